What follows belongs to an exercise in optimizing a design on an open flow for small area; a production flow would make more cautious choices. RTL that was checked went through simulation tests only; none was proved equivalent to the original. The runs stand in the order in which they began. Some may have run side by side, so a run need not build on the results above it, and the first need not be the original design. Not every run is shown, and edits may drop behaviour that the tests do not exercise. For runs 3 and 10, only the layout was checked, not whether the RTL still works. Power figures rest on the tool's default switching activity, not on a simulated workload.

==> flow/design.v <==
`timescale 1ns / 1ps
module packet_data #(
    parameter data_width = 8,
    parameter depth = 32
)(
    input wire clk,
    input wire rst,
    input wire [data_width-1:0] s_axis_data,  
    input wire s_axis_valid,
    output reg s_axis_ready,
    input wire s_axis_last,
    input wire [data_width + data_width - 1 : 0] packet_config,
    output reg [data_width-1 : 0] m_axis_data,
    output reg m_axis_valid,
    input wire m_axis_ready,
    output reg m_axis_last,
    output  full,
    output  empty
);
    reg [data_width-1:0] mem_1 [depth-1:0];
    reg [data_width-1:0] mem_2 [depth-1:0];
    reg mem_3 [depth-1:0];
    reg [data_width-1:0] wr_ptr;
    reg [data_width-1:0] rd_ptr;
    reg [data_width:0] wr_ptr2;
    reg m_tvalid;
    assign full = (wr_ptr == depth)?1:0;
    assign empty = (wr_ptr == 0)?1:0;
    wire [data_width-1:0] k;
    wire [data_width-1:0] len;
    assign {k,len} = packet_config ;
    wire [data_width-1:0] result;
    reg [data_width - 1:0] pipe1, pipe2, pipe3;
    integer i;
     always@(posedge clk) begin
       if(rst) begin
         s_axis_ready <= 0;
       end else begin
         s_axis_ready <= 1;
       end
     end
    always @(posedge clk) begin
        if (rst) begin
             wr_ptr <= 0;
             m_tvalid <= 0;
             for(i = 0; i < depth; i = i + 1)
             begin
               mem_1[i] <= 0;
               mem_2[i] <= 0;
               mem_3[i] <= 0;
             end
        end else begin
            if (s_axis_valid && s_axis_ready && ~full) begin
                mem_1[wr_ptr] <= s_axis_data;
                mem_3[wr_ptr] <= s_axis_last;  
                m_tvalid <= s_axis_valid;  
               if (wr_ptr > len - 1 - k) begin
                  mem_2[wr_ptr2] <= s_axis_data;
                  wr_ptr2 <= wr_ptr2 + 1;
                   pipe1 <= result;
                   pipe2 <= pipe1;
                   pipe3 <= pipe2;
                end else begin
                    wr_ptr2 <= 0;
                end
                wr_ptr <= wr_ptr + 1;
            end
            if (s_axis_last) begin
                wr_ptr <= 0;
                m_tvalid <= 0;
            end
        end
    end
    always @(posedge clk ) begin
        if (rst) begin
            m_axis_data <= 8'd0;
            m_axis_valid <= 0;
            m_axis_last <= 0;
            rd_ptr <= 0;
        end else begin
            if (m_axis_ready && ~empty) begin
                if (rd_ptr < depth) begin
                m_axis_data <=   result;
                m_axis_valid <=  1'b1;                
                m_axis_last <= mem_3[rd_ptr];
                rd_ptr <= rd_ptr + 1;
                if (rd_ptr == len - 1) begin               
                    rd_ptr <= 0;
                end
            end else begin
                m_axis_valid <= 0;
                m_axis_data  <= 0;
            end
        end
    end
 end
  assign result = mem_1[rd_ptr] + mem_2[rd_ptr];
endmodule
==> flow/constraint.sdc <==
create_clock -name core_clock -period 10.0 [get_ports {clk}]
set_input_delay 2.0000 -clock core_clock [delete_from_list [all_inputs] [get_ports {clk}]]
set_output_delay 2.0000 -clock core_clock [all_outputs]
set_load 0.01 [all_outputs]
==> flow/run.sh <==
#!/bin/bash
# synth_recipe.tcl (not shown) runs the flow's synth.tcl, then flattens the netlist and writes it again
# the make line also repeats each setting of config.mk as NAME=value (left out here)
make -C /OpenROAD-flow-scripts/flow DESIGN_CONFIG=/design/flow/config.mk WORK_HOME=/design/flow/orfs CLKGATE_MAP_FILE= SYNTH_SCRIPT=/design/flow/synth_recipe.tcl finish
==> flow/config.mk <==
export PLATFORM = sky130hd
export DESIGN_NAME = packet_data
export DESIGN_NICKNAME = packet_data
export VERILOG_FILES = /design/flow/design.v
export SDC_FILE = /design/flow/constraint.sdc
export NUM_CORES = 4
export LEC_CHECK = 0
export CAP_MARGIN = 20
export CORE_MARGIN = 2
export CORE_UTILIZATION = 40
export SLEW_MARGIN = 20
==> impl_metrics.yaml, run 1 <==
status:
  outcome: "complete, no violations"
cts:
  post_cts_buffers: 0
  ctsHoldBuffers: 0
  worstSkewPairLatency_ns: 0.64
  cts.clk_slew.worst_paths_ns: 0.06
  htree_num_levels: 2
  root_buffer: "clkbuf_16"
  cts_buffer_depth: 3
  cts_tree: "done"
  numCtsBuffers: 59
  cts.repair.resized: 0
  clock-sinks: 581
setup_path:
  r2r_slack_ns: 5.33
  crit_family: "simple AND/OR/NAND/NOR gates"
  cp_max_fo: 92
  slowest_delay_ns: 0.76
  r2r_end: "m_axis_data[6]$_SDFFE_PP0P_"
  cpMaxStageDelayCell: "nor4_1"
  cp_common_cell: "nor4_1"
  arrival_ns: 7.74
  cp-start-kind: "input port"
  endpoint_kind: "flop"
  r2r_cells: 13
  path_cells: "clkdlybuf4s50_1, nor3_1, nand2_1, xnor2_1, ha_1, a21oi_1, nand2_1, a21o_1, o21ai_0, nand3_1, ha_1, nor4_1, nand3_1, nor4_1, nand2_4, buf_4, nor4_1"
  path_buf_inv: 2
  cp_data_required_time_ns: 10.38
  path_class: "input port to flop"
logic_synthesis:
  syn_nets: 2178
  ys_ff_latch: 581
  synth.most_common_cell: "edfxtp_1"
  synth-seq-area-share: 0.601
  synth_edf_count: 549
  async_reset_ff_frac: 0
  ys_top_cells_by_area: "edfxtp_1 (58%), mux4_2 (12%), and2_1 (6.4%)"
  synth_cell_types: 52
  synth.largest_area_cell: "edfxtp_1"
  synth.top_cell.area_share: 0.579
  yosys-top-cells-count: "edfxtp_1 (549), and2_1 (293), nor2_1 (157)"
  yosys_warnings: 1
  synth_area_um2: 28500
  synthCells: 2106
  synth_ff_type: "edfxtp_1"
  avgSynthCellArea_um2: 13.5
cells_and_area:
  drive_gt1_frac: 0.169
  syn2layout_area_growth_pct: 11.6
  fill_cells: 6152
  instances_no_fill: 3077
  fin_nets: 2162
routing:
  drt-vias-per-instance: 5.89
  firstDrtPassIters: 5
  vias: 18100
  drc_errors: 0
  first_iter_violations: 2062
  wire_per_inst_um: 26.5
  wirelength_mm: 81.4
  ant_nets: 0
floorplan:
  die_h_um: 271
  start_util: 0.405
  core.rowCount: 97
  core_um2: 70300
  die_w_um: 271
  top_level_ports: 42
  die-area_um2: 73400
power_and_ir_drop:
  vdd_drop_max_mv: 0.128
  power_w: 0.00533
  p_leak_nw: 10.5
  p_per_area_nw_per_um2: 168
timing:
  timing.hold.ws_ns: 0.513
  max_freq_mhz: 136
  tightest_slew_ns: 1.18
  setup_violations: 0
  rsz0062_at_grt: "no"
  tns_ns: 0
  clock_skew_ns: 0.0391
  min_period_ns: 7.35
  relSlewSlack: 0.209
  setup_ws_ns: 2.65
  finalCritPeriodShare: 0.735
  hold_viol_final: 0
  drv_slew: 0
grt:
  antenna_found_initial: 2
  grt_pass1_wl_mm: 120
  grt_pass1_vias: 17900
  overflow: 0
  grt_use_total: 0.221
  grt_max_degree: 107
job:
  drv_cap: 0
place:
  place_inst: 2967
  place_congestion: 0.856
  place_hpwl_mm: 51.0
  pre_cts_slack_ns: 2.13
  port_buffers: 41
worst_hold_path:
  hold_path.class: "flop to flop"
  holdPathEnd: "m_axis_data[7]$_SDFFE_PP0P_"
  hp-start: "m_axis_data[7]$_SDFFE_PP0P_"
  hold_depth: 2
[layout by cell type, fill, tap and decap left out, drive strengths merged, types with 30 or more instances in the layout]
| cell type | Yosys | final |
|---|---|---|
| edfxtp | 549 | 549 |
| and2 | 293 | 293 |
| nor2 | 157 | 157 |
| mux4 | 152 | 152 |
| nor4 | 134 | 134 |
| buf | 59 | 92 |
| nand3 | 89 | 89 |
| clkbuf | 144 | 74 |
| nand2 | 65 | 65 |
| o21ai | 63 | 63 |
| nor3 | 46 | 46 |
| xor2 | 42 | 42 |
| ha | 41 | 41 |
| clkdlybuf4s50 | 0 | 34 |
| nand4 | 33 | 33 |
| dfxtp | 32 | 32 |
| inv | 29 | 30 |
[how the worst max path moves through the flow]
stage                     startpoint                          to  slack [ns]  cells past startpoint
floorplan           packet_config[0]  mem_2[20][0]$_SDFFCE_PN0P_        3.60                     15
global placement    packet_config[0]  mem_2[24][1]$_SDFFCE_PN0P_        2.38                     17
detailed placement  packet_config[2]  mem_2[18][4]$_SDFFCE_PN0P_        2.13                     17
CTS                 packet_config[0]  mem_2[18][4]$_SDFFCE_PN0P_        2.76                     17
global route        packet_config[0]   mem_2[2][5]$_SDFFCE_PN0P_        2.22                     17
finish              packet_config[0]  mem_2[18][4]$_SDFFCE_PN0P_        2.65                     17
[cell type report]
cell class,count,area (um^2),area share
Clock buffer,74,1630,0.0511
Inverter,29,111,0.00350
Tap cell,940,1180,0.0370
Timing Repair Buffer,126,1040,0.0326
Clock inverter,33,267,0.00838
Sequential cell,581,17100,0.539
Multi-Input combinational cell,1293,10400,0.328
Antenna cell,1,2.50,0.0000787
[stage by stage]
| step | utilization | instance area (um^2) |
|---|---|---|
| global route | 0.452 | 31800 |
| finish | 0.452 | 31800 |
| detailed placement | 0.425 | 29900 |
| global placement | 0.425 | 29900 |
| CTS | 0.452 | 31800 |
| floorplan | - | 28500 |
[worst reg2reg max path, cell delays in order (launching register included)]
cell and delay (ns):
dfxtp_4 0.65, buf_12 0.48, mux4_2 0.88, mux4_2 0.50, mux2_2 0.36, ha_1 0.25
fa_1 0.41, a21o_1 0.20, a21oi_1 0.22, o21bai_1 0.09, a21oi_1 0.17, xnor2_1 0.08
a22oi_1 0.15, nor2_1 0.05
[state kept, by name, summed over array words and instances, names as in the netlist, named ones only]
| name | cells |
|---|---|
| mem_1 | 256 |
| mem_2 | 256 |
| mem_3 | 32 |
| m_axis_data | 8 |
| rd_ptr | 8 |
| wr_ptr | 8 |
| wr_ptr2 | 5 |
| m_axis_last | 1 |
| m_axis_valid | 1 |
| s_axis_ready | 1 |
[logic make-up after synthesis]
logic type               synth area share
AND/OR/NAND/NOR                     0.172
flip-flops                          0.601
buffers and inverters              0.0336
multiplexers                        0.130
AO/OA/AOI/OAI                      0.0223
XOR/XNOR                           0.0209
adder cells (fa/ha/maj)            0.0194
[routing by layer]
layer / share of wire / up-vias / GRT usage
met3: 0.089 / 132 / 0.0473
li1: - / 7931 / -
met5: 0.00016 / - / 0
met2: 0.46 / 849 / 0.343
met1: 0.42 / 9214 / 0.314
met4: 0.026 / 2 / 0.0634
[power breakdown]
group / switching, W / internal, W
combinational: 0.000231 / 0.000129
clock: 0.000950 / 0.00125
sequential: 0.0000323 / 0.00274
==> run 2, diff against run 1 <==
==> flow/design.v (replaced) <==
`timescale 1ns / 1ps
module packet_data #(
    parameter data_width = 8,
    parameter depth = 32
)(
    input wire clk,
    input wire rst,
    input wire [data_width-1:0] s_axis_data,
    input wire s_axis_valid,
    output reg s_axis_ready,
    input wire s_axis_last,
    input wire [data_width + data_width - 1 : 0] packet_config,
    output reg [data_width-1 : 0] m_axis_data,
    output reg m_axis_valid,
    input wire m_axis_ready,
    output reg m_axis_last,
    output  full,
    output  empty
);
    wire [7:0] k   = packet_config[15:8];
    wire [7:0] len = packet_config[7:0];
    reg [7:0] mem_1 [0:31];
    reg [7:0] mem_2 [0:30];
    reg       mem_3 [0:31];
    reg [5:0] wr_ptr;
    reg [4:0] wr_ptr2;
    reg [5:0] rd_ptr;
    assign full  = wr_ptr[5];
    assign empty = (wr_ptr == 6'd0);
    wire beat = s_axis_valid & s_axis_ready & ~wr_ptr[5];
    wire [8:0] t = {1'b0, len} + {1'b0, ~k};
    wire hit = t[8] & (t[7:5] == 3'd0) & (wr_ptr[4:0] > t[4:0]);
    always @(posedge clk) begin
        s_axis_ready <= ~rst;
    end
    always @(posedge clk) begin
        if (rst) begin
            wr_ptr <= 6'd0;
        end else if (s_axis_last) begin
            wr_ptr <= 6'd0;
        end else if (beat) begin
            wr_ptr <= wr_ptr + 6'd1;
        end
    end
    always @(posedge clk) begin
        if (!rst && beat) begin
            if (hit) wr_ptr2 <= wr_ptr2 + 5'd1;
            else     wr_ptr2 <= 5'd0;
        end
    end
    wire [7:0] wdata = rst ? 8'd0 : s_axis_data;
    wire       wlast = ~rst & s_axis_last;
    genvar g;
    generate
        for (g = 0; g < 32; g = g + 1) begin : w1
            always @(posedge clk) begin
                if (rst | (beat & (wr_ptr[4:0] == g))) begin
                    mem_1[g] <= wdata;
                    mem_3[g] <= wlast;
                end
            end
        end
        for (g = 0; g < 31; g = g + 1) begin : w2
            always @(posedge clk) begin
                if (rst | (beat & hit & (wr_ptr2 == g))) begin
                    mem_2[g] <= wdata;
                end
            end
        end
    endgenerate
    wire [4:0] ra = rd_ptr[4:0];
    reg [7:0] rd1, rd2;
    reg       rd3;
    integer i;
    always @(*) begin
        rd1 = 8'd0;
        rd2 = 8'd0;
        rd3 = 1'b0;
        for (i = 0; i < 32; i = i + 1) begin
            rd1 = rd1 | (mem_1[i] & {8{ra == i}});
            rd3 = rd3 | (mem_3[i] & (ra == i));
        end
        for (i = 0; i < 31; i = i + 1) begin
            rd2 = rd2 | (mem_2[i] & {8{ra == i}});
        end
    end
    wire [5:0] rd_inc = rd_ptr + 6'd1;
    always @(posedge clk) begin
        if (rst) begin
            m_axis_data  <= 8'd0;
            m_axis_valid <= 1'b0;
            m_axis_last  <= 1'b0;
            rd_ptr       <= 6'd0;
        end else if (m_axis_ready && !empty) begin
            if (!rd_ptr[5]) begin
                m_axis_data  <= rd1 + rd2;
                m_axis_valid <= 1'b1;
                m_axis_last  <= rd3;
                rd_ptr       <= (len == {2'b00, rd_inc}) ? 6'd0 : rd_inc;
            end else begin
                m_axis_valid <= 1'b0;
                m_axis_data  <= 8'd0;
            end
        end
    end
endmodule
==> run 2 against run 1 <==
  * Still clean on timing, DRC and antenna
  * Non-clock buffer count is 21 lower
  * Clock power hardly changed
  * Wire length is 0.35% higher
  * Via count is 16% lower
  * Total power is 0.22% lower
  * Critical path type unchanged
  * Highest routed layer unchanged
==> impl_metrics.yaml, run 2 <==
status:
  outcome: "complete, no violations"
setup_path:
  cpMaxStageDelayCell: "o41ai_2"
  cp.depth: 14
  slowest_delay_ns: 1.03
  cp_common_cell: "ha_1"
  reg2reg_from: "rd_ptr[2]$_SDFFE_PP0P_"
  r2r_slack_ns: 4.23
  path_cells: "clkdlybuf4s50_1, ha_1, inv_1, fa_1, nor2b_1, o21ai_0, a21oi_1, nand2b_1, ha_1, and4_1, a221oi_1, o211ai_1, buf_4, o41ai_2"
  cp_max_fo: 36
  arrival_ns: 6.00
  path_class: "input port to flop"
  startpoint: "packet_config[0]"
  endpoint_kind: "flop"
  path_buf_inv: 3
  crit_family: "compound AO/OA/AOI/OAI gates"
  r2r_cells: 15
  cp_data_required_time_ns: 10.23
  cp-start-kind: "input port"
routing:
  vias: 15200
  wirelength_mm: 81.7
  firstDrtPassIters: 6
  ant_nets: 0
  drt-vias-per-instance: 6.49
  first_iter_violations: 2576
  wire_per_inst_um: 35.0
  drc_errors: 0
timing:
  clock_skew_ns: 0.0308
  setup_violations: 0
  max_freq_mhz: 173
  finalCritPeriodShare: 0.578
  drv_slew: 0
  tightest_slew_ns: 1.14
  tns_ns: 0
  relSlewSlack: 0.239
  min_period_ns: 5.78
  rsz0062_at_grt: "no"
  hold_viol_final: 0
grt:
  grt_use_total: 0.275
  antenna_found_initial: 2
  grt_pass1_wl_mm: 113
  grt_max_degree: 64
  overflow: 0
  grt_pass1_vias: 14300
floorplan:
  start_util: 0.403
  core.rowCount: 87
  die_w_um: 242
  core_um2: 56300
  top_level_ports: 42
  die_h_um: 242
  die-area_um2: 58600
cts:
  cts.repair.resized: 0
  ctsHoldBuffers: 0
  clock-sinks: 564
  worstSkewPairLatency_ns: 0.63
  root_buffer: "clkbuf_16"
  cts.clk_slew.worst_paths_ns: 0.06
  cts_tree: "done"
  numCtsBuffers: 57
  cts_buffer_depth: 3
  htree_num_levels: 2
  post_cts_buffers: 0
logic_synthesis:
  synth.top_cell.area_share: 0.716
  synth_edf_count: 541
  synthCells: 1449
  avgSynthCellArea_um2: 15.7
  synth.largest_area_cell: "edfxtp_1"
  synth.most_common_cell: "edfxtp_1"
  ys_top_cells_by_area: "edfxtp_1 (72%), a22oi_1 (3.2%), ha_1 (2.0%)"
  yosys-top-cells-count: "edfxtp_1 (541), a22oi_1 (97), nand2_1 (81)"
  syn_nets: 1517
  yosys_warnings: 4
  synth_area_um2: 22700
  synth-seq-area-share: 0.736
  ys_ff_latch: 564
  synth_ff_type: "edfxtp_1"
  synth_cell_types: 76
  async_reset_ff_frac: 0
cells_and_area:
  mostFrequentLayoutCells: "edfxtp_1 (541), a22oi_1 (97), nand2_1 (81), nor2_1 (73), buf_4 (64)"
  fin_nets: 1600
  largest_reg_flops: 256
  syn2layout_area_growth_pct: 16.1
  final_common_cell: "edfxtp_1"
  drive_gt1_frac: 0.146
  reg_top3: "mem_1: 256 flops, mem_2: 248 flops, mem_3: 32 flops"
  largest_register: "mem_1"
  instances_no_fill: 2337
  finish.utilization: 0.468
power_and_ir_drop:
  p_clk_frac: 0.408
  p_leak_nw: 8.81
  p_comb_frac: 0.053
  internal-power_w: 0.00411
  swShare: 0.228
  p_switching_w: 0.00121
  p_per_area_nw_per_um2: 202
  p_seq_frac: 0.539
  vdd_drop_max_mv: 0.149
place:
  place_congestion: 0.996
  place_hpwl_mm: 53.0
  place_inst: 2229
  port_buffers: 41
worst_hold_path:
  hp-start: "m_axis_valid$_SDFFE_PP0P_"
  hold_depth: 2
  hold_path.class: "flop to flop"
job:
  drv_cap: 0
==> run 2: changes by cell type after synthesis, sizes merged, moves of 59 or more <==
| cell | change |
|---|---|
| nor4 | -128 |
| nor2 | -82 |
| a22oi | +88 |
| clkbuf | -93 |
| mux4 | -149 |
| nand3 | -59 |
| and2 | -290 |
==> run 2: per-layer routing <==
layer | vias to the layer above | global-route usage | wire [um]
met2 | 1290 | 0.400 | 34900
met1 | 7622 | 0.382 | 31300
met3 | 241 | 0.0836 | 11600
li1 | 6022 | - | -
met5 | - | 0 | 13
met4 | 2 | 0.116 | 3900
==> run 2: path summary, 6_finish.rpt <==
path	to
worst min register to register	m_axis_valid$_SDFFE_PP0P_
worst max register to register	m_axis_data[6]$_SDFFE_PP0P_
worst min-delay path	m_axis_valid$_SDFFE_PP0P_
worst max-delay path	mem_2[7][5]$_DFFE_PP_
==> run 2: final cells by class <==
| type | instances | area (um^2) |
|---|---|---|
| clock buffer | 69 | 1480 |
| multi-input combinational | 763 | 5770 |
| inverter | 41 | 154 |
| sequential | 564 | 16700 |
| timing repair buffer | 105 | 886 |
| clock inverter | 37 | 383 |
| antenna | 2 | 5.00 |
| tap | 756 | 946 |
| fill | 4829 | 29900 |
==> run 2: kinds of logic (layout without fill, tap and decap cells) <==
logic type               count (synthesis)  in the layout  share of synthesized area
AO/OA/AOI/OAI                          346            346                      0.117
XOR/XNOR                                18             18                    0.00695
adder cells (fa/ha/maj)                 39             39                     0.0222
buffers and inverters                  122            252                     0.0236
flip-flops                             564            564                      0.736
multiplexers                            44             44                     0.0221
other                                    0              2                          0
AND/OR/NAND/NOR                        316            316                     0.0715
==> run 2: metrics by stage <==
step                area, um^2  worst slack (ns)  power, W  hold WS (ns)
global route             26300              3.99   0.00543         0.502
floorplan                22700              4.32   0.00301         0.476
detailed placement       24400              3.50   0.00318         0.448
global placement         24400              3.70   0.00318         0.447
CTS                      26300              4.16   0.00530         0.456
finish                   26300              4.22   0.00531         0.456
==> run 2: power by group through the flow <==
| stage | combinational [W] | sequential [W] | clock (W) |
|---|---|---|---|
| finish | 0.000279 | 0.00287 | 0.00217 |
| CTS | 0.000273 | 0.00286 | 0.00217 |
| detailed placement | 0.000272 | 0.00291 | 0 |
| floorplan | 0.000137 | 0.00287 | 0 |
| global route | 0.000291 | 0.00288 | 0.00226 |
| global placement | 0.000269 | 0.00291 | 0 |
==> run 2: tightest hold or removal path, cell delays in order (launching register included) <==
cell     delay, ns
dfxtp_1       0.31
nand2_1       0.05
a21oi_1       0.05
==> run 3, diff against run 2 <==
--- a/flow/design.v
+++ b/flow/design.v
@@ -1,3 +1,45 @@
 `timescale 1ns / 1ps
+module pd_dec32 (
+    input  wire [4:0]  a,
+    output wire [31:0] y
+);
+    wire [3:0] lo = 4'b0001 << a[1:0];
+    wire [7:0] hi = 8'b00000001 << a[4:2];
+    genvar g;
+    generate
+        for (g = 0; g < 32; g = g + 1) begin : d
+            assign y[g] = lo[g % 4] & hi[g / 4];
+        end
+    endgenerate
+endmodule
+module pd_wdec32 (
+    input  wire [4:0]  a,
+    input  wire        en,
+    input  wire        rst,
+    output wire [31:0] y
+);
+    wire [3:0] lo = (4'b0001 << a[1:0]) & {4{en}};
+    wire [7:0] hi = 8'b00000001 << a[4:2];
+    genvar g;
+    generate
+        for (g = 0; g < 32; g = g + 1) begin : d
+            assign y[g] = (lo[g % 4] | rst) & (hi[g / 4] | rst);
+        end
+    endgenerate
+endmodule
+module pd_mux32 (
+    input  wire [31:0] d,
+    input  wire [31:0] s,
+    output wire        y
+);
+    assign y = |(d & s);
+endmodule
+module pd_mux31 (
+    input  wire [30:0] d,
+    input  wire [30:0] s,
+    output wire        y
+);
+    assign y = |(d & s);
+endmodule
 module packet_data #(
     parameter data_width = 8,
@@ -20,7 +62,4 @@
     wire [7:0] k   = packet_config[15:8];
     wire [7:0] len = packet_config[7:0];
-    reg [7:0] mem_1 [0:31];
-    reg [7:0] mem_2 [0:30];
-    reg       mem_3 [0:31];
     reg [5:0] wr_ptr;
     reg [4:0] wr_ptr2;
@@ -51,38 +90,53 @@
     wire [7:0] wdata = rst ? 8'd0 : s_axis_data;
     wire       wlast = ~rst & s_axis_last;
-    genvar g;
+    wire [31:0] we1, we2;
+    pd_wdec32 u_we1 (.a(wr_ptr[4:0]), .en(beat),       .rst(rst), .y(we1));
+    pd_wdec32 u_we2 (.a(wr_ptr2),     .en(beat & hit), .rst(rst), .y(we2));
+    genvar g, b;
     generate
         for (g = 0; g < 32; g = g + 1) begin : w1
+            reg [7:0] mem_1;
+            reg       mem_3;
             always @(posedge clk) begin
-                if (rst | (beat & (wr_ptr[4:0] == g))) begin
-                    mem_1[g] <= wdata;
-                    mem_3[g] <= wlast;
+                if (we1[g]) begin
+                    mem_1 <= wdata;
+                    mem_3 <= wlast;
                 end
             end
         end
         for (g = 0; g < 31; g = g + 1) begin : w2
+            reg [7:0] mem_2;
             always @(posedge clk) begin
-                if (rst | (beat & hit & (wr_ptr2 == g))) begin
-                    mem_2[g] <= wdata;
+                if (we2[g]) begin
+                    mem_2 <= wdata;
                 end
             end
         end
     endgenerate
-    wire [4:0] ra = rd_ptr[4:0];
-    reg [7:0] rd1, rd2;
-    reg       rd3;
-    integer i;
-    always @(*) begin
-        rd1 = 8'd0;
-        rd2 = 8'd0;
-        rd3 = 1'b0;
-        for (i = 0; i < 32; i = i + 1) begin
-            rd1 = rd1 | (mem_1[i] & {8{ra == i}});
-            rd3 = rd3 | (mem_3[i] & (ra == i));
+    wire [31:0] sel;
+    pd_dec32 u_rsel (.a(rd_ptr[4:0]), .y(sel));
+    wire [7:0] rd1, rd2;
+    wire       rd3;
+    generate
+        for (b = 0; b < 8; b = b + 1) begin : r
+            wire [31:0] c1;
+            wire [30:0] c2;
+            for (g = 0; g < 32; g = g + 1) begin : c
+                assign c1[g] = w1[g].mem_1[b];
+                if (g < 31) begin : c2b
+                    assign c2[g] = w2[g].mem_2[b];
+                end
+            end
+            pd_mux32 u_m1 (.d(c1), .s(sel),       .y(rd1[b]));
+            pd_mux31 u_m2 (.d(c2), .s(sel[30:0]), .y(rd2[b]));
         end
-        for (i = 0; i < 31; i = i + 1) begin
-            rd2 = rd2 | (mem_2[i] & {8{ra == i}});
+    endgenerate
+    wire [31:0] c3;
+    generate
+        for (g = 0; g < 32; g = g + 1) begin : c3b
+            assign c3[g] = w1[g].mem_3;
         end
-    end
+    endgenerate
+    pd_mux32 u_m3 (.d(c3), .s(sel), .y(rd3));
     wire [5:0] rd_inc = rd_ptr + 6'd1;
     always @(posedge clk) begin
--- a/flow/config.mk
+++ b/flow/config.mk
@@ -10,2 +10,3 @@
 export CORE_UTILIZATION = 40
 export SLEW_MARGIN = 20
+export SYNTH_HIERARCHICAL = 1
==> run 3 against run 2 <==
  * First-iteration DRC count fell by 33%
  * Global-route usage down 7.2 points
  * Clock skew increased by 0.0063 ns
  * Via count decreased by 14%
  * Critical endpoint is now w2[22].mem_2[6]$_DFFE_PP_
  * Highest routed layer is now met4
==> impl_metrics.yaml, run 3 <==
setup_path:
  reg2reg_from: "wr_ptr[3]$_SDFFE_PP0P_"
  arrival_ns: 7.33
  cp_data_required_time_ns: 10.23
  r2r_end: "w2[22].mem_2[5]$_DFFE_PP_"
  endpoint_kind: "flop"
  slowest_delay_ns: 1.09
  path_cells: "clkdlybuf4s50_1, ha_1, inv_1, fa_1, nor2b_1, o21ai_0, a21oi_1, nand2b_1, ha_1, and3_1, and3_1, a311oi_4, nand2_2, a2111oi_2, nand3b_1, o21ai_0"
  r2r_cells: 8
  path_buf_inv: 2
  path_class: "input port to flop"
  crit_family: "compound AO/OA/AOI/OAI gates"
  cpMaxStageDelayCell: "o21ai_0"
  r2r_slack_ns: 5.33
  cp_max_fo: 8
  cp-start-kind: "input port"
grt:
  overflow: 0
  grt_pass1_wl_mm: 83.1
  antenna_found_initial: 2
  grt_max_degree: 64
  grt_use_total: 0.202
  grt_pass1_vias: 12300
place:
  port_buffers: 41
  place_congestion: 0.876
  dpl-instance-area_um2: 23400
  place_hpwl_mm: 37.1
timing:
  min_period_ns: 7.11
  finalCritPeriodShare: 0.711
  tns_ns: 0
  hold_viol_final: 0
  clock_skew_ns: 0.0371
  max_freq_mhz: 141
  tightest_slew_ns: 1.19
  relSlewSlack: 0.202
  rsz0062_at_grt: "no"
  drv_slew: 0
  setup_violations: 0
  timing.hold.ws_ns: 0.474
floorplan:
  core.rowCount: 85
  die-area_um2: 56400
  die_w_um: 238
  start_util: 0.405
  core_um2: 53900
  top_level_ports: 42
  die_h_um: 238
cts:
  ctsHoldBuffers: 0
  cts_buffer_depth: 3
  cts.clk_slew.worst_paths_ns: 0.06
  htree_num_levels: 2
  cts_tree: "done"
  root_buffer: "clkbuf_16"
  cts.repair.resized: 0
  worstSkewPairLatency_ns: 0.62
  numCtsBuffers: 54
  post_cts_buffers: 0
  clock-sinks: 564
cells_and_area:
  fin_area_um2: 25200
  final_common_cell: "edfxtp_1"
  syn2layout_area_growth_pct: 15.3
  largest_register: "w1.mem_1"
  mostFrequentLayoutCells: "edfxtp_1 (541), a22oi_1 (233), nand4_1 (57), clkbuf_16 (56), buf_4 (44)"
  largest_reg_flops: 256
  fin_nets: 1472
  drive_gt1_frac: 0.144
  reg_top3: "w1.mem_1: 256 flops, w2.mem_2: 248 flops, w1.mem_3: 32 flops"
job:
  drv_cap: 0
routing:
  wirelength_mm: 57.7
  wire_per_inst_um: 26.7
  first_iter_violations: 1730
  firstDrtPassIters: 7
  ant_nets: 0
  vias: 13100
  drc_errors: 0
  drt-vias-per-instance: 6.04
power_and_ir_drop:
  vdd_drop_max_mv: 0.161
  p_leak_nw: 8.22
  p_per_area_nw_per_um2: 199
worst_hold_path:
  holdPathEnd: "m_axis_valid$_SDFFE_PP0P_"
  hold_depth: 2
  hp-start: "m_axis_valid$_SDFFE_PP0P_"
  hold_path.class: "flop to flop"
logic_synthesis:
  yosys_warnings: 7
  syn_nets: 1349
  avgSynthCellArea_um2: 16.9
  synth_area_um2: 21800
  synthCells: 1294
status:
  outcome: "complete, no violations"
-- run 3: worst max-delay path by stage --
stage,end,start,cells past startpoint
after floorplan,w2[14].mem_2[0]$_DFFE_PP_,packet_config[8],16
after global placement,w2[22].mem_2[7]$_DFFE_PP_,packet_config[0],16
after detailed placement,w2[2].mem_2[5]$_DFFE_PP_,packet_config[0],16
after CTS,w2[14].mem_2[7]$_DFFE_PP_,packet_config[0],16
after global routing,w2[22].mem_2[0]$_DFFE_PP_,packet_config[0],16
final,w2[22].mem_2[6]$_DFFE_PP_,packet_config[0],16
-- run 3: worst reg2reg max path, stage by stage (launching register included) --
cell and delay (ns):
dfxtp_1 0.62, ha_1 0.33, and3_1 0.18, and3_1 0.21, a311oi_4 0.32, nand2_2 0.11
a2111oi_2 0.73, nand3b_1 0.70, o21ai_0 1.09
-- run 3: report_power, final --
part	switching, W	total, W	internal [W]	leakage [nW]
combinational	0.000161	0.000219	0.0000587	1.96
clock	0.000873	0.00197	0.00110	0.853
sequential	0.0000498	0.00282	0.00277	5.41
total	0.00108	0.00501	0.00393	8.22
-- run 3: through the flow --
stage | total power, W | cells | setup slack, ns | utilization
2_1_floorplan | 0.00297 | 1294 | 4.11 | -
3_3_place_gp | 0.00308 | 2056 | 2.53 | 0.434
3_5_place_dp | 0.00308 | 2056 | 2.37 | 0.434
4_1_cts | 0.00503 | 2158 | 3.02 | 0.466
5_1_grt | 0.00516 | 2159 | 2.64 | 0.467
6_report | 0.00501 | 2160 | 2.89 | 0.467
-- run 3: per-layer routing --
metal	track usage	part of all wire	wire length [um]	up-vias
met5	0	0	0	-
met2	0.309	0.45	25900	660
met4	0.0711	0.035	2020	0
met3	0.0376	0.088	5090	99
met1	0.292	0.43	24700	6614
li1	-	-	-	5681
-- run 3: layout make-up --
type	count	area, um^2
Fill cell	4552	28800
Sequential cell	564	16700
Multi-Input combinational cell	689	5030
Clock buffer	62	1420
Tap cell	696	871
Timing Repair Buffer	85	736
Clock inverter	40	300
Inverter	23	86.3
Antenna cell	1	2.50
==> run 4, diff against run 3 <==
==> flow/design.v (replaced) <==
`timescale 1ns / 1ps
module pd_fa (input wire a, b, c, output wire s, co);
    assign s  = a ^ b ^ c;
    assign co = (a & b) | (a & c) | (b & c);
endmodule
module pd_ha (input wire a, b, output wire s, co);
    assign s  = a ^ b;
    assign co = a & b;
endmodule
module pd_maj3 (input wire a, b, c, output wire y);
    assign y = (a & b) | (a & c) | (b & c);
endmodule
module pd_nor2 (input wire a, b, output wire y);
    assign y = ~(a | b);
endmodule
module pd_aoi222 (input wire a1, a2, b1, b2, c1, c2, output wire y);
    assign y = ~(a1 & a2 | b1 & b2 | c1 & c2);
endmodule
module pd_aoi22 (input wire a1, a2, b1, b2, output wire y);
    assign y = ~(a1 & a2 | b1 & b2);
endmodule
module pd_nand2 (input wire a, b, output wire y);
    assign y = ~(a & b);
endmodule
module pd_nand11 (input wire [10:0] a, output wire y);
    assign y = ~&a;
endmodule
module pd_predec (
    input  wire [4:0] a,
    output wire [3:0] nlo,
    output wire [7:0] nhi
);
    assign nlo = ~(4'b0001 << a[1:0]);
    assign nhi = ~(8'b00000001 << a[4:2]);
endmodule
module pd_wpredec (
    input  wire [4:0] a,
    input  wire       en,
    input  wire       rst,
    output wire [3:0] nlo,
    output wire [7:0] nhi
);
    assign nlo = ~(((4'b0001 << a[1:0]) & {4{en}}) | {4{rst}});
    assign nhi = ~((8'b00000001 << a[4:2]) | {8{rst}});
endmodule
module pd_dec32 (
    input  wire [3:0]  nlo,
    input  wire [7:0]  nhi,
    output wire [31:0] y
);
    genvar g;
    generate
        for (g = 0; g < 32; g = g + 1) begin : d
            pd_nor2 u (.a(nlo[g % 4]), .b(nhi[g / 4]), .y(y[g]));
        end
    endgenerate
endmodule
module pd_mux32 #(parameter N = 32) (
    input  wire [31:0] d,
    input  wire [31:0] s,
    output wire        y
);
    wire [10:0] n;
    genvar g;
    generate
        for (g = 0; g < 10; g = g + 1) begin : a
            pd_aoi222 u (.a1(d[3*g]), .a2(s[3*g]), .b1(d[3*g+1]), .b2(s[3*g+1]),
                         .c1(d[3*g+2]), .c2(s[3*g+2]), .y(n[g]));
        end
        if (N == 32) begin : f32
            pd_aoi22 u (.a1(d[30]), .a2(s[30]), .b1(d[31]), .b2(s[31]), .y(n[10]));
        end else begin : f31
            pd_nand2 u (.a(d[30]), .b(s[30]), .y(n[10]));
        end
    endgenerate
    pd_nand11 u_o (.a(n), .y(y));
endmodule
module pd_add8 (
    input  wire [7:0] a,
    input  wire [7:0] b,
    output wire [7:0] y
);
    wire [8:1] c;
    pd_ha u0 (.a(a[0]), .b(b[0]), .s(y[0]), .co(c[1]));
    genvar i;
    generate
        for (i = 1; i < 8; i = i + 1) begin : f
            pd_fa u (.a(a[i]), .b(b[i]), .c(c[i]), .s(y[i]), .co(c[i+1]));
        end
    endgenerate
endmodule
module pd_hit (
    input  wire [4:0] w,
    input  wire [7:0] len,
    input  wire [7:0] k,
    output wire       y
);
    wire [7:0] u;
    wire [8:1] d;
    assign u[0] = len[0] ^ k[0];
    assign d[1] = ~len[0] | k[0];
    genvar i;
    generate
        for (i = 1; i < 8; i = i + 1) begin : f
            pd_fa u_fa (.a(~len[i]), .b(k[i]), .c(d[i]), .s(u[i]), .co(d[i+1]));
        end
    endgenerate
    wire [5:1] e;
    assign e[1] = w[0] & u[0];
    generate
        for (i = 1; i < 5; i = i + 1) begin : g
            pd_maj3 u_mj (.a(w[i]), .b(u[i]), .c(e[i]), .y(e[i+1]));
        end
    endgenerate
    assign y = ~d[8] & u[7] & u[6] & u[5] & e[5];
endmodule
module packet_data #(
    parameter data_width = 8,
    parameter depth = 32
)(
    input wire clk,
    input wire rst,
    input wire [data_width-1:0] s_axis_data,
    input wire s_axis_valid,
    output reg s_axis_ready,
    input wire s_axis_last,
    input wire [data_width + data_width - 1 : 0] packet_config,
    output reg [data_width-1 : 0] m_axis_data,
    output reg m_axis_valid,
    input wire m_axis_ready,
    output reg m_axis_last,
    output  full,
    output  empty
);
    wire [7:0] k   = packet_config[15:8];
    wire [7:0] len = packet_config[7:0];
    reg [5:0] wr_ptr;
    reg [4:0] wr_ptr2;      
    reg [5:0] rd_ptr;
    assign full  = wr_ptr[5];
    assign empty = (wr_ptr == 6'd0);
    wire beat = s_axis_valid & s_axis_ready & ~wr_ptr[5];
    wire hit;
    pd_hit u_hit (.w(wr_ptr[4:0]), .len(len), .k(k), .y(hit));
    always @(posedge clk) begin
        s_axis_ready <= ~rst;
    end
    wire [5:0] wr_inc;
    wire [5:1] wc;
    assign wr_inc[0] = ~wr_ptr[0];
    assign wc[1] = wr_ptr[0];
    genvar g, b;
    generate
        for (g = 1; g < 5; g = g + 1) begin : wi
            pd_ha u (.a(wr_ptr[g]), .b(wc[g]), .s(wr_inc[g]), .co(wc[g+1]));
        end
    endgenerate
    assign wr_inc[5] = wc[5];
    always @(posedge clk) begin
        if (rst) begin
            wr_ptr <= 6'd0;
        end else if (s_axis_last) begin
            wr_ptr <= 6'd0;
        end else if (beat) begin
            wr_ptr <= wr_inc;
        end
    end
    always @(posedge clk) begin
        if (!rst && beat) begin
            if (hit) wr_ptr2 <= {wr_ptr2[3:0], ~(wr_ptr2[4] ^ wr_ptr2[2])};
            else     wr_ptr2 <= 5'd0;
        end
    end
    wire [7:0] wdata = rst ? 8'd0 : s_axis_data;
    wire       wlast = ~rst & s_axis_last;
    wire [3:0] wlo1, wlo2;
    wire [7:0] whi1, whi2;
    wire [31:0] we1, we2;
    pd_wpredec u_wp1 (.a(wr_ptr[4:0]), .en(beat),       .rst(rst), .nlo(wlo1), .nhi(whi1));
    pd_wpredec u_wp2 (.a(wr_ptr2),     .en(beat & hit), .rst(rst), .nlo(wlo2), .nhi(whi2));
    pd_dec32   u_we1 (.nlo(wlo1), .nhi(whi1), .y(we1));
    pd_dec32   u_we2 (.nlo(wlo2), .nhi(whi2), .y(we2));
    function [4:0] lfsr_state(input integer n);
        integer j;
        reg [4:0] s;
        begin
            s = 5'd0;
            for (j = 0; j < n; j = j + 1)
                s = {s[3:0], ~(s[4] ^ s[2])};
            lfsr_state = s;
        end
    endfunction
    generate
        for (g = 0; g < 32; g = g + 1) begin : w1
            reg [7:0] mem_1;
            reg       mem_3;
            always @(posedge clk) begin
                if (we1[g]) begin
                    mem_1 <= wdata;
                    mem_3 <= wlast;
                end
            end
        end
        for (g = 0; g < 31; g = g + 1) begin : w2
            localparam [4:0] ST = lfsr_state(g);
            reg [7:0] mem_2;
            always @(posedge clk) begin
                if (we2[ST]) begin
                    mem_2 <= wdata;
                end
            end
        end
    endgenerate
    wire [3:0] rlo;
    wire [7:0] rhi;
    wire [31:0] sel;
    pd_predec u_rp   (.a(rd_ptr[4:0]), .nlo(rlo), .nhi(rhi));
    pd_dec32  u_rsel (.nlo(rlo), .nhi(rhi), .y(sel));
    wire [7:0] rd1, rd2;
    wire       rd3;
    generate
        for (b = 0; b < 8; b = b + 1) begin : r
            wire [31:0] c1;
            wire [30:0] c2;
            for (g = 0; g < 32; g = g + 1) begin : c
                assign c1[g] = w1[g].mem_1[b];
                if (g < 31) begin : c2b
                    assign c2[g] = w2[g].mem_2[b];
                end
            end
            pd_mux32          u_m1 (.d(c1),         .s(sel), .y(rd1[b]));
            pd_mux32 #(.N(31)) u_m2 (.d({1'b0, c2}), .s(sel), .y(rd2[b]));
        end
    endgenerate
    wire [31:0] c3;
    generate
        for (g = 0; g < 32; g = g + 1) begin : c3b
            assign c3[g] = w1[g].mem_3;
        end
    endgenerate
    pd_mux32 u_m3 (.d(c3), .s(sel), .y(rd3));
    wire [7:0] sum;
    pd_add8 u_add (.a(rd1), .b(rd2), .y(sum));
    wire [5:0] rd_inc;
    wire [5:1] rc;
    assign rd_inc[0] = ~rd_ptr[0];
    assign rc[1] = rd_ptr[0];
    generate
        for (g = 1; g < 5; g = g + 1) begin : ri
            pd_ha u (.a(rd_ptr[g]), .b(rc[g]), .s(rd_inc[g]), .co(rc[g+1]));
        end
    endgenerate
    assign rd_inc[5] = rc[5];
    always @(posedge clk) begin
        if (rst) begin
            m_axis_data  <= 8'd0;
            m_axis_valid <= 1'b0;
            m_axis_last  <= 1'b0;
            rd_ptr       <= 6'd0;
        end else if (m_axis_ready && !empty) begin
            if (!rd_ptr[5]) begin
                m_axis_data  <= sum;
                m_axis_valid <= 1'b1;
                m_axis_last  <= rd3;
                rd_ptr       <= (len == {2'b00, rd_inc}) ? 6'd0 : rd_inc;
            end else begin
                m_axis_valid <= 1'b0;
                m_axis_data  <= 8'd0;
            end
        end
    end
endmodule
--- a/flow/config.mk
+++ b/flow/config.mk
@@ -9,4 +9,6 @@
 export CORE_MARGIN = 2
 export CORE_UTILIZATION = 40
+export CTS_BUF_LIST = sky130_fd_sc_hd__clkbuf_2 sky130_fd_sc_hd__clkbuf_4 sky130_fd_sc_hd__clkbuf_8
+export CTS_CLUSTER_SIZE = 30
 export SLEW_MARGIN = 20
 export SYNTH_HIERARCHICAL = 1
==> run 4 against run 3 <==
  * Non-clock buffer count rose by 2
  * Clock skew is 0.0094 ns lower
  * Critical path depth shrank 1
  * Largest cell class unchanged
  * First-iteration DRC count increased by 17%
  * Final cell count decreased by 6.5%
  * Utilization rose by 0.46 points
  * Largest power group unchanged
  * Sequential power is 1% lower
==> impl_metrics.yaml, run 4 <==
status:
  outcome: "complete, no violations"
power_and_ir_drop:
  p_leak_nw: 8.03
  vdd_drop_max_mv: 0.122
  p_per_area_nw_per_um2: 205
timing:
  drv_slew: 0
  rsz0062_at_grt: "no"
  max_freq_mhz: 141
  setup_violations: 0
  tightest_slew_ns: 1.18
  finalCritPeriodShare: 0.707
  clock_skew_ns: 0.0277
  relSlewSlack: 0.211
  tns_ns: 0
  hold_viol_final: 0
  timing.hold.ws_ns: 0.505
  min_period_ns: 7.07
logic_synthesis:
  avgSynthCellArea_um2: 18.9
  synth_area_um2: 20700
  synthCells: 1099
  yosys_warnings: 7
  syn_nets: 1152
worst_hold_path:
  holdPathEnd: "m_axis_last$_SDFFE_PP0P_"
  hold_depth: 2
  hold_path.class: "flop to flop"
  hp-start: "m_axis_last$_SDFFE_PP0P_"
routing:
  drt-vias-per-instance: 6.01
  drc_errors: 0
  ant_nets: 0
  firstDrtPassIters: 14
  first_iter_violations: 2028
  wirelength_mm: 54.0
  wire_per_inst_um: 26.8
  vias: 12100
setup_path:
  r2r_end: "m_axis_data[7]$_SDFFE_PP0P_"
  path_cells: "clkdlybuf4s50_1, ha_1, inv_1, fa_1, fa_1, fa_1, fa_1, fa_1, fa_1, fa_1, nand3b_1, nor2_1, and2_1, a31oi_1, nor2_1"
  cp_common_cell: "fa_1"
  cp_data_required_time_ns: 10.29
  endpoint_kind: "flop"
  r2r_cells: 16
  r2r_slack_ns: 4.11
  slowest_delay_ns: 0.69
  cpMaxStageDelayCell: "nor2_1"
  cp_max_fo: 8
  path_class: "input port to flop"
  arrival_ns: 7.37
  cp-start-kind: "input port"
  reg2reg_from: "rd_ptr[4]$_SDFFE_PP0P_"
cts:
  cts.repair.resized: 0
  clock-sinks: 564
  post_cts_buffers: 0
  worstSkewPairLatency_ns: 0.67
  cts.clk_slew.worst_paths_ns: 0.06
  numCtsBuffers: 87
  htree_num_levels: 3
  ctsHoldBuffers: 0
  cts_buffer_depth: 3
  cts_tree: "done"
  root_buffer: "clkbuf_8"
cells_and_area:
  largest_register: "w1.mem_1"
  final_common_cell: "edfxtp_1"
  fill_cells: 4415
  fin_nets: 1318
  multi_input_area_um2: 3950
  fin_area_um2: 24200
  drive_gt1_frac: 0.167
  largest_reg_flops: 256
  ff_latch_area_um2: 16700
  instances_no_fill: 2019
  reg_top3: "w1.mem_1: 256 flops, w2.mem_2: 248 flops, w1.mem_3: 32 flops"
  syn2layout_area_growth_pct: 16.6
  mostFrequentLayoutCells: "edfxtp_1 (541), a222oi_1 (170), nor2_1 (108), clkbuf_8 (92), buf_4 (45)"
  finish.utilization: 0.471
floorplan:
  core.rowCount: 83
  die_w_um: 232
  top_level_ports: 42
  die_h_um: 232
  start_util: 0.404
  die-area_um2: 53700
  core_um2: 51300
job:
  drv_cap: 0
place:
  place_inst: 1855
  dpl-instance-area_um2: 22300
  port_buffers: 41
  place_hpwl_mm: 32.9
  place_congestion: 0.819
grt:
  grt_pass1_wl_mm: 78.3
  antenna_found_initial: 2
  grt_use_total: 0.201
  grt_pass1_vias: 11800
  overflow: 0
  grt_max_degree: 64
## run 4: worst max path at each step
stage	to	depth (start not counted)	start	slack (ns)
detailed placement	w2[3].mem_2[4]$_DFFE_PP_	15	packet_config[0]	2.27
global placement	w2[15].mem_2[0]$_DFFE_PP_	15	packet_config[0]	2.38
CTS	w2[3].mem_2[6]$_DFFE_PP_	15	packet_config[0]	2.99
floorplan	w2[11].mem_2[0]$_DFFE_PP_	15	packet_config[8]	3.64
finish	w2[3].mem_2[5]$_DFFE_PP_	15	packet_config[0]	2.93
global route	w2[15].mem_2[3]$_DFFE_PP_	15	packet_config[0]	2.62
## run 4: power by group
part	total [W]	switching, W	internal [W]
Sequential	0.00278	0.0000399	0.00274
Combinational	0.000193	0.000147	0.0000458
Clock	0.00199	0.000872	0.00112
Total	0.00496	0.00106	0.00390
## run 4: cell type report
class / instances / area share
multi-input combinational: 502 / 0.164
timing repair buffer: 87 / 0.0311
clock inverter: 47 / 0.0159
clock buffer: 115 / 0.0595
tap: 680 / 0.0352
antenna: 1 / 0.000104
sequential: 564 / 0.691
inverter: 23 / 0.00357
## run 4: per-stage QoR
stage | worst slack, ns | total power (W)
after floorplan | 3.64 | 0.00291
after global placement | 2.38 | 0.00301
after detailed placement | 2.27 | 0.00302
after CTS | 2.99 | 0.00500
after global routing | 2.62 | 0.00512
final | 2.93 | 0.00496
## run 4: critical path: cells and delay by family
family                     cells  cell delay [ns]
and+or+nand+nor                4             1.40
adders and majority gates      8             3.00
buffers and inverters          2             0.55
AOI/OAI and AO/OA              1             0.41
## run 4: layer usage
| metal | vias up | share of wire | track usage | wire length (um) |
|---|---|---|---|---|
| li1 | 5161 | - | - | - |
| met1 | 6225 | 0.43 | 0.287 | 23000 |
| met2 | 672 | 0.47 | 0.315 | 25200 |
| met3 | 84 | 0.087 | 0.0378 | 4710 |
| met4 | 2 | 0.022 | 0.0625 | 1170 |
| met5 | - | 0.00015 | 0 | 8 |
==> run 5, diff against run 4 <==
--- a/flow/config.mk
+++ b/flow/config.mk
@@ -9,6 +9,5 @@
 export CORE_MARGIN = 2
 export CORE_UTILIZATION = 40
-export CTS_BUF_LIST = sky130_fd_sc_hd__clkbuf_2 sky130_fd_sc_hd__clkbuf_4 sky130_fd_sc_hd__clkbuf_8
-export CTS_CLUSTER_SIZE = 30
+export CTS_BUF_LIST = sky130_fd_sc_hd__clkbuf_4
 export SLEW_MARGIN = 20
 export SYNTH_HIERARCHICAL = 1
==> run 5 against run 4 <==
  * Area after synthesis is the same
  * Clock skew is 0.0023 ns higher
  * Die area stayed put
  * Utilization decreased by 0.25 points
  * Clock-buffer cell count up 80
  * Total power decreased by 3.4%
==> impl_metrics.yaml, run 5 <==
status:
  outcome: "complete, no violations"
setup_path:
  slowest_delay_ns: 0.53
  crit_family: "adder cells"
  cp-start-kind: "input port"
  path_cells: "clkdlybuf4s50_1, ha_1, inv_1, fa_1, fa_1, fa_1, fa_1, fa_1, fa_1, fa_1, nand3b_1, nor2_1, and2_1, a31oi_1, buf_4, nor2_1"
  cp_data_required_time_ns: 10.47
  cp_common_cell: "fa_1"
  cp_max_fo: 8
  path_class: "input port to flop"
  arrival_ns: 7.40
  path_buf_inv: 3
  endpoint_kind: "flop"
  cpMaxStageDelayCell: "nor2_1"
cts:
  numCtsBuffers: 140
  cts_tree: "done"
  cts.repair.resized: 0
  post_cts_buffers: 0
  root_buffer: "clkbuf_4"
  ctsHoldBuffers: 0
  cts.clk_slew.worst_paths_ns: 0.07
  clock-sinks: 564
  htree_num_levels: 4
  cts_buffer_depth: 3
  worstSkewPairLatency_ns: 0.86
power_and_ir_drop:
  p_comb_frac: 0.040
  p_seq_frac: 0.579
  p_per_area_nw_per_um2: 199
  internal-power_w: 0.00373
  swShare: 0.221
  p_clk_frac: 0.380
  p_switching_w: 0.00106
  p_leak_nw: 8.10
  vdd_drop_max_mv: 0.0884
cells_and_area:
  syn2layout_area_growth_pct: 16.0
  reg_top3: "w1.mem_1: 256 flops, w2.mem_2: 248 flops, w1.mem_3: 32 flops"
  fill_cells: 4474
  drive_gt1_frac: 0.218
  fin_area_um2: 24000
  mostFrequentLayoutCells: "edfxtp_1 (541), clkbuf_4 (196), a222oi_1 (170), nor2_1 (108), buf_4 (45)"
  final_common_cell: "edfxtp_1"
  multi_input_area_um2: 3960
  fin_nets: 1371
  ff_latch_area_um2: 16700
  largest_register: "w1.mem_1"
  instances_no_fill: 2091
  largest_reg_flops: 256
timing:
  min_period_ns: 6.93
  relSlewSlack: 0.176
  setup_ws_ns: 3.07
  max_freq_mhz: 144
  rsz0062_at_grt: "no"
  tightest_slew_ns: 1.23
  hold_viol_final: 0
  timing.hold.ws_ns: 0.512
  tns_ns: 0
  finalCritPeriodShare: 0.693
  clock_skew_ns: 0.0299
  drv_slew: 0
  setup_violations: 0
grt:
  grt_max_degree: 64
  overflow: 0
  grt_pass1_wl_mm: 78.7
  antenna_found_initial: 1
  grt_use_total: 0.203
  grt_pass1_vias: 12400
logic_synthesis:
  yosys_warnings: 7
  syn_nets: 1152
  synth_area_um2: 20700
  avgSynthCellArea_um2: 18.9
  synthCells: 1099
place:
  place_congestion: 0.819
  pre_cts_slack_ns: 2.27
  place_hpwl_mm: 32.9
  dpl-instance-area_um2: 22300
  place_inst: 1855
  port_buffers: 41
routing:
  drc_errors: 0
  first_iter_violations: 2014
  wirelength_mm: 54.2
  wire_per_inst_um: 25.9
  firstDrtPassIters: 14
  vias: 12400
  drt-vias-per-instance: 5.91
  ant_nets: 0
floorplan:
  start_util: 0.404
  top_level_ports: 42
  die_w_um: 232
  die-area_um2: 53700
  core_um2: 51300
  die_h_um: 232
  core.rowCount: 83
worst_hold_path:
  hold_path.class: "flop to flop"
job:
  drv_cap: 0
## run 5: final timing paths
path	start	cells past startpoint	slack [ns]	endpoint
worst max-delay path	packet_config[0]	16	3.07	w2[25].mem_2[4]$_DFFE_PP_
worst min-delay path	m_axis_last$_SDFFE_PP0P_	2	0.51	m_axis_last$_SDFFE_PP0P_
worst max register to register	rd_ptr[0]$_SDFFE_PP0P_	16	4.11	m_axis_data[7]$_SDFFE_PP0P_
worst min register to register	m_axis_last$_SDFFE_PP0P_	2	0.51	m_axis_last$_SDFFE_PP0P_
## run 5: metrics by stage
| step | utilization | power (W) |
|---|---|---|
| 6_report | 0.469 | 0.00479 |
| 2_1_floorplan | - | 0.00291 |
| 5_1_grt | 0.469 | 0.00498 |
| 3_3_place_gp | 0.435 | 0.00301 |
| 3_5_place_dp | 0.435 | 0.00302 |
| 4_1_cts | 0.468 | 0.00484 |
## run 5: layer usage
layer	part of all wire	wire length (um)	track usage	vias up
li1	-	-	-	5326
met1	0.41	22300	0.283	6234
met2	0.47	25300	0.313	709
met3	0.094	5110	0.0390	95
met4	0.028	1530	0.0863	0
met5	0	0	0	-
## run 5: cell type report
class	instances	area share
Antenna cell	1	0.000104
Sequential cell	564	0.695
Multi-Input combinational cell	502	0.165
Clock buffer	195	0.0609
Timing Repair Buffer	87	0.0312
Clock inverter	39	0.00942
Tap cell	680	0.0354
Inverter	23	0.00359
## run 5: worst min-delay path: cells and delay by family, from the launching register on
kind / cells / cell delay [ns]
flip-flops: 1 / 0.32
AO/OA/AOI/OAI: 2 / 0.14
## run 5: power groups by stage
| stage | Combinational, W | Sequential (W) | Clock, W |
|---|---|---|---|
| finish | 0.000193 | 0.00278 | 0.00182 |
| global route | 0.000209 | 0.00278 | 0.00198 |
| CTS | 0.000195 | 0.00277 | 0.00187 |
| detailed placement | 0.000194 | 0.00282 | 0 |
| global placement | 0.000191 | 0.00282 | 0 |
| floorplan | 0.000100 | 0.00281 | 0 |
==> run 6, diff against run 5 <==
==> flow/flow/run.sh (new file) <==
#!/bin/bash
# The standard layout (standard.sh), with a smaller clock tree (larger
# sink clusters, no dummy loads) and the smallest buffer on the ports.
set -u
export CTS_ARGS="-sink_clustering_enable -repair_clock_nets -dont_use_dummy_load -buf_list {sky130_fd_sc_hd__clkbuf_4 sky130_fd_sc_hd__clkbuf_8 sky130_fd_sc_hd__clkbuf_16} -sink_clustering_buffer sky130_fd_sc_hd__clkbuf_16 -sink_buffer_max_cap_derate 1.0 -sink_clustering_size 26 -sink_clustering_max_diameter 100"
export BUFFER_PORTS_ARGS="-buffer_cell sky130_fd_sc_hd__buf_1"
bash standard.sh > standard.log 2>&1
==> flow/standard.sh (new file) <==
#!/bin/bash
# synth_recipe.tcl (not shown) runs the flow's synth.tcl, then flattens the netlist and writes it again
# the make line also repeats each setting of config.mk as NAME=value (left out here)
make -C /OpenROAD-flow-scripts/flow DESIGN_CONFIG=/design/flow/config.mk WORK_HOME=/design/flow/orfs CLKGATE_MAP_FILE= SYNTH_SCRIPT=/design/flow/synth_recipe.tcl "${@:-finish}"
--- a/flow/config.mk
+++ b/flow/config.mk
@@ -9,5 +9,4 @@
 export CORE_MARGIN = 2
 export CORE_UTILIZATION = 40
-export CTS_BUF_LIST = sky130_fd_sc_hd__clkbuf_4
 export SLEW_MARGIN = 20
 export SYNTH_HIERARCHICAL = 1
removed: flow/run.sh
==> run 6 against run 5 <==
  * Design area fell by 5.8%
  * Still clean
  * Critical endpoint is now w2[18].mem_2[7]$_DFFE_PP_
  * Largest cell class unchanged
  * Sequential share of layout area increased by 4.3 points
  * Maximum frequency is 6.1% higher
==> impl_metrics.yaml, run 6 <==
status:
  outcome: "complete, no violations"
worst_hold_path:
  hold_path.class: "flop to flop"
  holdPathEnd: "m_axis_last$_SDFFE_PP0P_"
  hp-start: "m_axis_last$_SDFFE_PP0P_"
  hold_depth: 2
cells_and_area:
  final_common_cell: "edfxtp_1"
  fin_area_um2: 22700
  largest_register: "w1.mem_1"
  mostFrequentLayoutCells: "edfxtp_1 (541), a222oi_1 (170), nor2_1 (108), buf_4 (44), buf_1 (40)"
  instances_no_fill: 1881
  largest_reg_flops: 256
  fill_cells: 4453
  syn2layout_area_growth_pct: 9.33
  finish.utilization: 0.442
  drive_gt1_frac: 0.0951
  fin_nets: 1254
  reg_top3: "w1.mem_1: 256 flops, w2.mem_2: 248 flops, w1.mem_3: 32 flops"
power_and_ir_drop:
  vdd_drop_max_mv: 0.116
  p_per_area_nw_per_um2: 177
  p_leak_nw: 7.26
logic_synthesis:
  yosys_warnings: 7
  avgSynthCellArea_um2: 18.9
  synth_area_um2: 20700
  synthCells: 1099
  syn_nets: 1152
timing:
  max_freq_mhz: 153
  setup_violations: 0
  drv_slew: 0
  clock_skew_ns: 0.0327
  finalCritPeriodShare: 0.653
  relSlewSlack: 0.187
  setup_ws_ns: 3.47
  hold_viol_final: 0
  rsz0062_at_grt: "no"
  tns_ns: 0
  tightest_slew_ns: 1.21
  min_period_ns: 6.53
floorplan:
  die_h_um: 232
  start_util: 0.404
  die-area_um2: 53700
  core.rowCount: 83
  core_um2: 51300
  die_w_um: 232
  top_level_ports: 42
cts:
  clock-sinks: 564
  cts.clk_slew.worst_paths_ns: 0.11
  root_buffer: "clkbuf_4"
  cts.repair.resized: 0
  post_cts_buffers: 0
  numCtsBuffers: 25
  ctsHoldBuffers: 0
  cts_tree: "done"
  cts_buffer_depth: 3
  worstSkewPairLatency_ns: 0.88
  htree_num_levels: 1
place:
  place_congestion: 0.888
  pre_cts_slack_ns: 2.61
  port_buffers: 41
  place_hpwl_mm: 33.6
  dpl-instance-area_um2: 22100
  place_inst: 1854
setup_path:
  cp_data_required_time_ns: 10.51
  r2r_cells: 16
  cp_max_fo: 8
  endpoint_kind: "flop"
  reg2reg_from: "rd_ptr[0]$_SDFFE_PP0P_"
  arrival_ns: 7.04
  r2r_end: "m_axis_data[7]$_SDFFE_PP0P_"
  cp-start-kind: "input port"
  r2r_slack_ns: 4.04
  path_class: "input port to flop"
routing:
  firstDrtPassIters: 12
  vias: 11700
  wire_per_inst_um: 27.9
  first_iter_violations: 2146
  drt-vias-per-instance: 6.23
  wirelength_mm: 52.6
  ant_nets: 0
  drc_errors: 0
grt:
  grt_use_total: 0.194
  overflow: 0
  antenna_found_initial: 1
  grt_pass1_wl_mm: 76.1
  grt_pass1_vias: 11200
  grt_max_degree: 64
job:
  drv_cap: 0
[run 6: changes by cell type in the layout (fill, tap and decap cells not counted), sizes merged]
| cell | before | now |
|---|---|---|
| clkbuf | 196 | 26 |
| clkdlybuf4s50 | 40 | 0 |
| buf | 46 | 84 |
| clkinv | 27 | 1 |
| inv | 28 | 22 |
| clkinvlp | 5 | 0 |
| bufinv | 2 | 0 |
| diode | 1 | 2 |
[run 6: power by group]
part,leakage (nW),internal [W],switching [W]
Combinational,1.66,0.0000370,0.000147
Clock,0.285,0.000399,0.000656
Sequential,5.32,0.00273,0.0000391
[run 6: worst max-delay path, cell delays in order]
cell	delay [ns]
buf_1	0.13
ha_1	0.17
inv_1	0.05
fa_1	0.39
fa_1	0.40
fa_1	0.40
fa_1	0.41
fa_1	0.39
fa_1	0.39
fa_1	0.49
nand3b_1	0.07
nor2_1	0.36
and2_1	0.27
a31oi_1	0.29
buf_4	0.27
nor2_1	0.58
[run 6: cell type report]
cell class                      count  area [um^2]  area share
Antenna cell                        2         5.00    0.000221
Clock buffer                       25          573      0.0253
Inverter                           23         86.3     0.00381
Multi-Input combinational cell    502         3950       0.174
Sequential cell                   564        16700       0.737
Tap cell                          680          851      0.0375
Timing Repair Buffer               85          485      0.0214
[run 6: worst max-delay path by stage]
| stage | slack [ns] | cells past startpoint | from | end |
|---|---|---|---|---|
| 3_3_place_gp | 2.77 | 16 | packet_config[0] | w2[10].mem_2[6]$_DFFE_PP_ |
| 5_1_grt | 3.26 | 16 | packet_config[0] | w2[18].mem_2[7]$_DFFE_PP_ |
| 6_report | 3.47 | 16 | packet_config[0] | w2[18].mem_2[7]$_DFFE_PP_ |
| 3_5_place_dp | 2.61 | 16 | packet_config[0] | w2[18].mem_2[3]$_DFFE_PP_ |
| 2_1_floorplan | 3.64 | 15 | packet_config[8] | w2[11].mem_2[0]$_DFFE_PP_ |
| 4_1_cts | 3.56 | 16 | packet_config[0] | w2[18].mem_2[7]$_DFFE_PP_ |
[run 6: stage by stage]
step / hold WS, ns / total power [W]
final: 0.507 / 0.00401
after detailed placement: 0.485 / 0.00301
after CTS: 0.507 / 0.00403
after global routing: 0.545 / 0.00414
after floorplan: 0.482 / 0.00291
after global placement: 0.492 / 0.00300
[run 6: routing by layer]
layer / up-vias / routed length [um] / track usage / part of all wire
li1: 4953 / - / - / -
met1: 6032 / 22100 / 0.287 / 0.42
met2: 656 / 24400 / 0.304 / 0.46
met3: 79 / 4540 / 0.0221 / 0.086
met4: 2 / 1490 / 0.0571 / 0.028
met5: - / 13 / 0 / 0.00025
==> run 7, diff against run 6 <==
--- a/flow/config.mk
+++ b/flow/config.mk
@@ -8,5 +8,6 @@
 export CAP_MARGIN = 20
 export CORE_MARGIN = 2
-export CORE_UTILIZATION = 40
+export CORE_UTILIZATION = 60
+export GPL_TIMING_DRIVEN = 0
 export SLEW_MARGIN = 20
 export SYNTH_HIERARCHICAL = 1
==> run 7 against run 6 <==
  * Still clean on timing, DRC and antenna
  * Worst setup slack got worse by 0.27 ns
  * Maximum frequency fell by 4.0%
  * Clock-buffer cell count did not move
  * Sequential power barely moved
  * First-iteration DRC count fell by 18%
  * Final cell count fell by 13%
  * Wire length fell by 7.1%
  * Non-clock buffer count fell by 16
  * Die area fell by 33%
  * Via count fell by 2.8%
  * Clock skew rose by 0.038 ns
==> impl_metrics.yaml, run 7 <==
power_and_ir_drop:
  internal-power_w: 0.00317
  p_clk_frac: 0.262
  swShare: 0.207
  p_per_area_nw_per_um2: 178
  p_seq_frac: 0.691
  p_comb_frac: 0.047
  vdd_drop_max_mv: 0.176
  p_leak_nw: 7.21
  p_switching_w: 0.000829
cts:
  worstSkewPairLatency_ns: 0.88
  cts_buffer_depth: 3
  ctsHoldBuffers: 0
  cts_tree: "done"
  clock-sinks: 564
  post_cts_buffers: 0
  cts.clk_slew.worst_paths_ns: 0.11
  numCtsBuffers: 25
  root_buffer: "clkbuf_4"
  htree_num_levels: 1
  cts.repair.resized: 0
timing:
  setup_violations: 0
  max_freq_mhz: 147
  rsz0062_at_grt: "no"
  relSlewSlack: 0.211
  hold_viol_final: 0
  finalCritPeriodShare: 0.680
  tightest_slew_ns: 1.18
  min_period_ns: 6.80
  clock_skew_ns: 0.0708
  drv_slew: 0
  tns_ns: 0
cells_and_area:
  mostFrequentLayoutCells: "edfxtp_1 (541), a222oi_1 (170), nor2_1 (80), buf_1 (41), nand4_1 (34)"
  fill_cells: 2352
  multi_input_area_um2: 4030
  final_common_cell: "edfxtp_1"
  largest_register: "w1.mem_1"
  largest_reg_flops: 256
  finish.utilization: 0.657
  fin_nets: 1238
  reg_top3: "w1.mem_1: 256 flops, w2.mem_2: 248 flops, w1.mem_3: 32 flops"
  ff_latch_area_um2: 16700
  drive_gt1_frac: 0.101
  syn2layout_area_growth_pct: 8.71
grt:
  antenna_found_initial: 2
  grt_pass1_wl_mm: 70.7
  overflow: 0
  grt_max_degree: 37
  grt_pass1_vias: 10700
  grt_use_total: 0.270
setup_path:
  r2r_end: "m_axis_data[7]$_SDFFE_PP0P_"
  r2r_cells: 16
  r2r_slack_ns: 3.75
  reg2reg_from: "rd_ptr[0]$_SDFFE_PP0P_"
  path_cells: "buf_1, ha_1, inv_1, fa_1, fa_1, fa_1, fa_1, fa_1, fa_1, fa_1, nand3b_1, nor2_1, and2_1, a31oi_1, nor2_1"
  slowest_delay_ns: 0.74
  cp_data_required_time_ns: 10.45
  cp-start-kind: "input port"
  cp_common_cell: "fa_1"
  arrival_ns: 7.26
  cpMaxStageDelayCell: "nor2_1"
  cp_max_fo: 8
  path_class: "input port to flop"
  endpoint_kind: "flop"
logic_synthesis:
  avgSynthCellArea_um2: 18.9
  syn_nets: 1152
  yosys_warnings: 7
  synthCells: 1099
  synth_area_um2: 20700
floorplan:
  die_w_um: 190
  die-area_um2: 36000
  core.rowCount: 68
  die_h_um: 190
  core_um2: 34300
  top_level_ports: 42
  start_util: 0.604
worst_hold_path:
  hold_path.class: "flop to flop"
  hold_depth: 2
  hp-start: "m_axis_last$_SDFFE_PP0P_"
  holdPathEnd: "m_axis_last$_SDFFE_PP0P_"
place:
  place_hpwl_mm: 32.7
  port_buffers: 41
  place_congestion: 0.848
routing:
  ant_nets: 0
  vias: 11400
  first_iter_violations: 1750
  drt-vias-per-instance: 6.95
  drc_errors: 0
  wirelength_mm: 48.9
  firstDrtPassIters: 9
  wire_per_inst_um: 29.8
status:
  outcome: "complete, no violations"
job:
  drv_cap: 0
==> run 7: critical path, delay by kind of cell <==
kind	cells	cell delay, ns
buffers and inverters	2	0.18
AOI/OAI and AO/OA	1	0.37
adders and majority gates	8	2.98
and+or+nand+nor	4	1.71
==> run 7: worst max path at each step <==
stage / from / endpoint / slack (ns) / cells past startpoint
after global placement: packet_config[0] / w2[12].mem_2[0]$_DFFE_PP_ / 2.50 / 15
final: packet_config[0] / w2[12].mem_2[6]$_DFFE_PP_ / 3.20 / 15
after floorplan: packet_config[8] / w2[11].mem_2[0]$_DFFE_PP_ / 3.64 / 15
after global routing: packet_config[0] / w2[28].mem_2[6]$_DFFE_PP_ / 2.99 / 15
after detailed placement: packet_config[0] / w2[28].mem_2[0]$_DFFE_PP_ / 2.41 / 15
after CTS: packet_config[0] / w2[28].mem_2[2]$_DFFE_PP_ / 3.31 / 15
==> run 7: cell type report <==
type                    instances  area share
plain buffers                  10     0.00278
clock buffers                  25      0.0254
diodes                          1    0.000111
well taps                     455      0.0253
flip-flops and latches        564       0.741
multi-input cells             502       0.179
inverters                      23     0.00383
repair buffers                 59      0.0223
==> run 7: stage by stage <==
| step | worst slack [ns] | std cells | power (W) | area (um^2) | hold slack [ns] |
|---|---|---|---|---|---|
| 2_1_floorplan | 3.64 | 1099 | 0.00291 | 20700 | 0.482 |
| 4_1_cts | 3.31 | 1638 | 0.00402 | 22500 | 0.509 |
| 5_1_grt | 2.99 | 1639 | 0.00412 | 22500 | 0.554 |
| 6_report | 3.20 | 1639 | 0.00400 | 22500 | 0.514 |
| 3_3_place_gp | 2.50 | 1595 | 0.00299 | 21400 | 0.481 |
| 3_5_place_dp | 2.41 | 1613 | 0.00301 | 21900 | 0.492 |
==> run 7: power groups by stage <==
stage	Combinational [W]	Sequential (W)	Clock [W]
3_5_place_dp	0.000188	0.00282	0
4_1_cts	0.000189	0.00276	0.00107
3_3_place_gp	0.000169	0.00282	0
6_report	0.000188	0.00276	0.00105
2_1_floorplan	0.000100	0.00281	0
5_1_grt	0.000203	0.00278	0.00114
==> run 7: routing by layer <==
layer,routed length (um),track usage,vias to the layer above
met1,20900,0.416,5906
met2,23400,0.430,506
met3,3730,0.0260,48
li1,-,-,4932
met5,0,0,-
met4,870,0.0519,0
==> run 8, diff against run 7 <==
--- a/flow/config.mk
+++ b/flow/config.mk
@@ -9,5 +9,4 @@
 export CORE_MARGIN = 2
 export CORE_UTILIZATION = 60
-export GPL_TIMING_DRIVEN = 0
 export SLEW_MARGIN = 20
 export SYNTH_HIERARCHICAL = 1
==> run 8 against run 7 <==
  * Via count is 2.9% higher
  * Global-route usage grew 2.2 points
  * Still clean
  * First-iteration DRC count increased by 29%
  * Clock-buffer cell count is the same
  * Synthesized cell count stayed put
  * Flip-flop and latch count did not move
  * Register-to-register slack better by 0.37 ns
  * Final cell count is 1.0% higher
  * Wire length rose by 7.7%
==> impl_metrics.yaml, run 8 <==
floorplan:
  die_w_um: 190
  start_util: 0.604
  die-area_um2: 36000
  core.rowCount: 68
  core_um2: 34300
  top_level_ports: 42
  die_h_um: 190
timing:
  hold_viol_final: 0
  min_period_ns: 6.50
  clock_skew_ns: 0.0573
  rsz0062_at_grt: "no"
  finalCritPeriodShare: 0.650
  tightest_slew_ns: 1.25
  drv_slew: 0
  relSlewSlack: 0.160
  tns_ns: 0
  setup_violations: 0
  max_freq_mhz: 154
setup_path:
  cpMaxStageDelayCell: "nor2_1"
  path_cells: "buf_1, ha_1, inv_1, fa_1, fa_1, fa_1, fa_1, fa_1, fa_1, fa_1, nand3b_1, nor2_1, and2_1, a31oi_1, nor2_1"
  cp_max_fo: 8
  cp-start-kind: "input port"
  slowest_delay_ns: 0.66
  cp_data_required_time_ns: 10.47
  path_class: "input port to flop"
  endpoint_kind: "flop"
  cp_common_cell: "fa_1"
  arrival_ns: 6.97
power_and_ir_drop:
  power_w: 0.00400
  p_per_area_nw_per_um2: 179
  vdd_drop_max_mv: 0.127
  p_leak_nw: 7.27
routing:
  first_iter_violations: 2262
  vias: 11700
  drc_errors: 0
  firstDrtPassIters: 13
  drt-vias-per-instance: 7.08
  wirelength_mm: 52.6
  ant_nets: 0
  wire_per_inst_um: 31.8
cells_and_area:
  largest_register: "w1.mem_1"
  fill_cells: 2397
  largest_reg_flops: 256
  reg_top3: "w1.mem_1: 256 flops, w2.mem_2: 248 flops, w1.mem_3: 32 flops"
  drive_gt1_frac: 0.0967
  ff_latch_area_um2: 16700
  mostFrequentLayoutCells: "edfxtp_1 (541), a222oi_1 (170), nor2_1 (105), buf_4 (45), buf_1 (40)"
  final_common_cell: "edfxtp_1"
  multi_input_area_um2: 3950
  syn2layout_area_growth_pct: 8.00
  fin_nets: 1255
grt:
  grt_max_degree: 64
  overflow: 0
  grt_pass1_vias: 11000
  grt_use_total: 0.292
  antenna_found_initial: 2
  grt_pass1_wl_mm: 74.9
place:
  port_buffers: 41
  place_congestion: 0.875
  place_hpwl_mm: 33.0
logic_synthesis:
  syn_nets: 1152
  synthCells: 1099
  synth_area_um2: 20700
  avgSynthCellArea_um2: 18.9
  yosys_warnings: 7
cts:
  cts.clk_slew.worst_paths_ns: 0.10
  post_cts_buffers: 0
  ctsHoldBuffers: 0
  worstSkewPairLatency_ns: 0.88
  htree_num_levels: 1
  cts_buffer_depth: 3
  root_buffer: "clkbuf_4"
  cts_tree: "done"
  numCtsBuffers: 25
  cts.repair.resized: 0
  clock-sinks: 564
worst_hold_path:
  hold_path.class: "flop to flop"
status:
  outcome: "complete, no violations"
job:
  drv_cap: 0
[run 8: cell count changes in the layout (fill, tap and decap cells not counted), moves of 2 or more]
cell	change
nor2_1	+25
buf_12	-5
buf_2	-2
a31oi_2	-2
nor2_2	-25
buf_4	+44
a31oi_1	+2
buf_16	-6
clkbuf_1	-5
buf_8	-2
buf_6	-7
[run 8: critical path, delay by kind of cell]
| kind | cells | cell delay (ns) |
|---|---|---|
| buffers and inverters | 2 | 0.16 |
| AOI/OAI and AO/OA | 1 | 0.43 |
| and+or+nand+nor | 4 | 1.37 |
| adders and majority gates | 8 | 3.00 |
[run 8: stage by stage]
step / area, um^2 / util / hold slack [ns] / instances / setup slack [ns]
final: 22400 / 0.653 / 0.517 / 1656 / 3.50
after global routing: 22400 / 0.653 / 0.521 / 1656 / 3.31
after CTS: 22400 / 0.652 / 0.509 / 1654 / 3.61
after detailed placement: 21800 / 0.636 / 0.488 / 1629 / 2.69
after global placement: 21800 / 0.635 / 0.469 / 1629 / 2.83
after floorplan: 20700 / - / 0.482 / 1099 / 3.64
[run 8: worst paths after layout]
kind / start / to / slack [ns] / depth (start not counted)
hold / removal: m_axis_last$_SDFFE_PP0P_ / m_axis_last$_SDFFE_PP0P_ / 0.52 / 2
setup / recovery: packet_config[0] / w2[8].mem_2[7]$_DFFE_PP_ / 3.50 / 15
hold reg to reg: m_axis_last$_SDFFE_PP0P_ / m_axis_last$_SDFFE_PP0P_ / 0.52 / 2
setup reg to reg: rd_ptr[4]$_SDFFE_PP0P_ / m_axis_data[7]$_SDFFE_PP0P_ / 4.12 / 16
[run 8: layer usage]
layer / up-vias / wire length, um / track usage
li1: 4955 / - / -
met1: 5964 / 21200 / 0.437
met2: 726 / 24300 / 0.445
met3: 82 / 5290 / 0.0553
met4: 0 / 1740 / 0.0886
met5: - / 0 / 0
[run 8: layout make-up]
cell class	instances	share of cell area
timing repair buffer	86	0.0220
sequential	564	0.746
multi-input combinational	502	0.177
inverter	23	0.00386
antenna	1	0.000112
clock buffer	25	0.0256
tap	455	0.0254
[run 8: report_power, final]
part	internal, W	total, W	switching [W]
clock	0.000399	0.00105	0.000649
sequential	0.00273	0.00277	0.0000396
combinational	0.0000369	0.000185	0.000148
==> run 9, diff against run 8 <==
--- a/flow/config.mk
+++ b/flow/config.mk
@@ -6,7 +6,7 @@
 export NUM_CORES = 4
 export LEC_CHECK = 0
-export CAP_MARGIN = 20
+export CAP_MARGIN = 0
 export CORE_MARGIN = 2
 export CORE_UTILIZATION = 60
-export SLEW_MARGIN = 20
+export SLEW_MARGIN = 0
 export SYNTH_HIERARCHICAL = 1
==> run 9 against run 8 <==
  * Design area about the same
  * Global-route usage about the same
  * Hold slack worse by 0.0093 ns
  * Clock power about the same
  * Total power down 0.39%
  * First-iteration DRC count down 6.1%
  * Sequential power about the same
  * Utilization down 0.058 points
  * Highest routed layer unchanged
  * Clock-buffer cell count unchanged
  * Worst setup slack worse by 0.015 ns
  * Final cell count about the same
  * Via count down 0.46%
==> impl_metrics.yaml, run 9 <==
timing:
  relSlewSlack: 0.126
  drv_slew: 0
  tns_ns: 0
  min_period_ns: 6.52
  finalCritPeriodShare: 0.652
  tightest_slew_ns: 1.31
  setup_violations: 0
  clock_skew_ns: 0.0908
  hold_viol_final: 0
  max_freq_mhz: 153
  rsz0062_at_grt: "no"
floorplan:
  core.rowCount: 68
  die_h_um: 190
  start_util: 0.604
  die_w_um: 190
  top_level_ports: 42
  die-area_um2: 36000
  core_um2: 34300
setup_path:
  cp_data_required_time_ns: 10.44
  startpoint: "packet_config[0]"
  cp-start-kind: "input port"
  cpMaxStageDelayCell: "nor2_1"
  path_cells: "buf_1, ha_1, inv_1, fa_1, fa_1, fa_1, fa_1, fa_1, fa_1, fa_1, nand3b_1, nor2_1, and2_1, a31oi_1, buf_4, nor2_1"
  arrival_ns: 6.96
  path_buf_inv: 3
  slowest_delay_ns: 0.52
  path_class: "input port to flop"
  cp_common_cell: "fa_1"
  crit_family: "adder cells"
  reg2reg_from: "rd_ptr[1]$_SDFFE_PP0P_"
  endpoint_kind: "flop"
  cp_max_fo: 8
  r2r_slack_ns: 4.15
logic_synthesis:
  avgSynthCellArea_um2: 18.9
  syn_nets: 1152
  synthCells: 1099
  yosys_warnings: 7
  synth_area_um2: 20700
routing:
  drt-vias-per-instance: 7.05
  vias: 11700
  wirelength_mm: 52.2
  ant_nets: 0
  drc_errors: 0
  wire_per_inst_um: 31.5
  first_iter_violations: 2123
  firstDrtPassIters: 14
cts:
  cts_buffer_depth: 3
  worstSkewPairLatency_ns: 0.87
  numCtsBuffers: 25
  post_cts_buffers: 0
  ctsHoldBuffers: 0
  clock-sinks: 564
  cts_tree: "done"
  cts.repair.resized: 0
  cts.clk_slew.worst_paths_ns: 0.11
  root_buffer: "clkbuf_4"
  htree_num_levels: 1
job:
  drv_cap: 0
cells_and_area:
  drive_gt1_frac: 0.0934
  largest_register: "w1.mem_1"
  largest_reg_flops: 256
  fin_nets: 1254
  reg_top3: "w1.mem_1: 256 flops, w2.mem_2: 248 flops, w1.mem_3: 32 flops"
  final_common_cell: "edfxtp_1"
  fill_cells: 2415
  mostFrequentLayoutCells: "edfxtp_1 (541), a222oi_1 (170), nor2_1 (108), buf_4 (44), buf_1 (40)"
  syn2layout_area_growth_pct: 7.90
  instances_no_fill: 1655
grt:
  overflow: 0
  grt_use_total: 0.292
  grt_max_degree: 64
  antenna_found_initial: 2
  grt_pass1_wl_mm: 74.8
  grt_pass1_vias: 11100
place:
  place_inst: 1629
  port_buffers: 41
  place_hpwl_mm: 33.1
  place_congestion: 0.875
worst_hold_path:
  hp-start: "m_axis_last$_SDFFE_PP0P_"
  hold_path.class: "flop to flop"
power_and_ir_drop:
  vdd_drop_max_mv: 0.157
  p_per_area_nw_per_um2: 178
  p_leak_nw: 7.26
status:
  outcome: "complete, no violations"
-- run 9: tightest hold or removal path: cells and delay by family, from the launching register on --
family	cells	cell delay, ns
flip-flops	1	0.33
AO/OA/AOI/OAI	2	0.14
-- run 9: worst paths after layout --
kind | cells after the start | to
worst min-delay path | 2 | m_axis_last$_SDFFE_PP0P_
worst max-delay path | 16 | w2[6].mem_2[1]$_DFFE_PP_
worst min register to register | 2 | m_axis_last$_SDFFE_PP0P_
worst max register to register | 16 | m_axis_data[7]$_SDFFE_PP0P_
-- run 9: cell type report --
type | count | area, um^2 | share of cell area
timing repair buffer | 85 | 485 | 0.0217
sequential | 564 | 16700 | 0.747
clock buffer | 25 | 573 | 0.0256
tap | 455 | 569 | 0.0255
multi-input combinational | 502 | 3940 | 0.176
inverter | 23 | 86.3 | 0.00386
antenna | 1 | 2.50 | 0.000112
-- run 9: where the power goes --
part	total [W]	switching, W	internal [W]	leakage [nW]
combinational	0.000184	0.000147	0.0000365	1.66
clock	0.00103	0.000635	0.000399	0.285
sequential	0.00277	0.0000394	0.00273	5.32
-- run 9: per-stage QoR --
stage	cell area [um^2]	total power, W	setup WS, ns	utilization	hold slack (ns)
after CTS	22400	0.00401	3.59	0.652	0.511
after detailed placement	21800	0.00301	2.70	0.635	0.487
after global routing	22400	0.00410	3.35	0.652	0.521
after global placement	21800	0.00300	2.83	0.635	0.469
after floorplan	20700	0.00291	3.64	-	0.482
final	22400	0.00399	3.48	0.652	0.508
-- run 9: routing by layer --
| layer | wire, um | share of wire | vias to the layer above | track usage |
|---|---|---|---|---|
| met5 | 0 | 0 | - | 0 |
| met4 | 2020 | 0.039 | 0 | 0.100 |
| met3 | 5260 | 0.10 | 94 | 0.0585 |
| met2 | 23600 | 0.45 | 708 | 0.435 |
| met1 | 21200 | 0.41 | 5916 | 0.438 |
| li1 | - | - | 4955 | - |
==> run 10, diff against run 9 <==
--- a/flow/design.v
+++ b/flow/design.v
@@ -14,4 +14,7 @@
     assign y = ~(a | b);
 endmodule
+module pd_and2 (input wire a, b, output wire y);
+    assign y = a & b;
+endmodule
 module pd_aoi222 (input wire a1, a2, b1, b2, c1, c2, output wire y);
     assign y = ~(a1 & a2 | b1 & b2 | c1 & c2);
@@ -28,9 +31,9 @@
 module pd_predec (
     input  wire [4:0] a,
-    output wire [3:0] nlo,
-    output wire [7:0] nhi
-);
-    assign nlo = ~(4'b0001 << a[1:0]);
-    assign nhi = ~(8'b00000001 << a[4:2]);
+    output wire [3:0] lo,
+    output wire [7:0] hi
+);
+    assign lo = 4'b0001 << a[1:0];
+    assign hi = 8'b00000001 << a[4:2];
 endmodule
 module pd_wpredec (
@@ -43,4 +46,16 @@
     assign nlo = ~(((4'b0001 << a[1:0]) & {4{en}}) | {4{rst}});
     assign nhi = ~((8'b00000001 << a[4:2]) | {8{rst}});
+endmodule
+module pd_rdec32 (
+    input  wire [3:0]  lo,
+    input  wire [7:0]  hi,
+    output wire [31:0] y
+);
+    genvar g;
+    generate
+        for (g = 0; g < 32; g = g + 1) begin : d
+            pd_and2 u (.a(lo[g % 4]), .b(hi[g / 4]), .y(y[g]));
+        end
+    endgenerate
 endmodule
 module pd_dec32 (
@@ -215,6 +230,6 @@
     wire [7:0] rhi;
     wire [31:0] sel;
-    pd_predec u_rp   (.a(rd_ptr[4:0]), .nlo(rlo), .nhi(rhi));
-    pd_dec32  u_rsel (.nlo(rlo), .nhi(rhi), .y(sel));
+    pd_predec u_rp   (.a(rd_ptr[4:0]), .lo(rlo), .hi(rhi));
+    pd_rdec32 u_rsel (.lo(rlo), .hi(rhi), .y(sel));
     wire [7:0] rd1, rd2;
     wire       rd3;
--- a/flow/config.mk
+++ b/flow/config.mk
@@ -6,7 +6,7 @@
 export NUM_CORES = 4
 export LEC_CHECK = 0
-export CAP_MARGIN = 0
+export CAP_MARGIN = 20
 export CORE_MARGIN = 2
 export CORE_UTILIZATION = 60
-export SLEW_MARGIN = 0
+export SLEW_MARGIN = 20
 export SYNTH_HIERARCHICAL = 1
==> run 10 against run 9 <==
  * Wire length up 0.37%
  * Die area up 0.40%
  * Clock-buffer cell count unchanged
==> impl_metrics.yaml, run 10 <==
status:
  outcome: "complete, no violations"
timing:
  relSlewSlack: 0.165
  rsz0062_at_grt: "no"
  hold_viol_final: 0
  clock_skew_ns: 0.0210
  setup_ws_ns: 3.41
  finalCritPeriodShare: 0.659
  tightest_slew_ns: 1.25
  tns_ns: 0
  min_period_ns: 6.59
  drv_slew: 0
  max_freq_mhz: 152
  setup_violations: 0
routing:
  drc_errors: 0
  drt-vias-per-instance: 7.07
  wirelength_mm: 52.4
  vias: 11500
  firstDrtPassIters: 12
  wire_per_inst_um: 32.0
  first_iter_violations: 1999
  ant_nets: 0
cts:
  clock-sinks: 564
  ctsHoldBuffers: 0
  worstSkewPairLatency_ns: 0.82
  numCtsBuffers: 25
  cts.clk_slew.worst_paths_ns: 0.10
  post_cts_buffers: 0
  htree_num_levels: 1
  cts_tree: "done"
  root_buffer: "clkbuf_4"
  cts_buffer_depth: 3
  cts.repair.resized: 0
grt:
  grt_use_total: 0.291
  grt_max_degree: 64
  grt_pass1_vias: 11000
  grt_pass1_wl_mm: 74.6
  overflow: 0
  antenna_found_initial: 1
power_and_ir_drop:
  swShare: 0.206
  p_clk_frac: 0.259
  internal-power_w: 0.00317
  p_per_area_nw_per_um2: 179
  p_switching_w: 0.000819
  p_leak_nw: 7.22
  vdd_drop_max_mv: 0.136
  p_comb_frac: 0.046
  p_seq_frac: 0.695
place:
  port_buffers: 41
  pre_cts_slack_ns: 2.64
  place_hpwl_mm: 33.6
  place_congestion: 0.880
floorplan:
  top_level_ports: 42
  start_util: 0.605
  core_um2: 34400
  die_h_um: 190
  die-area_um2: 36200
  core.rowCount: 68
  die_w_um: 190
logic_synthesis:
  avgSynthCellArea_um2: 18.9
  synth_area_um2: 20800
  yosys_warnings: 7
  synthCells: 1099
  syn_nets: 1152
setup_path:
  cp-start-kind: "input port"
  arrival_ns: 7.04
  r2r_slack_ns: 3.94
  cp_data_required_time_ns: 10.46
  endpoint_kind: "flop"
  path_class: "input port to flop"
  cp_max_fo: 8
worst_hold_path:
  hold_path.class: "flop to flop"
cells_and_area:
  final_common_cell: "edfxtp_1"
  largest_register: "w1.mem_1"
  drive_gt1_frac: 0.0798
  reg_top3: "w1.mem_1: 256 flops, w2.mem_2: 248 flops, w1.mem_3: 32 flops"
  mostFrequentLayoutCells: "edfxtp_1 (541), a222oi_1 (170), nor2_1 (79), buf_1 (40), and2_1 (39)"
  largest_reg_flops: 256
  fin_nets: 1233
  syn2layout_area_growth_pct: 7.15
job:
  drv_cap: 0
==> run 10: area by class of cell <==
class,instances,area [um^2]
clock buffer,25,573
fill,2413,12100
multi-input combinational,502,4030
antenna,1,2.50
inverter,23,86.3
tap,455,569
timing repair buffer,64,328
sequential,564,16700
==> run 10: final timing paths <==
kind	depth (start not counted)	endpoint	from
setup / recovery	15	w2[17].mem_2[4]$_DFFE_PP_	packet_config[0]
hold / removal	2	m_axis_last$_SDFFE_PP0P_	m_axis_last$_SDFFE_PP0P_
setup reg to reg	16	m_axis_data[7]$_SDFFE_PP0P_	rd_ptr[0]$_SDFFE_PP0P_
hold reg to reg	2	m_axis_last$_SDFFE_PP0P_	m_axis_last$_SDFFE_PP0P_
==> run 10: metal layers <==
metal | GRT usage | wire [um] | vias to the layer above
li1 | - | - | 4919
met1 | 0.439 | 21500 | 5865
met2 | 0.435 | 23600 | 685
met3 | 0.0593 | 5610 | 78
met4 | 0.0897 | 1640 | 0
met5 | 0 | 0 | -
==> run 10: power by group through the flow <==
stage                     registers [W]  logic, W  clock network [W]
after floorplan                 0.00281  0.000100                  0
after global placement          0.00282  0.000181                  0
after detailed placement        0.00282  0.000183                  0
after CTS                       0.00277  0.000183            0.00105
after global routing            0.00278  0.000198            0.00112
final                           0.00277  0.000183            0.00103
==> run 10: stage by stage <==
| step | utilization | hold WS [ns] | power, W | area [um^2] | std cells |
|---|---|---|---|---|---|
| 2_1_floorplan | - | 0.482 | 0.00291 | 20800 | 1099 |
| 6_report | 0.649 | 0.488 | 0.00399 | 22300 | 1634 |
| 5_1_grt | 0.649 | 0.511 | 0.00410 | 22300 | 1634 |
| 3_3_place_gp | 0.632 | 0.466 | 0.00300 | 21700 | 1608 |
| 3_5_place_dp | 0.632 | 0.472 | 0.00301 | 21700 | 1608 |
| 4_1_cts | 0.648 | 0.488 | 0.00400 | 22300 | 1633 |
==> run 10: worst max-delay path: stages <==
cell	delay [ns]
buf_1	0.12
ha_1	0.16
inv_1	0.05
fa_1	0.37
fa_1	0.41
fa_1	0.40
fa_1	0.39
fa_1	0.40
fa_1	0.40
fa_1	0.49
nand3b_1	0.07
nor2_1	0.37
and2_1	0.27
a31oi_1	0.44
nor2_1	0.70
==> run 11, diff against run 10 <==
--- a/flow/design.v
+++ b/flow/design.v
@@ -20,11 +20,11 @@
     assign y = ~(a1 & a2 | b1 & b2 | c1 & c2);
 endmodule
-module pd_aoi22 (input wire a1, a2, b1, b2, output wire y);
-    assign y = ~(a1 & a2 | b1 & b2);
-endmodule
 module pd_nand2 (input wire a, b, output wire y);
     assign y = ~(a & b);
 endmodule
 module pd_nand11 (input wire [10:0] a, output wire y);
+    assign y = ~&a;
+endmodule
+module pd_nand12 (input wire [11:0] a, output wire y);
     assign y = ~&a;
 endmodule
@@ -76,5 +76,5 @@
     output wire        y
 );
-    wire [10:0] n;
+    wire [11:0] n;
     genvar g;
     generate
@@ -83,11 +83,12 @@
                          .c1(d[3*g+2]), .c2(s[3*g+2]), .y(n[g]));
         end
+        pd_nand2 u30 (.a(d[30]), .b(s[30]), .y(n[10]));
         if (N == 32) begin : f32
-            pd_aoi22 u (.a1(d[30]), .a2(s[30]), .b1(d[31]), .b2(s[31]), .y(n[10]));
+            pd_nand2 u31 (.a(d[31]), .b(s[31]), .y(n[11]));
+            pd_nand12 u_o (.a(n), .y(y));
         end else begin : f31
-            pd_nand2 u (.a(d[30]), .b(s[30]), .y(n[10]));
-        end
-    endgenerate
-    pd_nand11 u_o (.a(n), .y(y));
+            pd_nand11 u_o (.a(n[10:0]), .y(y));
+        end
+    endgenerate
 endmodule
 module pd_add8 (
==> flow/flow/run.sh (replaced) <==
#!/bin/bash
# The standard layout (standard.sh), with a smaller clock tree (larger
# sink clusters of clkbuf_8 leaves, no dummy loads) and the smallest buffer
# on the ports.
set -u
export CTS_ARGS="-sink_clustering_enable -repair_clock_nets -dont_use_dummy_load -buf_list {sky130_fd_sc_hd__clkbuf_4 sky130_fd_sc_hd__clkbuf_8} -sink_clustering_buffer sky130_fd_sc_hd__clkbuf_8 -sink_buffer_max_cap_derate 1.0 -sink_clustering_size 18 -sink_clustering_max_diameter 100"
export BUFFER_PORTS_ARGS="-buffer_cell sky130_fd_sc_hd__buf_1"
bash standard.sh > standard.log 2>&1
==> run 11 against run 10 <==
  * Flip-flop and latch count unchanged
  * Clock skew is 0.049 ns higher
  * Hold slack better by 0.0036 ns
  * Critical path type unchanged
  * Critical path depth did not move
  * Still clean on timing, DRC and antenna
  * Register-to-register slack gained 0.13 ns
==> impl_metrics.yaml, run 11 <==
timing:
  drv_slew: 0
  rsz0062_at_grt: "no"
  timing.hold.ws_ns: 0.492
  hold_viol_final: 0
  setup_violations: 0
  relSlewSlack: 0.164
  tightest_slew_ns: 1.25
  finalCritPeriodShare: 0.659
  min_period_ns: 6.59
  tns_ns: 0
  clock_skew_ns: 0.0700
  max_freq_mhz: 152
cts:
  ctsHoldBuffers: 0
  cts_tree: "done"
  cts.clk_slew.worst_paths_ns: 0.12
  root_buffer: "clkbuf_4"
  post_cts_buffers: 0
  numCtsBuffers: 37
  htree_num_levels: 2
  clock-sinks: 564
  worstSkewPairLatency_ns: 0.76
  cts.repair.resized: 0
  cts_buffer_depth: 3
setup_path:
  cp_common_cell: "fa_1"
  reg2reg_from: "rd_ptr[2]$_SDFFE_PP0P_"
  cp-start-kind: "input port"
  cp_max_fo: 8
  path_class: "input port to flop"
  cp_data_required_time_ns: 10.36
  cpMaxStageDelayCell: "nor2_1"
  arrival_ns: 6.95
  slowest_delay_ns: 0.72
  path_cells: "buf_1, ha_1, inv_1, fa_1, fa_1, fa_1, fa_1, fa_1, fa_1, fa_1, nand3b_1, nor2_1, and2_1, a31oi_1, nor2_1"
  startpoint: "packet_config[0]"
  endpoint_kind: "flop"
cells_and_area:
  fin_area_um2: 22200
  largest_reg_flops: 256
  largest_register: "w1.mem_1"
  finish.utilization: 0.647
  drive_gt1_frac: 0.0824
  final_common_cell: "edfxtp_1"
  mostFrequentLayoutCells: "edfxtp_1 (541), a222oi_1 (170), nor2_1 (78), nand4_1 (43), buf_1 (40)"
  instances_no_fill: 1658
  reg_top3: "w1.mem_1: 256 flops, w2.mem_2: 248 flops, w1.mem_3: 32 flops"
  fin_nets: 1257
  ff_latch_area_um2: 16700
  multi_input_area_um2: 3990
  fill_cells: 2348
  syn2layout_area_growth_pct: 6.76
grt:
  grt_pass1_wl_mm: 75.7
  grt_pass1_vias: 11100
  overflow: 0
  grt_use_total: 0.296
  grt_max_degree: 64
  antenna_found_initial: 2
logic_synthesis:
  avgSynthCellArea_um2: 18.8
  syn_nets: 1161
  synth_area_um2: 20800
  synthCells: 1108
  yosys_warnings: 7
routing:
  vias: 11800
  drc_errors: 0
  wirelength_mm: 52.7
  first_iter_violations: 1925
  firstDrtPassIters: 10
  wire_per_inst_um: 31.8
  ant_nets: 0
  drt-vias-per-instance: 7.10
power_and_ir_drop:
  p_per_area_nw_per_um2: 177
  vdd_drop_max_mv: 0.130
  p_leak_nw: 7.19
floorplan:
  die_h_um: 190
  core_um2: 34300
  core.rowCount: 68
  die-area_um2: 36100
  start_util: 0.606
  top_level_ports: 42
  die_w_um: 190
job:
  drv_cap: 0
place:
  dpl-instance-area_um2: 21700
  place_congestion: 0.824
  place_hpwl_mm: 32.9
  port_buffers: 41
  place_inst: 1620
status:
  outcome: "complete, no violations"
worst_hold_path:
  hp-start: "m_axis_last$_SDFFE_PP0P_"
  hold_path.class: "flop to flop"
## run 11: path summary, 6_finish.rpt
path,endpoint,slack [ns],cells after the start
worst min-delay path,m_axis_last$_SDFFE_PP0P_,0.49,2
worst max-delay path,w2[0].mem_2[7]$_DFFE_PP_,3.41,15
worst min register to register,m_axis_last$_SDFFE_PP0P_,0.49,2
worst max register to register,m_axis_data[7]$_SDFFE_PP0P_,4.07,15
## run 11: layer usage
layer  vias up  share of wire  global-route usage
met5         -              0                   0
met4         0          0.031              0.0948
met2       791           0.45               0.437
met1      5936           0.41               0.454
li1       4957              -                   -
met3        83           0.11              0.0552
## run 11: report_power, final
| group | switching (W) | internal (W) |
|---|---|---|
| registers | 0.0000389 | 0.00273 |
| clock network | 0.000651 | 0.000309 |
| logic | 0.000149 | 0.0000371 |
| total | 0.000838 | 0.00308 |
## run 11: through the flow
| step | setup WS (ns) | total power, W |
|---|---|---|
| after floorplan | 3.64 | 0.00291 |
| after global placement | 2.81 | 0.00300 |
| after detailed placement | 2.73 | 0.00301 |
| after CTS | 3.52 | 0.00393 |
| after global routing | 3.25 | 0.00403 |
| final | 3.41 | 0.00392 |
## run 11: critical path, delay by kind of cell
kind                     cells  cell delay [ns]
AO/OA/AOI/OAI                1             0.41
AND/OR/NAND/NOR              4             1.38
buffers and inverters        2             0.18
adder cells (fa/ha/maj)      8             2.97
## run 11: final cells by class
class / instances / area share
diodes: 1 / 0.000113
clock buffers: 37 / 0.0215
inverters: 23 / 0.00389
multi-input cells: 511 / 0.180
flip-flops and latches: 564 / 0.753
well taps: 455 / 0.0257
repair buffers: 67 / 0.0158
==> run 12, diff against run 11 <==
--- a/flow/config.mk
+++ b/flow/config.mk
@@ -8,5 +8,5 @@
 export CAP_MARGIN = 20
 export CORE_MARGIN = 2
-export CORE_UTILIZATION = 60
+export CORE_UTILIZATION = 75
 export SLEW_MARGIN = 20
 export SYNTH_HIERARCHICAL = 1
==> run 12 against run 11 <==
  * Non-clock buffer count is 4 lower
  * Worst setup slack worse by 0.16 ns
  * Die area is 20% lower
  * Maximum frequency is 2.3% lower
  * Hold slack better by 0.011 ns
  * Area after synthesis stayed put
  * Sequential power hardly changed
  * Final cell count is 5.2% lower
  * Utilization is 17 points higher
==> impl_metrics.yaml, run 12 <==
floorplan:
  die_w_um: 170
  die-area_um2: 29000
  core_um2: 27100
  top_level_ports: 42
  die_h_um: 170
  start_util: 0.767
  core.rowCount: 60
setup_path:
  cp_data_required_time_ns: 10.34
  cpMaxStageDelayCell: "nor2_1"
  slowest_delay_ns: 0.70
  endpoint_kind: "flop"
  path_class: "input port to flop"
  arrival_ns: 7.09
  crit_family: "adder cells"
  cp.depth: 15
  path_cells: "buf_1, ha_1, inv_1, fa_1, fa_1, fa_1, fa_1, fa_1, fa_1, fa_1, nand3b_1, nor2_1, and2_1, a31oi_1, nor2_1"
  path_buf_inv: 2
  cp_common_cell: "fa_1"
  cp-start-kind: "input port"
  cp_max_fo: 8
  r2r_cells: 16
routing:
  drc_errors: 0
  ant_nets: 0
  wire_per_inst_um: 32.0
  firstDrtPassIters: 15
  first_iter_violations: 2584
  drt-vias-per-instance: 7.68
  vias: 12100
  wirelength_mm: 50.3
cells_and_area:
  mostFrequentLayoutCells: "edfxtp_1 (541), a222oi_1 (170), nor2_1 (79), nand4_1 (43), buf_1 (40)"
  largest_register: "w1.mem_1"
  reg_top3: "w1.mem_1: 256 flops, w2.mem_2: 248 flops, w1.mem_3: 32 flops"
  drive_gt1_frac: 0.0785
  largest_reg_flops: 256
  fin_nets: 1253
  instances_no_fill: 1571
  syn2layout_area_growth_pct: 6.13
  final_common_cell: "edfxtp_1"
grt:
  overflow: 0
  grt_pass1_wl_mm: 72.5
  grt_use_total: 0.354
  antenna_found_initial: 1
  grt_max_degree: 64
  grt_pass1_vias: 11500
timing:
  hold_viol_final: 0
  min_period_ns: 6.75
  tightest_slew_ns: 1.19
  clock_skew_ns: 0.112
  max_freq_mhz: 148
  finalCritPeriodShare: 0.675
  relSlewSlack: 0.206
  timing.hold.ws_ns: 0.503
  tns_ns: 0
  rsz0062_at_grt: "no"
  drv_slew: 0
  setup_violations: 0
cts:
  clock-sinks: 564
  cts.repair.resized: 0
  htree_num_levels: 2
  cts.clk_slew.worst_paths_ns: 0.10
  root_buffer: "clkbuf_4"
  numCtsBuffers: 37
  cts_tree: "done"
  ctsHoldBuffers: 0
  cts_buffer_depth: 3
  post_cts_buffers: 0
  worstSkewPairLatency_ns: 0.74
logic_synthesis:
  avgSynthCellArea_um2: 18.8
  syn_nets: 1161
  yosys_warnings: 7
  synth_area_um2: 20800
  synthCells: 1108
status:
  outcome: "complete, no violations"
power_and_ir_drop:
  p_per_area_nw_per_um2: 177
  vdd_drop_max_mv: 0.154
  p_leak_nw: 7.18
place:
  place_inst: 1533
  place_congestion: 0.939
  place_hpwl_mm: 31.6
  port_buffers: 41
job:
  drv_cap: 0
worst_hold_path:
  hold_path.class: "flop to flop"
  hold_depth: 2
run 12: final cells by class:
| cell class | instances | area (um^2) |
|---|---|---|
| tap | 372 | 465 |
| timing repair buffer | 63 | 320 |
| fill | 1390 | 5050 |
| clock buffer | 37 | 478 |
| inverter | 23 | 86.3 |
| sequential | 564 | 16700 |
| antenna | 1 | 2.50 |
| multi-input combinational | 511 | 3990 |
run 12: report_power, final:
part           internal [W]  switching (W)  leakage, nW  total, W
logic             0.0000364       0.000146         1.61  0.000183
clock network      0.000309       0.000634        0.253  0.000942
registers           0.00273      0.0000413         5.32   0.00277
run 12: final timing paths:
path | slack (ns) | endpoint | from
max | 3.25 | w2[3].mem_2[5]$_DFFE_PP_ | packet_config[0]
min | 0.50 | m_axis_last$_SDFFE_PP0P_ | m_axis_last$_SDFFE_PP0P_
max reg2reg | 3.85 | m_axis_data[7]$_SDFFE_PP0P_ | rd_ptr[0]$_SDFFE_PP0P_
min reg2reg | 0.50 | m_axis_last$_SDFFE_PP0P_ | m_axis_last$_SDFFE_PP0P_
run 12: routing by layer:
metal,global-route usage,vias up,wire (um)
met3,0.0667,124,7380
met2,0.540,1115,23300
met4,0.118,0,1830
met1,0.533,5881,17800
li1,-,4944,-
met5,0,-,0
run 12: through the flow:
stage               instance area, um^2  total power, W  utilization  setup WS [ns]
finish                            22100         0.00390        0.814           3.25
global route                      22100         0.00399        0.814           3.07
CTS                               22000         0.00389        0.813           3.39
detailed placement                21600         0.00300        0.796           2.66
global placement                  21600         0.00299        0.796           2.88
floorplan                         20800         0.00291            -           3.64
run 12: worst reg2reg max path, delay by kind of cell, from the launching register on:
kind / cells / cell delay [ns]
adder cells (fa/ha/maj): 8 / 3.08
AND/OR/NAND/NOR: 5 / 1.34
AO/OA/AOI/OAI: 2 / 0.77
flip-flops: 1 / 0.52
buffers and inverters: 1 / 0.22
==> run 13, diff against run 12 <==
==> flow/flow/run.sh (replaced) <==
#!/bin/bash
# The standard layout (standard.sh), with a smaller clock tree (larger
# sink clusters of clkbuf_8 leaves, no dummy loads) and the smallest buffer
# on the ports.
set -u
export CTS_ARGS="-sink_clustering_enable -repair_clock_nets -dont_use_dummy_load -buf_list {sky130_fd_sc_hd__clkbuf_4 sky130_fd_sc_hd__clkbuf_8} -sink_clustering_buffer sky130_fd_sc_hd__clkbuf_8 -sink_buffer_max_cap_derate 1.0 -sink_clustering_size 20 -sink_clustering_max_diameter 100"
export BUFFER_PORTS_ARGS="-buffer_cell sky130_fd_sc_hd__buf_1"
bash standard.sh > standard.log 2>&1
==> run 13 against run 12 <==
  * Still clean on timing, DRC and antenna
  * Hold slack better by 0.0035 ns
  * Non-clock buffer count did not move
  * Worst setup slack better by 0.0054 ns
  * Highest routed layer unchanged
  * Critical path depth did not move
  * Largest cell class unchanged
==> impl_metrics.yaml, run 13 <==
timing:
  rsz0062_at_grt: "no"
  finalCritPeriodShare: 0.674
  relSlewSlack: 0.207
  setup_violations: 0
  max_freq_mhz: 148
  clock_skew_ns: 0.0779
  setup_ws_ns: 3.26
  tns_ns: 0
  drv_slew: 0
  min_period_ns: 6.74
  hold_viol_final: 0
  tightest_slew_ns: 1.18
grt:
  grt_use_total: 0.355
  grt_pass1_wl_mm: 72.7
  overflow: 0
  grt_max_degree: 64
  antenna_found_initial: 1
  grt_pass1_vias: 11500
power_and_ir_drop:
  internal-power_w: 0.00305
  p_per_area_nw_per_um2: 176
  p_switching_w: 0.000816
  p_comb_frac: 0.047
  p_seq_frac: 0.717
  p_leak_nw: 7.16
  p_clk_frac: 0.236
  power_w: 0.00387
  swShare: 0.211
  vdd_drop_max_mv: 0.142
cts:
  post_cts_buffers: 0
  clock-sinks: 564
  root_buffer: "clkbuf_4"
  numCtsBuffers: 34
  cts.clk_slew.worst_paths_ns: 0.12
  ctsHoldBuffers: 0
  cts_tree: "done"
  cts.repair.resized: 0
  cts_buffer_depth: 3
  worstSkewPairLatency_ns: 0.71
  htree_num_levels: 2
routing:
  wire_per_inst_um: 32.2
  first_iter_violations: 2791
  vias: 12100
  drc_errors: 0
  firstDrtPassIters: 21
  wirelength_mm: 50.6
  drt-vias-per-instance: 7.70
  ant_nets: 0
setup_path:
  cpMaxStageDelayCell: "nor2_1"
  path_cells: "buf_1, ha_1, inv_1, fa_1, fa_1, fa_1, fa_1, fa_1, fa_1, fa_1, nand3b_1, nor2_1, and2_1, a31oi_1, nor2_1"
  cp_common_cell: "fa_1"
  endpoint_kind: "flop"
  cp.depth: 15
  startpoint: "packet_config[0]"
  path_class: "input port to flop"
  cp-start-kind: "input port"
  cp_data_required_time_ns: 10.34
  cp_max_fo: 8
  slowest_delay_ns: 0.70
  reg2reg_from: "rd_ptr[0]$_SDFFE_PP0P_"
  r2r_cells: 16
  path_buf_inv: 2
  crit_family: "adder cells"
  arrival_ns: 7.08
status:
  outcome: "complete, no violations"
worst_hold_path:
  hp-start: "m_axis_last$_SDFFE_PP0P_"
  hold_path.class: "flop to flop"
  hold_depth: 2
cells_and_area:
  fill_cells: 1398
  mostFrequentLayoutCells: "edfxtp_1 (541), a222oi_1 (170), nor2_1 (79), nand4_1 (43), buf_1 (40)"
  instances_no_fill: 1571
  largest_reg_flops: 256
  largest_register: "w1.mem_1"
  syn2layout_area_growth_pct: 5.97
  fin_nets: 1250
  final_common_cell: "edfxtp_1"
  reg_top3: "w1.mem_1: 256 flops, w2.mem_2: 248 flops, w1.mem_3: 32 flops"
  finish.utilization: 0.812
  drive_gt1_frac: 0.0762
floorplan:
  die_w_um: 170
  start_util: 0.767
  die-area_um2: 29000
  die_h_um: 170
  top_level_ports: 42
  core_um2: 27100
  core.rowCount: 60
logic_synthesis:
  syn_nets: 1161
  avgSynthCellArea_um2: 18.8
  synthCells: 1108
  synth_area_um2: 20800
  yosys_warnings: 7
job:
  drv_cap: 0
place:
  port_buffers: 41
  place_hpwl_mm: 31.6
  place_congestion: 0.939
  pre_cts_slack_ns: 2.66
  place_inst: 1533
-- run 13: per-layer routing --
layer  global-route usage  wire length, um  share of wire
met1                0.537            18200           0.36
met5                    0                0              0
met4                0.124             1830          0.036
met3               0.0605             7050           0.14
met2                0.541            23500           0.46
-- run 13: tightest hold or removal path: cells and delay by family, from the launching register on --
family	cells	cell delay, ns
AOI/OAI and AO/OA	2	0.14
DFF	1	0.33
-- run 13: layout make-up --
cell class / count / area (um^2) / share of cell area
clock buffers: 34 / 437 / 0.0198
inverters: 23 / 86.3 / 0.00392
diodes: 4 / 10.0 / 0.000455
repair buffers: 63 / 320 / 0.0145
flip-flops and latches: 564 / 16700 / 0.759
well taps: 372 / 465 / 0.0211
multi-input cells: 511 / 3990 / 0.181
-- run 13: path summary, 6_finish.rpt --
kind | endpoint | slack, ns
max | w2[3].mem_2[0]$_DFFE_PP_ | 3.26
min | m_axis_last$_SDFFE_PP0P_ | 0.51
max reg2reg | m_axis_data[7]$_SDFFE_PP0P_ | 3.85
min reg2reg | m_axis_last$_SDFFE_PP0P_ | 0.51
-- run 13: stage by stage --
step                hold WS (ns)  cell area, um^2
finish                     0.506            22000
global route               0.524            22000
CTS                        0.505            22000
detailed placement         0.484            21600
global placement           0.469            21600
floorplan                  0.482            20800
-- run 13: power groups by stage --
| stage | clock (W) | combinational (W) | sequential (W) |
|---|---|---|---|
| floorplan | 0 | 0.000100 | 0.00281 |
| global placement | 0 | 0.000174 | 0.00282 |
| detailed placement | 0 | 0.000180 | 0.00283 |
| CTS | 0.000908 | 0.000180 | 0.00277 |
| global route | 0.000978 | 0.000194 | 0.00278 |
| finish | 0.000912 | 0.000184 | 0.00277 |

==> port drivers added, routing unchanged <==
The flow's constraints put no driver on any port. The routed layouts listed below were extracted and timed again, unchanged, in two steps.
Step 1: set_driving_cell puts a clkbuf_16 on clk and a buf_2 on each other input, an assumption about the parent block.
Step 2, shift: input delay + t, output delay - t, t = (earliest + latest rising clock arrival at the registers) / 2. This alone moves slack from input paths to output paths.
a / b / c = no drivers / after step 1 / after step 2; a / b = the first two.
run | t, ns | setup slack, ns | worst setup path at the end
run 1 | 0.689 | 2.647 / 2.688 / 1.999 | input to register
run 2 | 0.676 | 4.224 / 4.232 / 3.586 | input to register
run 3 | 0.654 | 2.893 / 2.925 / 2.271 | input to register
run 4 | 0.705 | 2.926 / 2.955 / 2.250 | input to register
run 5 | 0.895 | 3.069 / 3.099 / 2.205 | input to register
run 6 | 0.917 | 3.468 / 3.498 / 2.581 | input to register
run 7 | 0.893 | 3.196 / 3.223 / 2.330 | input to register
run 8 | 0.900 | 3.498 / 3.525 / 2.625 | input to register
run 9 | 0.879 | 3.483 / 3.509 / 2.631 | input to register
run 10 | 0.867 | 3.414 / 3.443 / 2.577 | input to register
run 11 | 0.750 | 3.409 / 3.432 / 2.682 | input to register
run 12 | 0.727 | 3.251 / 3.273 / 2.546 | input to register
run 13 | 0.714 | 3.256 / 3.280 / 2.566 | input to register
After both steps setup and hold are still met in every run listed. The setup slack of run 6, which loses most, moves by +0.030 ns with the drivers and by -0.887 ns with both steps.
